Context: an optimization exercise on an open-source flow, tuned for small area. The choices shown serve that exercise and are no tape-out recipe. At most, simulation tests tie the RTL to the original design; equivalence was not proved. The runs stand in the order in which they began. Some may have run side by side, so a run need not build on the results above it, and the first need not be the original design. Not every run is shown, and edits may drop behaviour that the tests do not exercise. Only the layout flow was run in runs 2 to 4, 7 and 8; the RTL was not checked for function there. The clock port is modelled as an ideal driver; clocking choices that lean on that would not hold on a real chip. Power figures rest on the tool's default switching activity, not on a simulated workload.

File: design/flow/design.v
module DoutReader (
    input clk_i,   
    input reset_i,   
    input drdy,   
    input dclk,   
    input din,   
    output [23:0] ch1_o,   
    output [23:0] ch2_o,   
    output tick_o   
);
    typedef enum logic [4:0] {
        WAIT_DRDY,
        WAIT_DLCK,
        WRITE_DATA,
        FINALISE_DATA
    } state_e;
    typedef struct packed {
        state_e state;
        logic [5:0] i;   
        logic drdy_1;   
        logic drdy_2;   
        logic dclk_1;   
        logic dclk_2;   
        logic [63:0] in_data;   
        logic [63:0] final_data;
        logic tick;   
    } state_t;
    state_t state_d;
    state_t state_q;
    always_ff @(posedge clk_i) begin
        if (reset_i) begin
            state_q.state <= WAIT_DRDY;
            state_q.i <= 63;
            state_q.in_data <= 0;
            state_q.final_data <= 0;
            state_q.drdy_1 <= 0;
            state_q.drdy_2 <= 0;
            state_q.dclk_1 <= 0;
            state_q.dclk_2 <= 0;
            state_q.tick <= 0;
        end
        else begin
            state_q <= state_d;   
            state_q.drdy_2 <= state_d.drdy_1;
            state_q.drdy_1 <= drdy;
            state_q.dclk_2 <= state_d.dclk_1;
            state_q.dclk_1 <= dclk;
        end
    end   
    always_comb begin
        state_d = state_q;   
        case (state_q.state)
            WAIT_DRDY: begin
                state_d.i = 63;
                state_d.in_data = 0;
                state_d.tick = 0;
                if (state_q.drdy_2 && !state_q.drdy_1) begin
                    state_d.state = WAIT_DLCK;
                end
            end
            WAIT_DLCK: begin
                if (state_q.dclk_2 && !state_q.dclk_1) begin
                    state_d.state = WRITE_DATA;
                end
            end
            WRITE_DATA: begin
                state_d.in_data[state_q.i] = din;
                state_d.i = state_q.i - 1;
                if (state_q.i == 0) begin
                    state_d.state = FINALISE_DATA;
                end   
                else begin
                    state_d.state = WAIT_DLCK;
                end
            end
            FINALISE_DATA: begin
                state_d.final_data = state_q.in_data;
                state_d.state = WAIT_DRDY;
                state_d.tick = 1;
            end
            default: begin
                state_d.state = WAIT_DRDY;
            end
        endcase
    end   
    assign ch1_o = state_q.final_data[55:32];
    assign ch2_o = state_q.final_data[23:0];
    assign tick_o = state_q.tick;
endmodule
File: design/flow/run.sh
#!/bin/bash
# synth_recipe.tcl (not shown) runs the flow's synth.tcl, then flattens the netlist and writes it again
# the make line also repeats each setting of config.mk as NAME=value (left out here)
make -C /OpenROAD-flow-scripts/flow DESIGN_CONFIG=/design/flow/config.mk WORK_HOME=/design/flow/orfs CLKGATE_MAP_FILE= SYNTH_SCRIPT=/design/flow/synth_recipe.tcl finish
File: design/flow/config.mk
export PLATFORM = sky130hd
export DESIGN_NAME = DoutReader
export DESIGN_NICKNAME = DoutReader
export VERILOG_FILES = /design/flow/design.v
export SDC_FILE = /design/flow/constraint.sdc
export NUM_CORES = 4
export LEC_CHECK = 0
export CAP_MARGIN = 20
export CORE_MARGIN = 2
export CORE_UTILIZATION = 40
export SLEW_MARGIN = 20
File: design/flow/constraint.sdc
create_clock -name core_clock -period 5.0 [get_ports {clk_i}]
set_input_delay 1.0000 -clock core_clock [delete_from_list [all_inputs] [get_ports {clk_i}]]
set_output_delay 1.0000 -clock core_clock [all_outputs]
set_load 0.01 [all_outputs]
==> flow_metrics.tcl, run 1 <==
set metrics [dict create \
    setup-tns-final_ps 0 \
    critPathMaxFanout 16 \
    syn-cell-area_sq_um 5270 \
    grt_pass1_vias 3751 \
    die_area_sq_um 14100 \
    layout_common_cells "dfxtp_1 (109), nor2_1 (74), mux2i_1 (52), clkdlybuf4s50_1 (52), nand2_1 (46)" \
    reg_top3 "state_q: 109 flops" \
    post_cts_resized 0 \
    area_growth_pct 9.17 \
    ir_drop_uv 194 \
    max_slew_margin_pct 28.7 \
    diodes 0 \
    synth.area.top_cells "dfxtp_1 (41%), mux2i_1 (9.9%), buf_4 (7.0%), nor2_1 (5.3%), a32o_1 (4.4%)" \
    drive_gt1_share_pct 8.04 \
    hpwlAfterDp_mm 8.81 \
    tightest_slew_ps 1070 \
    drc 0 \
    clock.fmax_ghz 0.319 \
    place_congestion 0.967 \
    ys.warnings.count 1 \
    rsz0062_at_grt "no" \
    fin_nets 571 \
    port_buffers 53 \
    htree_levels 3 \
    dp_cells 718 \
    start_kind "flop" \
    place_area_sq_um 5480 \
    dr.pass1.iters 4 \
    core-area_sq_um 12700 \
    timing.rr.end "state_q[101]$_SDFFE_PP0P_" \
    finalInstanceArea_sq_um 5750 \
    numCtsBuffers 9 \
    fin_skew_ps 7.08 \
    hold_path_startpoint "state_q[132]$_SDFF_PP0_" \
    grt_pass1_wl_mm 20.3 \
    top_usage_layer "met2" \
    top_register "state_q" \
    cap_violations 0 \
    grt_use_met1_pct 25.1 \
    hold_viol 0 \
    die_w_microns 119 \
    synth.distinct_cells 63 \
    synth_edf_count 0 \
    min_path_type "flop to flop" \
    cts_root_buf "clkbuf_16" \
    clk_pin_slew_ps 70 \
    post_cts.repair.setup_buffers 0 \
    clock_path_buffers 2 \
    fin_util_pct 45.2 \
    maxSlewViolCount 0 \
    antenna_found_initial 0 \
    postRouteWirelength_mm 12.5 \
    io_pins 54 \
    min_to "state_q[131]$_SDFF_PP0_" \
    drtAntennaViolNets 0 \
    hold_buffers 0 \
    critPathKind "flop to flop" \
    met2_usage_pct 27.2 \
    clock_latency_ps 350 \
    rr_worst_depth 7 \
    wl_per_cell_microns 17.0 \
    use_met3_pct 4.49 \
    cts_num_sinks 109 \
    synth-seq-cells 109 \
    synth_top_area_cell "dfxtp_1" \
    worstReg2RegStart "state_q[133]$_SDFFE_PP1P_" \
    ys_seq_area_share_pct 41.4 \
    synth_cells 576 \
    hold_path_depth 1 \
    synthFlopType "dfxtp_1" \
    period_share_pct 62.6 \
    die_h_microns 119 \
    cp.required_ps 5210 \
    cts_tree "done" \
    synth_area_per_cell_sq_um 9.14 \
    drtIter0Drc 302 \
    grt.overflow.total 0 \
    track_usage_pct 18.0 \
    vias_per_cell 5.45 \
    num_vias 3987 \
    p_per_area_nw_per_um2 307 \
    largest_reg_flops 109 \
    synth_top_area_share_pct 41.4 \
    fin_cells 732 \
    rows 41 \
    leakage_nw 1.93 \
    final_common_cell "dfxtp_1" \
    outcome "timing/DRC/antenna clean" \
    async_reset_ff_share_pct 0 \
    fin_crit_ps 3130 \
    rrSetupSlack_ps 1870 \
    end_kind "flop" \
    finalSetupViolCount 0 \
    arrival_ps 3340 \
    start_util_pct 41.4 \
    grt_max_degree 48 \
    syn-num-nets 590 \
]
-- kinds of logic after synthesis --
group                    Yosys count  share of synthesized area (%)
buffers and inverters             96                           11.2
adder cells (fa/ha/maj)            9                           2.14
flip-flops                       109                           41.4
AO/OA/AOI/OAI                     99                           15.2
multiplexers                      52                           9.89
AND/OR/NAND/NOR                  207                           19.5
XOR/XNOR                           4                          0.666
-- power breakdown --
| group | internal (mW) | switching (mW) | total [mW] |
|---|---|---|---|
| sequential | 0.876 | 0.0115 | 0.888 |
| clock | 0.348 | 0.318 | 0.666 |
| combinational | 0.0593 | 0.149 | 0.209 |
-- metal layers --
metal | share of wire [%] | vias to the layer above
met4 | 1.5 | 0
met1 | 50 | 1907
met3 | 4.9 | 20
met5 | 0 | -
met2 | 44 | 90
li1 | - | 1970
-- final cells by class --
cell class,count,area [sq um]
fillers,1276,6970
multi-input cells,371,2500
flip-flops and latches,109,2180
repair buffers,57,556
clock buffers,11,243
well taps,172,215
inverters,9,33.8
clock inverters,3,21.3
-- worst max-delay path by stage --
stage,slack (ps),startpoint,cells past startpoint,end
finish,1870,state_q[133]$_SDFFE_PP1P_,7,state_q[101]$_SDFFE_PP0P_
global route,1690,state_q[133]$_SDFFE_PP1P_,7,state_q[68]$_SDFFE_PP0P_
CTS,1920,state_q[133]$_SDFFE_PP1P_,7,state_q[101]$_SDFFE_PP0P_
detailed placement,1910,reset_i,6,state_q[99]$_SDFFE_PP0P_
global placement,1950,reset_i,6,state_q[99]$_SDFFE_PP0P_
floorplan,2400,state_q[133]$_SDFFE_PP1P_,9,state_q[67]$_SDFFE_PP0P_
-- per-stage QoR --
step | power, mW | setup WS, ps | hold WS [ps]
detailed placement | 1.11 | 1910 | 450
CTS | 1.77 | 1920 | 460
global route | 1.83 | 1690 | 485
global placement | 1.11 | 1950 | 439
floorplan | 1.06 | 2400 | 429
finish | 1.76 | 1870 | 459
-- critical path: stages (launching register included) --
cell	delay [ps]
dfxtp_1	640
inv_1	220
ha_1	340
xor2_1	320
nor3_1	810
o21ai_0	300
a22oi_1	250
o22ai_1	110
-- cell usage after synthesis (8+ instances only) --
master,count
a21oi_1,16
a32o_1,23
buf_1,12
buf_4,49
clkbuf_1,15
dfxtp_1,109
ha_1,9
inv_1,9
mux2i_1,52
nand2_1,46
nand2b_1,8
nand3_1,19
nor2_1,74
o21ai_0,12
==> run 2: changes to the inputs <==
==> design/flow/design.v (replaced) <==
module DoutReader (
    input clk_i,   
    input reset_i,   
    input drdy,   
    input dclk,   
    input din,   
    output [23:0] ch1_o,   
    output [23:0] ch2_o,   
    output tick_o   
);
    localparam logic [1:0] WAIT_DRDY = 2'd0, WAIT_DCLK = 2'd1, WRITE_DATA = 2'd2, FINALISE_DATA = 2'd3;
    logic [1:0] state_q;
    logic [5:0] i_q;   
    logic drdy_1, drdy_2, dclk_1, dclk_2;
    logic tick_q;
    logic [23:0] sr1_q, sr2_q;   
    logic [23:0] ch1_q, ch2_q;   
    wire drdy_fall = drdy_2 & ~drdy_1;
    wire dclk_fall = dclk_2 & ~dclk_1;
    wire in_write = (state_q == WRITE_DATA);
    wire fin = (state_q == FINALISE_DATA);
    wire not_crc = ~(i_q[4] & i_q[3]);
    wire sh1 = in_write & i_q[5] & not_crc;
    wire sh2 = in_write & ~i_q[5] & not_crc;
    wire hold1 = ~sh1;
    wire hold2 = ~sh2;
    wire ld = fin & ~reset_i;
    wire keep = ~fin & ~reset_i;
    logic [1:0] state_d;
    always_comb begin
        state_d = state_q;
        case (state_q)
            WAIT_DRDY: if (drdy_fall) state_d = WAIT_DCLK;
            WAIT_DCLK: if (dclk_fall) state_d = WRITE_DATA;
            WRITE_DATA: state_d = (i_q == 6'd0) ? FINALISE_DATA : WAIT_DCLK;
            default: state_d = WAIT_DRDY;
        endcase
    end
    always_ff @(posedge clk_i) begin
        if (reset_i) begin
            state_q <= WAIT_DRDY;
            i_q <= 6'd63;
            drdy_1 <= 1'b0;
            drdy_2 <= 1'b0;
            dclk_1 <= 1'b0;
            dclk_2 <= 1'b0;
            tick_q <= 1'b0;
        end else begin
            state_q <= state_d;
            if (state_q == WAIT_DRDY) i_q <= 6'd63;
            else if (in_write) i_q <= i_q - 6'd1;
            drdy_1 <= drdy;
            drdy_2 <= drdy_1;
            dclk_1 <= dclk;
            dclk_2 <= dclk_1;
            tick_q <= fin;
        end
    end
    always_ff @(posedge clk_i) begin
        sr1_q <= ({24{sh1}} & {sr1_q[22:0], din}) | ({24{hold1}} & sr1_q);
        sr2_q <= ({24{sh2}} & {sr2_q[22:0], din}) | ({24{hold2}} & sr2_q);
        ch1_q <= ({24{ld}} & sr1_q) | ({24{keep}} & ch1_q);
        ch2_q <= ({24{ld}} & sr2_q) | ({24{keep}} & ch2_q);
    end
    assign ch1_o = ch1_q;
    assign ch2_o = ch2_q;
    assign tick_o = tick_q;
endmodule
==> run 2 against run 1 <==
Effect of this change: clock power down about 30%; fmax up 21%; die area down 33%; setup slack better by 550 ps; power down 19%; via count down 53%; critical path type is now input port to flop; critical endpoint is now ch1_q[5]$_DFF_P_; largest cell class is now registers; highest routed layer unchanged.
==> flow_metrics.tcl, run 2 <==
set metrics [dict create \
    outcome "timing/DRC/antenna clean" \
    max_stage_delay_ps 650 \
    diodes 0 \
    synth.area.top_cells "edfxtp_1 (41%), dfxtp_1 (35%), a22o_1 (12%), buf_2 (1.0%), a211oi_1 (0.86%)" \
    syn-cell-area_sq_um 3480 \
    synth_cells 218 \
    post_cts.repair.setup_buffers 0 \
    ir_drop_uv 116 \
    port_buffers 53 \
    worst_hold_slack_ps 434 \
    clock_latency_ps 360 \
    num_vias 1879 \
    hpwlAfterDp_mm 3.38 \
    finalInstanceArea_sq_um 4320 \
    maxSlewViolCount 0 \
    critPathKind "input port to flop" \
    post_cts_resized 0 \
    critPathMaxFanout 25 \
    wl_per_cell_microns 14.1 \
    clock.fmax_ghz 0.387 \
    path_cells "clkdlybuf4s50_1 -> a21oi_4 -> buf_4 -> a22o_1" \
    fin_skew_ps 9.23 \
    rrSetupSlack_ps 2910 \
    syn-num-nets 225 \
    synth-seq-cells 109 \
    start_util_pct 40.5 \
    postRouteWirelength_mm 5.44 \
    finalSetupViolCount 0 \
    fin_crit_ps 2580 \
    numCtsBuffers 9 \
    setup-tns-final_ps 0 \
    start_kind "input port" \
    period_share_pct 51.7 \
    dr.pass1.iters 4 \
    place_congestion 0.689 \
    rows 34 \
    grt_pass1_vias 1763 \
    grt_pass1_wl_mm 8.96 \
    io_pins 54 \
    synth_area_per_cell_sq_um 16.0 \
    hold_viol 0 \
    clk_pin_slew_ps 90 \
    core-area_sq_um 8590 \
    final_common_cell "dfxtp_1" \
    cts_num_sinks 109 \
    synth.distinct_cells 31 \
    clock_path_buffers 2 \
    crit_slowest_cell "clkdlybuf4s50_1" \
    nFillCells 762 \
    area_growth_pct 24.2 \
    cts_tree "done" \
    grt.overflow.total 0 \
    synthFlopType "dfxtp_1" \
    arrival_ps 2890 \
    ys.warnings.count 1 \
    fin_util_pct 50.3 \
    drc 0 \
    htree_levels 3 \
    p_total_mw 1.43 \
    place_area_sq_um 4120 \
    dp_slack_ps 2010 \
    drtIter0Drc 85 \
    leakage_nw 1.56 \
    path_buf_inv 2 \
    cap_violations 0 \
    crit_family "buffers and inverters" \
    min_path_type "flop to flop" \
    track_usage_pct 12.0 \
    synth_top_area_cell "edfxtp_1" \
    vias_per_cell 4.87 \
    synth_edf_count 48 \
    max_slew_margin_pct 54.4 \
    dp_cells 369 \
    cp.required_ps 5300 \
    die_h_microns 97.3 \
    die_w_microns 97.3 \
    ys_seq_area_share_pct 76.5 \
    synth_top_area_share_pct 41.4 \
    fin_nets 280 \
    hold_buffers 0 \
    drtAntennaViolNets 0 \
    layout_common_cells "dfxtp_1 (61), clkdlybuf4s50_1 (53), a22o_1 (48), edfxtp_1 (48), clkbuf_8 (9)" \
    async_reset_ff_share_pct 0 \
    cts_root_buf "clkbuf_8" \
    yosysMostFrequentCell "dfxtp_1" \
    grt_max_degree 50 \
    synth_commonest_cells "dfxtp_1 (61), a22o_1 (48), edfxtp_1 (48)" \
    antenna_found_initial 0 \
    end_kind "flop" \
    drive_gt1_share_pct 10.1 \
    die_area_sq_um 9460 \
    tightest_slew_ps 682 \
    fin_cells 386 \
    rsz0062_at_grt "no" \
    p_per_area_nw_per_um2 331 \
    worst_slack_ps 2420 \
]
## run 2: kinds of logic (layout without fill, tap and decap cells)
group | after synthesis | count (layout) | share of synthesized area [%]
and+or+nand+nor | 26 | 26 | 4.78
buffers and inverters | 19 | 79 | 2.84
adders and majority gates | 2 | 2 | 0.719
DFF | 109 | 109 | 76.5
xor gates and xnor gates | 1 | 1 | 0.252
AOI/OAI and AO/OA | 61 | 61 | 14.9
## run 2: area by class of cell
type                    count  area, sq um  share of cell area, %
clock inverters             7         48.8                   1.13
clock buffers               9          124                   2.87
well taps                 108          135                   3.13
repair buffers             57          588                   13.6
inverters                   6         22.5                  0.521
flip-flops and latches    109         2660                   61.6
multi-input cells          90          738                   17.1
## run 2: worst paths after layout
path,from,end,cells past startpoint
max,reset_i,ch1_q[5]$_DFF_P_,4
max reg2reg,state_q[1]$_SDFFE_PP0P_,flop,4
min,drdy_1$_SDFF_PP0_,drdy_2$_SDFF_PP0_,2
min reg2reg,drdy_1$_SDFF_PP0_,drdy_2$_SDFF_PP0_,2
## run 2: layer usage
metal	vias up	track usage, %	part of all wire (%)
met1	890	18.1	53
met4	0	6.09	1.8
li1	938	-	-
met3	9	3.38	4.6
met2	42	15.5	40
met5	-	0	0
## run 2: worst min-delay path: stages (launching register included)
cell and delay [ps]:
dfxtp_1 310, inv_1 60, nor2_1 40
## run 2: power by group
part / internal [mW] / switching, mW
combinational: 0.0150 / 0.0162
sequential: 0.927 / 0.00706
clock: 0.183 / 0.283
total: 1.12 / 0.306
==> run 3: changes to the inputs <==
--- a/design/flow/design.v
+++ b/design/flow/design.v
@@ -24,4 +24,6 @@
     wire sh2 = in_write & ~i_q[5] & not_crc;
-    wire hold1 = ~sh1;
-    wire hold2 = ~sh2;
+    wire shr1 = sh1 & ~reset_i;
+    wire shr2 = sh2 & ~reset_i;
+    wire hold1 = ~sh1 & ~reset_i;
+    wire hold2 = ~sh2 & ~reset_i;
     wire ld = fin & ~reset_i;
@@ -41,3 +43,2 @@
             state_q <= WAIT_DRDY;
-            i_q <= 6'd63;
             drdy_1 <= 1'b0;
@@ -49,4 +50,2 @@
             state_q <= state_d;
-            if (state_q == WAIT_DRDY) i_q <= 6'd63;
-            else if (in_write) i_q <= i_q - 6'd1;
             drdy_1 <= drdy;
@@ -59,4 +58,8 @@
     always_ff @(posedge clk_i) begin
-        sr1_q <= ({24{sh1}} & {sr1_q[22:0], din}) | ({24{hold1}} & sr1_q);
-        sr2_q <= ({24{sh2}} & {sr2_q[22:0], din}) | ({24{hold2}} & sr2_q);
+        if (state_q == WAIT_DRDY) i_q <= 6'd63;
+        else if (in_write) i_q <= i_q - 6'd1;
+    end
+    always_ff @(posedge clk_i) begin
+        sr1_q <= ({24{shr1}} & {sr1_q[22:0], din}) | ({24{hold1}} & sr1_q);
+        sr2_q <= ({24{shr2}} & {sr2_q[22:0], din}) | ({24{hold2}} & sr2_q);
         ch1_q <= ({24{ld}} & sr1_q) | ({24{keep}} & ch1_q);
==> design/flow/flow/run.sh (new file) <==
#!/bin/bash
# Own layout flow: the standard flow (standard.sh, standard synthesis
# unchanged) with smaller port buffers and a clock tree without dummy loads.
set -euo pipefail
bash standard.sh \
  "BUFFER_PORTS_ARGS=-buffer_cell sky130_fd_sc_hd__buf_1" \
  "CTS_ARGS=-sink_clustering_enable -repair_clock_nets -dont_use_dummy_load" \
  finish > flow_make.log 2>&1
==> design/flow/standard.sh (new file) <==
#!/bin/bash
# synth_recipe.tcl (not shown) runs the flow's synth.tcl, then flattens the netlist and writes it again
# the make line also repeats each setting of config.mk as NAME=value (left out here)
make -C /OpenROAD-flow-scripts/flow DESIGN_CONFIG=/design/flow/config.mk WORK_HOME=/design/flow/orfs CLKGATE_MAP_FILE= SYNTH_SCRIPT=/design/flow/synth_recipe.tcl "${@:-finish}"
--- a/design/flow/config.mk
+++ b/design/flow/config.mk
@@ -9,3 +9,3 @@
 export CORE_MARGIN = 2
-export CORE_UTILIZATION = 40
+export CORE_UTILIZATION = 60
 export SLEW_MARGIN = 20
removed: design/flow/run.sh
==> run 3 against run 2 <==
Effect of this change: flip-flop and latch count stayed put; routed wire length is 12% higher; combinational power is 34% lower; hold slack better by 29 ps; sequential power is 6.7% lower; first-iteration DRC count is 71% higher; synthesized area is 2.2% higher; highest routed layer unchanged.
==> flow_metrics.tcl, run 3 <==
set metrics [dict create \
    numCtsBuffers 9 \
    tightest_slew_ps 864 \
    fin_crit_ps 2260 \
    synth_area_per_cell_sq_um 12.9 \
    cap_violations 0 \
    synth_cells 276 \
    regArea_sq_um 2180 \
    synth-seq-cells 109 \
    vias_per_cell 5.76 \
    worstReg2RegStart "state_q[1]$_SDFFE_PP0P_" \
    layout_common_cells "dfxtp_1 (109), a22o_1 (96), buf_1 (53)" \
    critPathMaxFanout 24 \
    end_kind "flop" \
    port_buffers 53 \
    maxSlewViolCount 0 \
    grt.overflow.total 0 \
    synth.area.top_cells "dfxtp_1 (61%), a22o_1 (24%), buf_6 (1.9%), nor2b_1 (1.2%), a31oi_4 (1.2%)" \
    drtAntennaViolNets 0 \
    setup-tns-final_ps 0 \
    area_growth_pct 7.64 \
    grt_pass1_vias 2034 \
    dr.pass1.iters 4 \
    syn-cell-area_sq_um 3550 \
    internal_power_mw 1.04 \
    synth_commonest_cells "dfxtp_1 (109), a22o_1 (96), nor2b_1 (7)" \
    hold_viol 0 \
    fin_nets 326 \
    fin_util_pct 65.8 \
    leakage_nw 1.45 \
    power_frac_comb_pct 1.6 \
    synth.distinct_cells 33 \
    rr_worst_depth 3 \
    drtIter0Drc 145 \
    min_to "drdy_2$_SDFF_PP0_" \
    synthFlopType "dfxtp_1" \
    swShare_pct 20.4 \
    multi_input_area_sq_um 1180 \
    outcome "timing/DRC/antenna clean" \
    async_reset_ff_share_pct 0 \
    start_util_pct 61.1 \
    synth_top_family_by_area "compound AO/OA/AOI/OAI gates" \
    clock_latency_ps 350 \
    synth_top_area_share_pct 61.4 \
    worst_hold_slack_ps 463 \
    drive_gt1_share_pct 5.36 \
    post_cts_resized 0 \
    hpwlAfterDp_mm 3.65 \
    met2_usage_pct 29.0 \
    start_kind "input port" \
    worst_slack_ps 2740 \
    final_common_cell "dfxtp_1" \
    seqPwrFrac_pct 66.9 \
    ys.warnings.count 1 \
    grt_pass1_wl_mm 9.78 \
    place_congestion 0.796 \
    rsz0062_at_grt "no" \
    post_cts.repair.setup_buffers 0 \
    arrival_ps 2480 \
    die_h_microns 81.0 \
    htree_levels 3 \
    num_vias 2257 \
    core-area_sq_um 5820 \
    dp_slack_ps 2330 \
    hold_path_startpoint "drdy_1$_SDFF_PP0_" \
    synth_compound_area_share_pct 27.1 \
    clock_path_buffers 2 \
    ir_drop_uv 189 \
    hold_buffers 0 \
    wl_per_cell_microns 15.5 \
    critPathKind "input port to flop" \
    max_slew_margin_pct 42.4 \
    cts_tree "done" \
    use_met3_pct 4.89 \
    p_total_mw 1.30 \
    antenna_found_initial 0 \
    p_per_area_nw_per_um2 340 \
    syn-num-nets 283 \
    clk_pin_slew_ps 70 \
    period_share_pct 45.3 \
    finalSetupViolCount 0 \
    hold_path_depth 1 \
    rows 28 \
    synth-xor-area-share_pct 0 \
    cts_root_buf "clkbuf_8" \
    drc 0 \
    timing.rr.end "sr1_q[1]$_DFF_P_" \
    top_usage_layer "met2" \
    die_area_sq_um 6560 \
    nFillCells 486 \
    min_path_type "flop to flop" \
    grt_use_met1_pct 26.0 \
    grt_max_degree 50 \
    cts_num_sinks 109 \
    diodes 0 \
    ys_seq_area_share_pct 61.4 \
    synth_mux_area_share_pct 0.282 \
    fin_skew_ps 30.2 \
    die_w_microns 81.0 \
    track_usage_pct 19.3 \
    synth_edf_count 0 \
    yosysMostFrequentCell "dfxtp_1" \
    synth_top_area_cell "dfxtp_1" \
    yosys.area_share.simple_pct 4.82 \
    cp.required_ps 5220 \
    io_pins 54 \
    p_clk_share_pct 31.5 \
    rrSetupSlack_ps 3010 \
    synth_fa_ha_area_share_pct 0.704 \
    p_sw_mw 0.265 \
    postRouteWirelength_mm 6.07 \
    clock.fmax_ghz 0.442 \
]
==> run 3: cell count changes in the layout (fill, tap and decap cells not counted), moves of 3 or more <==
cell             before  now
buf_1                 0   53
clkdlybuf4s50_1      53    0
a22o_1               48   96
dfxtp_1              61  109
edfxtp_1             48    0
a211oi_1              4    0
nor2b_1               3    7
a311oi_1              0    3
==> run 3: per-layer routing <==
layer | routed length (microns) | vias up
li1 | - | 1128
met1 | 3100 | 1078
met4 | 87 | 0
met2 | 2640 | 44
met5 | 0 | -
met3 | 253 | 7
==> run 3: power by group through the flow <==
stage | Sequential (mW) | Combinational (mW) | Clock, mW
floorplan | 0.890 | 0.0202 | 0
global placement | 0.891 | 0.0203 | 0
detailed placement | 0.892 | 0.0207 | 0
CTS | 0.871 | 0.0206 | 0.417
global route | 0.872 | 0.0227 | 0.450
finish | 0.871 | 0.0205 | 0.410
==> run 3: kinds of logic (layout without fill, tap and decap cells) <==
group | after synthesis | after routing
multiplexers | 1 | 1
flip-flops | 109 | 109
adder cells (fa/ha/maj) | 2 | 2
AO/OA/AOI/OAI | 109 | 109
AND/OR/NAND/NOR | 28 | 28
buffers and inverters | 27 | 68
==> run 3: worst max-delay path: stages <==
cell	delay (ps)
buf_1	610
and4b_1	560
a22o_1	300
==> run 3: how the worst max path moves through the flow <==
stage | start | end | slack (ps)
global placement | reset_i | ch1_q[10]$_DFF_P_ | 2370
detailed placement | reset_i | ch1_q[11]$_DFF_P_ | 2330
floorplan | reset_i | ch2_q[10]$_DFF_P_ | 3110
CTS | reset_i | ch1_q[3]$_DFF_P_ | 2680
global route | reset_i | sr1_q[7]$_DFF_P_ | 2630
finish | reset_i | sr1_q[1]$_DFF_P_ | 2740
==> run 3: final cells by class <==
cell class	instances	area share [%]
Inverter	4	0.392
Clock buffer	9	3.24
Tap cell	75	2.45
Sequential cell	109	57.0
Timing Repair Buffer	55	5.92
Multi-Input combinational cell	140	31.0
==> run 3: per-stage QoR <==
| stage | std cells | instance area (sq um) |
|---|---|---|
| final | 392 | 3830 |
| after global routing | 392 | 3830 |
| after CTS | 391 | 3810 |
| after detailed placement | 382 | 3680 |
| after global placement | 382 | 3680 |
| after floorplan | 276 | 3550 |
==> run 4: changes to the inputs <==
--- a/design/flow/design.v
+++ b/design/flow/design.v
@@ -10,3 +10,3 @@
 );
-    localparam logic [1:0] WAIT_DRDY = 2'd0, WAIT_DCLK = 2'd1, WRITE_DATA = 2'd2, FINALISE_DATA = 2'd3;
+    localparam logic [1:0] WAIT_DRDY = 2'b00, WAIT_DCLK = 2'b01, WRITE_DATA = 2'b11, FINALISE_DATA = 2'b10;
     logic [1:0] state_q;
@@ -45,4 +45,2 @@
             drdy_2 <= 1'b0;
-            dclk_1 <= 1'b0;
-            dclk_2 <= 1'b0;
             tick_q <= 1'b0;
@@ -52,6 +50,8 @@
             drdy_2 <= drdy_1;
-            dclk_1 <= dclk;
-            dclk_2 <= dclk_1;
             tick_q <= fin;
         end
+    end
+    always_ff @(posedge clk_i) begin
+        dclk_1 <= dclk;
+        dclk_2 <= dclk_1;
     end
==> design/flow/flow/run.sh (replaced) <==
#!/bin/bash
# Own layout flow: the standard flow (standard.sh, standard synthesis
# unchanged) with smaller port buffers and a smaller clock tree.
set -euo pipefail
bash standard.sh \
  "BUFFER_PORTS_ARGS=-buffer_cell sky130_fd_sc_hd__buf_1" \
  "CTS_ARGS=-sink_clustering_enable -repair_clock_nets -dont_use_dummy_load -buf_list sky130_fd_sc_hd__clkbuf_8 -root_buf sky130_fd_sc_hd__clkbuf_8 -sink_clustering_size 25 -sink_clustering_max_diameter 100" \
  finish > flow_make.log 2>&1
==> run 4 against run 3 <==
Effect of this change: still clean; count of clock-buffer cells in the layout is the same; synthesized cell count grew 1.4%; clock skew shrank 2.2 ps; sequential power is essentially flat; critical path depth grew 1; sequential share of layout area shrank 0.52 points.
==> flow_metrics.tcl, run 4 <==
set metrics [dict create \
    io_pins 54 \
    cp.required_ps 5290 \
    grt_max_degree 50 \
    synth_edf_count 0 \
    drtAntennaViolNets 0 \
    grt.overflow.total 0 \
    tightest_slew_ps 1070 \
    outcome "timing/DRC/antenna clean" \
    end_kind "flop" \
    top_layer "met4" \
    power_frac_comb_pct 1.7 \
    dp_slack_ps 2460 \
    internal_power_mw 1.04 \
    wl_met1_mm 2.99 \
    fin_nets 332 \
    wl_per_cell_microns 15.8 \
    num_vias 2366 \
    p_sw_mw 0.264 \
    yosysMostFrequentCell "dfxtp_1" \
    place_area_sq_um 3730 \
    ys_seq_area_share_pct 62.1 \
    critPathKind "flop to flop" \
    leakage_nw 1.43 \
    fin_skew_ps 28.0 \
    final_common_cell "dfxtp_1" \
    die_h_microns 80.5 \
    finalSetupViolCount 0 \
    cap_violations 0 \
    synth.area.top_cells "dfxtp_1 (62%), a22o_1 (24%), buf_2 (1.6%), a2111oi_4 (0.78%), a21oi_1 (0.71%)" \
    synth_top_area_share_pct 62.1 \
    finalInstanceArea_sq_um 3860 \
    worstReg2RegStart "state_q[0]$_SDFFE_PP0P_" \
    drc 0 \
    routed-wl-met3_microns 262 \
    ir_drop_uv 227 \
    hold_buffers 0 \
    drtIter0Drc 104 \
    synthFlopType "dfxtp_1" \
    p_total_mw 1.30 \
    async_reset_ff_share_pct 0 \
    worst_slack_ps 2740 \
    max_slew_margin_pct 28.6 \
    arrival_ps 2550 \
    clock.fmax_ghz 0.442 \
    p_clk_share_pct 31.2 \
    htree_levels 3 \
    synth_area_per_cell_sq_um 12.6 \
    clk_pin_slew_ps 80 \
    diodes 0 \
    drive_gt1_share_pct 6.50 \
    synth.distinct_cells 36 \
    clock_path_buffers 2 \
    setup-tns-final_ps 0 \
    hold_viol 0 \
    syn-cell-area_sq_um 3510 \
    dr.pass1.iters 4 \
    hpwlAfterDp_mm 3.92 \
    synth-seq-cells 109 \
    rows 27 \
    postRouteWirelength_mm 6.26 \
    period_share_pct 45.3 \
    antenna_found_initial 0 \
    p_per_area_nw_per_um2 337 \
    post_cts.repair.setup_buffers 0 \
    grt_pass1_vias 2160 \
    synth_commonest_cells "dfxtp_1 (109), a22o_1 (96), buf_2 (11)" \
    die_area_sq_um 6490 \
    start_util_pct 63.1 \
    rsz0062_at_grt "no" \
    vias_per_cell 5.99 \
    met2WireLength_mm 2.92 \
    cts_root_buf "clkbuf_8" \
    cts_num_sinks 109 \
    swShare_pct 20.3 \
    critPathMaxFanout 25 \
    fin_crit_ps 2260 \
    track_usage_pct 21.3 \
    cts_tree "done" \
    clock_latency_ps 350 \
    seqPwrFrac_pct 67.1 \
    numCtsBuffers 9 \
    synth_top_area_cell "dfxtp_1" \
    syn-num-nets 287 \
    crit_path_start "state_q[0]$_SDFFE_PP0P_" \
    grt_pass1_wl_mm 10.5 \
    maxSlewViolCount 0 \
    hold_path_startpoint "dclk_1$_DFF_P_" \
    port_buffers 53 \
    start_kind "flop" \
    synth_cells 280 \
    area_growth_pct 9.86 \
    layout_common_cells "dfxtp_1 (109), a22o_1 (96), buf_1 (53)" \
    place_congestion 0.772 \
    min_path_type "flop to flop" \
    core-area_sq_um 5570 \
    ys.warnings.count 1 \
    post_cts_resized 0 \
    die_w_microns 80.5 \
]
==> run 4: cell count changes after synthesis, moves of 2 or more <==
| cell | before | now |
|---|---|---|
| a21oi_1 | 3 | 5 |
| a311oi_1 | 3 | 1 |
| a31oi_1 | 0 | 2 |
| a31oi_4 | 2 | 0 |
| buf_12 | 2 | 0 |
| buf_2 | 5 | 11 |
| buf_4 | 5 | 3 |
| buf_6 | 6 | 2 |
| clkbuf_1 | 3 | 6 |
| nand3b_1 | 2 | 0 |
| nor2_1 | 4 | 6 |
| nor2b_1 | 7 | 2 |
==> run 4: metal layers <==
metal	track usage, %	vias to the layer above
met3	6.63	8
met5	0	-
li1	-	1150
met4	8.47	0
met2	31.9	45
met1	28.6	1163
==> run 4: logic make-up after synthesis <==
family / synth area share, %
AO/OA/AOI/OAI: 28.8
flip-flops: 62.1
buffers and inverters: 4.13
AND/OR/NAND/NOR: 4.06
adder cells (fa/ha/maj): 0.712
XOR/XNOR: 0.249
==> run 4: power by group through the flow <==
stage	clock network [mW]	logic, mW	registers (mW)
global placement	0	0.0222	0.893
CTS	0.417	0.0224	0.872
floorplan	0	0.0189	0.890
detailed placement	0	0.0223	0.893
global route	0.456	0.0252	0.873
finish	0.406	0.0225	0.872
==> run 4: worst paths after layout <==
check	end	slack, ps	cells after the start
max	ch2_q[16]$_DFF_P_	2740	4
min	dclk_2$_DFF_P_	350	0
max reg2reg	ch2_q[16]$_DFF_P_	2740	4
min reg2reg	dclk_2$_DFF_P_	350	0
==> run 4: area by class of cell <==
cell class	count	area, sq um
timing repair buffer	57	229
multi-input combinational	143	1220
inverter	5	18.8
clock buffer	9	124
sequential	109	2180
fill	470	1710
tap	72	90.1
==> run 4: through the flow <==
stage	instances	utilization (%)	hold WS [ps]
6_report	395	69.3	354
5_1_grt	395	69.3	361
3_5_place_dp	386	66.9	343
3_3_place_gp	386	66.9	338
2_1_floorplan	280	-	332
4_1_cts	395	69.1	357
==> run 4: critical path, cell delays in order (launching register included) <==
cell	delay, ps
dfxtp_1	790
inv_1	200
a21oi_4	620
buf_4	410
a22o_1	190
==> run 5: changes to the inputs <==
==> design/flow/design.v (replaced) <==
module DoutReader (
    input clk_i,   
    input reset_i,   
    input drdy,   
    input dclk,   
    input din,   
    output [23:0] ch1_o,   
    output [23:0] ch2_o,   
    output tick_o   
);
    logic x_q, y_q;
    logic [5:0] cnt_q;   
    logic drdy_1, drdy_2, dclk_1, dclk_2;
    logic tick_q;
    logic [23:0] sr1_q, sr2_q;   
    logic [23:0] ch1_q, ch2_q;   
    wire drdy_fall = drdy_2 & ~drdy_1;
    wire dclk_fall = dclk_2 & ~dclk_1;
    wire wait_drdy = ~x_q & ~y_q;
    wire wait_dclk = x_q & ~y_q;
    wire write = ~x_q & y_q;
    wire fin = x_q & y_q;
    wire last = &cnt_q;   
    wire first_half = ~cnt_q[5];   
    wire x_d = wait_drdy & drdy_fall | wait_dclk & ~dclk_fall | write;
    wire y_d = wait_dclk & dclk_fall | write & last;
    always_ff @(posedge clk_i) begin
        if (reset_i) begin
            x_q <= 1'b0;
            y_q <= 1'b0;
            cnt_q <= 6'd0;
            drdy_1 <= 1'b0;
            drdy_2 <= 1'b0;
            tick_q <= 1'b0;
        end else begin
            x_q <= x_d;
            y_q <= y_d;
            if (write) cnt_q <= cnt_q + 6'd1;
            drdy_1 <= drdy;
            drdy_2 <= drdy_1;
            tick_q <= fin;
        end
    end
    always_ff @(posedge clk_i) begin
        dclk_1 <= dclk;
        dclk_2 <= dclk_1;
    end
    wire sh1 = y_q & first_half;
    wire hold1 = x_q | ~first_half;
    wire sh2 = y_q;
    wire hold2 = x_q;
    wire ld = fin & ~reset_i;
    wire keep = ~fin & ~reset_i;
    always_ff @(posedge clk_i) begin
        sr1_q <= ({24{sh1}} & {sr1_q[22:0], din}) | ({24{hold1}} & sr1_q);
        sr2_q <= ({24{sh2}} & {sr2_q[22:0], din}) | ({24{hold2}} & sr2_q);
        ch1_q <= ({24{ld}} & sr1_q) | ({24{keep}} & ch1_q);
        ch2_q <= ({24{ld}} & sr2_q) | ({24{keep}} & ch2_q);
    end
    assign ch1_o = ch1_q;
    assign ch2_o = ch2_q;
    assign tick_o = tick_q;
endmodule
==> design/flow/flow/run.sh (replaced) <==
#!/bin/bash
# Own layout flow: the standard flow (standard.sh, standard synthesis
# unchanged) with the smallest buffer on each port, a clock tree without dummy
# loads, and clock buffers sized to their loads (flow/post_cts.tcl).
set -euo pipefail
here=$(pwd)
bash standard.sh \
  "BUFFER_PORTS_ARGS=-buffer_cell sky130_fd_sc_hd__buf_1" \
  "CTS_ARGS=-sink_clustering_enable -repair_clock_nets -dont_use_dummy_load" \
  "POST_CTS_TCL=$here/flow/post_cts.tcl" \
  finish > flow_make.log 2>&1
==> design/flow/flow/post_cts.tcl (new file) <==
# After clock tree synthesis: give each clock buffer the smallest clkbuf size
# that keeps every flip-flop clock pin's slew under a target (with margin for
# the routed parasitics), instead of one size for the whole tree.
set clk_slew_target 0.115
set clk_sizes {sky130_fd_sc_hd__clkbuf_2 sky130_fd_sc_hd__clkbuf_4 sky130_fd_sc_hd__clkbuf_8 sky130_fd_sc_hd__clkbuf_16}

proc worst_clk_pin_slew {} {
  set worst 0
  foreach p [get_pins -hierarchical */CLK] {
    set s [get_property $p slew_max]
    if { $s > $worst } { set worst $s }
  }
  return $worst
}

proc worst_buf_in_slew {} {
  set worst 0
  foreach inst [get_cells clkbuf_*] {
    set s [get_property [get_pins [get_full_name $inst]/A] slew_max]
    if { $s > $worst } { set worst $s }
  }
  return $worst
}

estimate_parasitics -placement
puts "clock slew before resizing: [worst_clk_pin_slew]"
# leaves first (those driving flip-flops), then the buffers above them
set bufs {}
foreach c [get_cells clkbuf_*] { lappend bufs [get_full_name $c] }
set bufs [lsort -decreasing $bufs]
foreach name $bufs {
  set inst [get_cells $name]
  set orig [get_property $inst ref_name]
  set done 0
  foreach c $clk_sizes {
    replace_cell $inst $c
    estimate_parasitics -placement
    puts "  try $c: [worst_clk_pin_slew] [worst_buf_in_slew]"
    if { [worst_clk_pin_slew] <= $clk_slew_target && [worst_buf_in_slew] <= 0.25 } {
      set done 1
      break
    }
  }
  if { !$done } { replace_cell $inst $orig }
  estimate_parasitics -placement
  puts "clock buffer $name: $orig -> [get_property $inst ref_name]"
}
puts "clock slew after resizing: [worst_clk_pin_slew]"
==> run 5 against run 4 <==
Effect of this change: still clean on timing, DRC and antenna; non-clock buffer count fell by 2; final area decreased by 3.0%; sequential power about the same; sequential share of layout area up 1.8 points; register-to-register slack better by 360 ps; combinational power shrank 23%; largest cell class unchanged; highest routed layer unchanged.
==> flow_metrics.tcl, run 5 <==
set metrics [dict create \
    synth_mux_area_share_pct 1.39 \
    hold_viol 0 \
    syn-num-nets 273 \
    critPathKind "input port to flop" \
    io_pins 54 \
    wl_per_cell_microns 15.6 \
    synth_compound_area_share_pct 25.4 \
    yosys.area_share.simple_pct 4.62 \
    path_buf_inv 2 \
    synth_cells 267 \
    synth-seq-cells 109 \
    track_usage_pct 20.1 \
    hold_path_startpoint "dclk_1$_DFF_P_" \
    diodes 0 \
    timing.rr.end "sr1_q[11]$_DFF_P_" \
    start_util_pct 62.0 \
    drtIter0Drc 95 \
    synth_edf_count 0 \
    power_frac_comb_pct 1.4 \
    async_reset_ff_share_pct 0 \
    ir_drop_uv 197 \
    clk_pin_slew_ps 100 \
    fin_skew_ps 26.7 \
    antenna_found_initial 0 \
    setup-tns-final_ps 0 \
    ys.warnings.count 1 \
    postRouteWirelength_mm 5.90 \
    cts_tree "done" \
    worst_slack_ps 2810 \
    fin_util_pct 68.0 \
    cts_num_sinks 109 \
    grt_pass1_wl_mm 9.79 \
    clock.fmax_ghz 0.456 \
    synth_top_area_cell "dfxtp_1" \
    drtAntennaViolNets 0 \
    rrSetupSlack_ps 3100 \
    rr_worst_depth 2 \
    vias_per_cell 5.80 \
    finalSetupViolCount 0 \
    synth_commonest_cells "dfxtp_1 (109), a22o_1 (96), buf_2 (15)" \
    synth_top_family_by_area "compound AO/OA/AOI/OAI gates" \
    crit_family "compound AO/OA/AOI/OAI gates" \
    hold_path_depth 0 \
    die_h_microns 79.4 \
    cp.required_ps 5350 \
    period_share_pct 43.9 \
    crit_slowest_cell "a21oi_4" \
    swShare_pct 20.1 \
    die_area_sq_um 6310 \
    cap_violations 0 \
    rows 27 \
    p_total_mw 1.27 \
    synthFlopType "dfxtp_1" \
    core-area_sq_um 5510 \
    arrival_ps 2540 \
    grt_max_degree 50 \
    synth.area.top_cells "dfxtp_1 (64%), a22o_1 (25%), buf_2 (2.2%), nor2b_1 (1.5%), buf_4 (1.1%)" \
    max_stage_delay_ps 620 \
    p_clk_share_pct 29.9 \
    synth_fa_ha_area_share_pct 0.367 \
    p_per_area_nw_per_um2 340 \
    synth.distinct_cells 24 \
    layout_common_cells "dfxtp_1 (107), a22o_1 (96), buf_1 (53)" \
    synth_area_per_cell_sq_um 12.8 \
    max_slew_margin_pct 37.1 \
    min_to "dclk_2$_DFF_P_" \
    fin_crit_ps 2190 \
    yosysMostFrequentCell "dfxtp_1" \
    drive_gt1_share_pct 5.86 \
    end_kind "flop" \
    port_buffers 53 \
    p_sw_mw 0.256 \
    hpwlAfterDp_mm 3.54 \
    fin_nets 315 \
    leakage_nw 1.42 \
    area_growth_pct 9.72 \
    seqPwrFrac_pct 68.7 \
    dp_slack_ps 2370 \
    synth-xor-area-share_pct 0.513 \
    outcome "timing/DRC/antenna clean" \
    internal_power_mw 1.02 \
    path_cells "buf_1 -> a21oi_4 -> buf_4 -> a22o_1" \
    worstReg2RegStart "y_q$_SDFF_PP0_" \
    dr.pass1.iters 4 \
    maxSlewViolCount 0 \
    rsz0062_at_grt "no" \
    num_vias 2199 \
    grt_pass1_vias 2048 \
    place_congestion 0.737 \
    grt.overflow.total 0 \
    die_w_microns 79.4 \
    critPathMaxFanout 26 \
    clock_latency_ps 430 \
    ys_seq_area_share_pct 64.0 \
    drc 0 \
    synth_top_area_share_pct 64.0 \
    tightest_slew_ps 939 \
    syn-cell-area_sq_um 3410 \
    final_common_cell "dfxtp_1" \
    min_path_type "flop to flop" \
    start_kind "input port" \
]
-- run 5: changes by cell type after synthesis, moves of 2 or more --
cell,delta
and3_1,+2
buf_2,+4
a31oi_1,-2
buf_4,+2
mux2_1,+2
clkbuf_1,-2
nand3b_1,+2
buf_6,-2
nor2_1,+2
nor3_1,-4
nor2b_1,+6
inv_1,-5
a21oi_1,-3
o21ai_0,-2
-- run 5: area by class of cell --
| class | count | area [sq um] |
|---|---|---|
| multi-input cells | 134 | 1120 |
| clock buffers | 9 | 111 |
| flip-flops and latches | 109 | 2180 |
| fillers | 436 | 1760 |
| well taps | 72 | 90.1 |
| repair buffers | 55 | 234 |
-- run 5: metal layers --
metal / global-route usage (%) / part of all wire, % / vias to the layer above
met5: 0 / 0 / -
met3: 5.43 / 4.9 / 7
li1: - / - / 1085
met1: 26.4 / 49 / 1060
met4: 10.3 / 1.6 / 0
met2: 30.3 / 45 / 47
-- run 5: power by group through the flow --
stage | Clock [mW] | Combinational [mW] | Sequential (mW)
after floorplan | 0 | 0.0171 | 0.891
after global placement | 0 | 0.0171 | 0.895
after detailed placement | 0 | 0.0174 | 0.895
after global routing | 0.426 | 0.0196 | 0.876
final | 0.381 | 0.0174 | 0.875
-- run 5: how the worst max path moves through the flow --
stage	cells after the start	from	endpoint
2_1_floorplan	4	reset_i	ch2_q[10]$_DFF_P_
3_3_place_gp	3	reset_i	ch1_q[10]$_DFF_P_
3_5_place_dp	3	reset_i	ch2_q[8]$_DFF_P_
5_1_grt	4	reset_i	ch2_q[3]$_DFF_P_
6_report	4	reset_i	ch2_q[12]$_DFF_P_
-- run 5: logic make-up after synthesis --
kind of cell,after synthesis
xor+xnor,2
flops,109
buf+inv,24
simple gates,27
compound gates,100
mux,4
fa+ha+maj,1
-- run 5: metrics by stage --
| stage | cell area, sq um | hold slack [ps] | std cells |
|---|---|---|---|
| final | 3740 | 379 | 379 |
| after global routing | 3740 | 387 | 379 |
| after detailed placement | 3600 | 365 | 369 |
| after global placement | 3600 | 358 | 369 |
| after floorplan | 3410 | 344 | 267 |
==> run 6: changes to the inputs <==
--- a/design/flow/config.mk
+++ b/design/flow/config.mk
@@ -7,5 +7,5 @@
 export LEC_CHECK = 0
-export CAP_MARGIN = 20
+export CAP_MARGIN = 0
 export CORE_MARGIN = 2
 export CORE_UTILIZATION = 60
-export SLEW_MARGIN = 20
+export SLEW_MARGIN = 0
==> run 6 against run 5 <==
Effect of this change: via count increased by 0.14%; final area decreased by 0.80%; non-clock buffer count decreased by 1; cell count decreased by 0.26%; critical path depth decreased by 1; sequential power about the same; synthesized cell count unchanged; first-iteration DRC count increased by 15%; sequential share of layout area increased by 0.40 points; global-route usage unchanged; critical path type is now flop to flop; largest power group unchanged; highest routed layer unchanged.
==> flow_metrics.tcl, run 6 <==
set metrics [dict create \
    critPathKind "flop to flop" \
    grt_pass1_vias 2048 \
    drc 0 \
    num_vias 2202 \
    ys_seq_area_share_pct 64.0 \
    hpwlAfterDp_mm 3.54 \
    worstReg2RegStart "x_q$_SDFF_PP0_" \
    fin_skew_ps 27.1 \
    fin_crit_ps 2530 \
    clk_pin_slew_ps 100 \
    leakage_nw 1.41 \
    drtAntennaViolNets 0 \
    drtIter0Drc 109 \
    synth_area_per_cell_sq_um 12.8 \
    internal_power_mw 1.02 \
    cts_tree "done" \
    critPathMaxFanout 49 \
    maxSlewViolCount 0 \
    hold_path_startpoint "dclk_1$_DFF_P_" \
    yosysMostFrequentCell "dfxtp_1" \
    place_congestion 0.737 \
    track_usage_pct 20.1 \
    wl_per_cell_microns 15.6 \
    max_slew_margin_pct 25.3 \
    finalInstanceArea_sq_um 3710 \
    antenna_found_initial 0 \
    drive_gt1_share_pct 4.90 \
    diodes 0 \
    die_w_microns 79.4 \
    grt.overflow.total 0 \
    cts_num_sinks 109 \
    cp.required_ps 5350 \
    final_common_cell "dfxtp_1" \
    die_area_sq_um 6310 \
    min_path_type "flop to flop" \
    area_growth_pct 8.84 \
    dr.pass1.iters 4 \
    synth.distinct_cells 24 \
    ys.warnings.count 1 \
    swShare_pct 20.2 \
    synthFlopType "dfxtp_1" \
    die_h_microns 79.4 \
    p_clk_share_pct 30.1 \
    p_total_mw 1.28 \
    fin_nets 314 \
    grt_pass1_wl_mm 9.79 \
    clock_latency_ps 430 \
    p_per_area_nw_per_um2 343 \
    grt_max_degree 50 \
    power_frac_comb_pct 1.4 \
    postRouteWirelength_mm 5.91 \
    crit_path_start "x_q$_SDFF_PP0_" \
    start_kind "flop" \
    period_share_pct 50.5 \
    synth-seq-cells 109 \
    io_pins 54 \
    synth_top_area_cell "dfxtp_1" \
    rsz0062_at_grt "no" \
    synth_cells 267 \
    place_area_sq_um 3600 \
    syn-cell-area_sq_um 3410 \
    arrival_ps 2870 \
    hold_viol 0 \
    end_kind "flop" \
    ir_drop_uv 196 \
    p_sw_mw 0.258 \
    rows 27 \
    finalSetupViolCount 0 \
    synth_commonest_cells "dfxtp_1 (109), a22o_1 (96), buf_2 (15)" \
    port_buffers 53 \
    rrSetupSlack_ps 2470 \
    seqPwrFrac_pct 68.6 \
    cap_violations 0 \
    clock.fmax_ghz 0.396 \
    setup-tns-final_ps 0 \
    vias_per_cell 5.83 \
    layout_common_cells "dfxtp_1 (109), a22o_1 (96), buf_1 (53)" \
    core-area_sq_um 5510 \
    start_util_pct 62.0 \
    outcome "timing/DRC/antenna clean" \
    synth_top_area_share_pct 64.0 \
    syn-num-nets 273 \
    synth_edf_count 0 \
    async_reset_ff_share_pct 0 \
    tightest_slew_ps 1120 \
    synth.area.top_cells "dfxtp_1 (64%), a22o_1 (25%), buf_2 (2.2%), nor2b_1 (1.5%), buf_4 (1.1%)" \
]
## run 6: cell count changes in the layout (fill, tap and decap cells not counted), sizes merged
cell	delta
buf	-1
## run 6: cell type report
| class | instances | area [sq um] |
|---|---|---|
| sequential | 109 | 2180 |
| clock buffer | 9 | 111 |
| fill | 437 | 1790 |
| tap | 72 | 90.1 |
| multi-input combinational | 134 | 1120 |
| timing repair buffer | 54 | 206 |
## run 6: worst paths after layout
check	cells past startpoint	end
hold reg to reg	0	dclk_2$_DFF_P_
hold / removal	0	dclk_2$_DFF_P_
setup / recovery	3	ch2_q[8]$_DFF_P_
setup reg to reg	3	ch2_q[8]$_DFF_P_
## run 6: per-layer routing
metal | vias up | share of wire (%) | track usage (%)
li1 | 1082 | - | -
met1 | 1068 | 49 | 26.4
met2 | 45 | 45 | 30.3
met3 | 7 | 4.6 | 5.43
met4 | 0 | 1.6 | 10.3
met5 | - | 0 | 0
## run 6: cell families after synthesis
kind of cell	share of synthesized area, %
flip-flops	64.0
AO/OA/AOI/OAI	25.4
AND/OR/NAND/NOR	4.62
buffers and inverters	3.74
multiplexers	1.39
XOR/XNOR	0.513
adder cells (fa/ha/maj)	0.367
## run 6: stage by stage
| stage | cells | worst slack (ps) | hold WS [ps] | util, % |
|---|---|---|---|---|
| final | 378 | 2470 | 375 | 67.4 |
| after global routing | 378 | 2160 | 387 | 67.4 |
| after detailed placement | 369 | 2370 | 365 | 65.4 |
| after global placement | 369 | 2410 | 358 | 65.4 |
| after floorplan | 267 | 3290 | 344 | - |
## run 6: power by group through the flow
stage | clock network [mW] | logic, mW | registers, mW
after global routing | 0.426 | 0.0196 | 0.876
after detailed placement | 0 | 0.0174 | 0.895
final | 0.383 | 0.0175 | 0.874
after floorplan | 0 | 0.0171 | 0.891
after global placement | 0 | 0.0171 | 0.895
## run 6: critical path, stage by stage, from the launching register on
cell	delay, ps
dfxtp_1	1050
nand2_1	210
nor2_4	900
a22o_1	250
==> run 7: changes to the inputs <==
--- a/design/flow/design.v
+++ b/design/flow/design.v
@@ -30,3 +30,2 @@
             y_q <= 1'b0;
-            cnt_q <= 6'd0;
             drdy_1 <= 1'b0;
@@ -37,3 +36,2 @@
             y_q <= y_d;
-            if (write) cnt_q <= cnt_q + 6'd1;
             drdy_1 <= drdy;
@@ -42,2 +40,6 @@
         end
+    end
+    always_ff @(posedge clk_i) begin
+        for (int k = 0; k < 6; k++)
+            cnt_q[k] <= ~wait_drdy & (cnt_q[k] ^ (y_q & (&(cnt_q | ~((6'd1 << k) - 6'd1)))));
     end
==> run 7 against run 6 <==
Effect of this change: still clean on timing, DRC and antenna; routed wire length down 3.5%; sequential share of layout area about the same; sequential power down 0.5%; synthesized cell count down 0.37%; cell count up 1.1%; first-iteration DRC count up 18%; final area about the same.
==> flow_metrics.tcl, run 7 <==
set metrics [dict create \
    clock.fmax_ghz 0.487 \
    cts_tree "done" \
    period_share_pct 41.0 \
    finalSetupViolCount 0 \
    place_congestion 0.714 \
    synth_cells 266 \
    p_total_mw 1.27 \
    die_h_microns 79.6 \
    setup-tns-final_ps 0 \
    p_per_area_nw_per_um2 343 \
    worst_slack_ps 2950 \
    postRouteWirelength_mm 5.70 \
    grt_max_degree 50 \
    final_common_cell "dfxtp_1" \
    worst_hold_slack_ps 350 \
    layout_common_cells "dfxtp_1 (109), a22o_1 (96), buf_1 (53)" \
    critPathKind "input port to flop" \
    maxSlewViolCount 0 \
    num_vias 2217 \
    start_util_pct 62.2 \
    clk_pin_slew_ps 80 \
    yosysMostFrequentCell "dfxtp_1" \
    synthFlopType "dfxtp_1" \
    core-area_sq_um 5510 \
    async_reset_ff_share_pct 0 \
    path_cells "buf_1 -> nor2_4 -> a22o_1" \
    cp.required_ps 5350 \
    multi_input_area_sq_um 1090 \
    synth_area_per_cell_sq_um 12.9 \
    ys.warnings.count 1 \
    rsz0062_at_grt "no" \
    vias_per_cell 5.80 \
    critPathMaxFanout 49 \
    synth_top_area_share_pct 63.7 \
    start_kind "input port" \
    max_slew_margin_pct 24.7 \
    syn-cell-area_sq_um 3430 \
    synth_commonest_cells "dfxtp_1 (109), a22o_1 (96), buf_2 (13)" \
    clock_latency_ps 420 \
    drtIter0Drc 129 \
    end_kind "flop" \
    area_growth_pct 8.29 \
    syn-num-nets 272 \
    track_usage_pct 18.7 \
    nFillCells 445 \
    drtAntennaViolNets 0 \
    synth.distinct_cells 26 \
    rows 27 \
    ys_seq_area_share_pct 63.7 \
    wl_per_cell_microns 14.9 \
    grt_pass1_wl_mm 9.42 \
    cap_violations 0 \
    grt_pass1_vias 1995 \
    max_stage_delay_ps 920 \
    die_w_microns 79.6 \
    arrival_ps 2400 \
    synth-seq-cells 109 \
    port_buffers 53 \
    antenna_found_initial 0 \
    dr.pass1.iters 4 \
    leakage_nw 1.39 \
    min_path_type "flop to flop" \
    drive_gt1_share_pct 5.81 \
    regArea_sq_um 2180 \
    dp_slack_ps 2520 \
    synth.area.top_cells "dfxtp_1 (64%), a22o_1 (25%), buf_6 (2.3%), buf_2 (1.9%), nand2_1 (0.77%)" \
    fin_skew_ps 24.2 \
    hold_viol 0 \
    grt.overflow.total 0 \
    crit_slowest_cell "nor2_4" \
    ir_drop_uv 246 \
    synth_edf_count 0 \
    fin_crit_ps 2050 \
    fin_nets 318 \
    outcome "timing/DRC/antenna clean" \
    io_pins 54 \
    synth_top_area_cell "dfxtp_1" \
    drc 0 \
    diodes 0 \
    tightest_slew_ps 1130 \
    cts_num_sinks 109 \
    die_area_sq_um 6330 \
    hpwlAfterDp_mm 3.45 \
]
-- run 7: routing by layer --
layer	up-vias	share of wire, %	track usage (%)
met5	-	0	0
met4	0	1.6	7.93
met3	9	4.8	4.19
met2	46	43	27.7
met1	1078	51	26.4
li1	1084	-	-
-- run 7: layout make-up --
type,instances,share of cell area (%)
Sequential cell,109,58.8
Multi-Input combinational cell,133,29.4
Timing Repair Buffer,57,6.17
Clock buffer,9,3.00
Tap cell,72,2.43
Inverter,2,0.202
-- run 7: worst paths after layout --
kind | slack, ps | start | end | depth (start not counted)
worst min register to register | 350 | dclk_1$_DFF_P_ | dclk_2$_DFF_P_ | 0
worst max register to register | 3240 | y_q$_SDFF_PP0_ | ch1_q[15]$_DFF_P_ | 4
worst max-delay path | 2950 | reset_i | ch2_q[11]$_DFF_P_ | 3
worst min-delay path | 350 | dclk_1$_DFF_P_ | dclk_2$_DFF_P_ | 0
-- run 7: cells by family after synthesis --
group	Yosys count	synth area share [%]
flops	109	63.7
compound gates	105	26.3
buf+inv	24	4.86
simple gates	23	3.76
xor+xnor	4	1.02
fa+ha+maj	1	0.365
-- run 7: critical path, delay by kind of cell --
family	cells	cell delay, ps
AND/OR/NAND/NOR	1	920
AO/OA/AOI/OAI	1	260
buffers and inverters	1	200
-- run 7: stage by stage --
stage                     cell area [sq um]  cells  utilization (%)
final                                  3710    382             67.4
after floorplan                        3430    266                -
after detailed placement               3600    373             65.4
after global placement                 3600    373             65.4
after global routing                   3710    382             67.4
-- run 7: where the power goes --
group          internal [mW]  switching (mW)
Combinational        0.00474          0.0174
Clock                  0.144           0.238
Sequential             0.869        0.000718
==> run 8: changes to the inputs <==
--- a/design/flow/config.mk
+++ b/design/flow/config.mk
@@ -9,3 +9,4 @@
 export CORE_MARGIN = 2
-export CORE_UTILIZATION = 60
+export CORE_UTILIZATION = 80
+export PLACE_DENSITY = 0.85
 export SLEW_MARGIN = 0
==> run 8 against run 7 <==
Effect of this change: setup slack lost 610 ps; sequential share of layout area is 0.89 points higher; fmax shrank 23%; cell count is 6.3% lower; largest cell class unchanged; critical path type is now flop to flop; die area down 24%; power fell by 0.69%; critical path depth stayed put; synthesized cell count is the same; routed wire length increased by 27%; via count up 6.1%.
==> flow_metrics.tcl, run 8 <==
set metrics [dict create \
    outcome "timing/DRC/antenna clean" \
    power_frac_comb_pct 1.4 \
    synth-seq-cells 109 \
    synth_top_area_share_pct 63.7 \
    place_congestion 0.724 \
    rows 23 \
    die_h_microns 69.5 \
    end_kind "flop" \
    clk_pin_slew_ps 110 \
    crit_slowest_cell "dfxtp_1" \
    p_per_area_nw_per_um2 346 \
    clock.fmax_ghz 0.375 \
    cap_violations 0 \
    cp.required_ps 5350 \
    drtAntennaViolNets 0 \
    synth.area.top_cells "dfxtp_1 (64%), a22o_1 (25%), buf_6 (2.3%), buf_2 (1.9%), nand2_1 (0.77%)" \
    synth_top_area_cell "dfxtp_1" \
    ys_seq_area_share_pct 63.7 \
    crit_family "flip-flops" \
    num_vias 2353 \
    max_slew_margin_pct 18.0 \
    fin_cells 358 \
    fin_util_pct 90.1 \
    core-area_sq_um 4060 \
    tightest_slew_ps 1230 \
    place_area_sq_um 3560 \
    synth_area_per_cell_sq_um 12.9 \
    cts_num_sinks 109 \
    fin_crit_ps 2670 \
    dp_slack_ps 2470 \
    path_buf_inv 0 \
    drtIter0Drc 248 \
    p_sw_mw 0.264 \
    critPathMaxFanout 49 \
    maxSlewViolCount 0 \
    track_usage_pct 31.8 \
    swShare_pct 20.9 \
    synth_cells 266 \
    min_path_type "flop to flop" \
    diodes 0 \
    grt_pass1_wl_mm 12.0 \
    drc 0 \
    rsz0062_at_grt "no" \
    clock_latency_ps 430 \
    ir_drop_uv 245 \
    grt.overflow.total 0 \
    finalSetupViolCount 0 \
    die_area_sq_um 4820 \
    finalInstanceArea_sq_um 3660 \
    critPathKind "flop to flop" \
    syn-cell-area_sq_um 3430 \
    internal_power_mw 1.00 \
    seqPwrFrac_pct 69.1 \
    layout_common_cells "dfxtp_1 (109), a22o_1 (96), buf_1 (53)" \
    period_share_pct 53.3 \
    start_util_pct 84.5 \
    hold_viol 0 \
    synth_commonest_cells "dfxtp_1 (109), a22o_1 (96), buf_2 (13)" \
    cts_tree "done" \
    postRouteWirelength_mm 7.26 \
    max_stage_delay_ps 1150 \
    worst_slack_ps 2330 \
    p_clk_share_pct 29.5 \
    area_growth_pct 6.68 \
    dp_cells 349 \
    io_pins 54 \
    async_reset_ff_share_pct 0 \
    nFillCells 171 \
    synthFlopType "dfxtp_1" \
    regArea_sq_um 2180 \
    arrival_ps 3020 \
    leakage_nw 1.37 \
    final_common_cell "dfxtp_1" \
    setup-tns-final_ps 0 \
    multi_input_area_sq_um 1090 \
    syn-num-nets 272 \
    path_cells "nand2_1 -> nor2_4 -> a22o_1" \
    vias_per_cell 6.57 \
    start_kind "flop" \
    fin_skew_ps 33.3 \
    port_buffers 53 \
    die_w_microns 69.5 \
    dr.pass1.iters 4 \
    antenna_found_initial 0 \
    drive_gt1_share_pct 5.19 \
    synth.distinct_cells 26 \
    hpwlAfterDp_mm 4.06 \
    synth_edf_count 0 \
    ys.warnings.count 1 \
    fin_nets 316 \
    grt_pass1_vias 2306 \
    grt_max_degree 50 \
    wl_per_cell_microns 20.3 \
    yosysMostFrequentCell "dfxtp_1" \
]
[run 8: cell counts after synthesis]
No cell type changed its count.
[run 8: path summary, 6_finish.rpt]
kind                            slack, ps          endpoint  cells past startpoint            from
worst max register to register       2330  ch1_q[1]$_DFF_P_                      3  y_q$_SDFF_PP0_
worst min register to register        350    dclk_2$_DFF_P_                      0  dclk_1$_DFF_P_
worst min-delay path                  350    dclk_2$_DFF_P_                      0  dclk_1$_DFF_P_
worst max-delay path                 2330  ch1_q[1]$_DFF_P_                      3  y_q$_SDFF_PP0_
[run 8: power by group through the flow]
| stage | clock [mW] | combinational (mW) | sequential, mW |
|---|---|---|---|
| floorplan | 0 | 0.0200 | 0.891 |
| global placement | 0 | 0.0167 | 0.894 |
| global route | 0.398 | 0.0194 | 0.875 |
| detailed placement | 0 | 0.0171 | 0.895 |
| finish | 0.373 | 0.0177 | 0.875 |
[run 8: through the flow]
stage | total power [mW] | hold WS, ps
floorplan | 0.911 | 323
global placement | 0.911 | 332
detailed placement | 0.912 | 338
global route | 1.29 | 369
finish | 1.26 | 354
[run 8: cells by family (layout without fill, tap and decap cells)]
group,after synthesis,count (layout),synth area share (%)
and+or+nand+nor,23,23,3.76
adders and majority gates,1,1,0.365
buffers and inverters,24,66,4.86
xor gates and xnor gates,4,4,1.02
DFF,109,109,63.7
AOI/OAI and AO/OA,105,105,26.3
[run 8: cell type report]
class,count,area share (%)
Inverter,2,0.205
Sequential cell,109,59.7
Tap cell,50,1.71
Multi-Input combinational cell,133,29.8
Timing Repair Buffer,55,5.85
Clock buffer,9,2.70
[run 8: worst reg2reg max path: stages, from the launching register on]
cell and delay [ps]:
dfxtp_1 1150, nand2_1 240, nor2_4 900, a22o_1 290
[run 8: layer usage]
metal	up-vias	global-route usage (%)	share of wire (%)
li1	1077	-	-
met1	1145	40.0	41
met2	118	54.8	51
met5	-	0	0
met4	0	10.2	1.8
met3	13	6.98	6.1
==> run 9: changes to the inputs <==
--- a/design/flow/design.v
+++ b/design/flow/design.v
@@ -13,3 +13,2 @@
     logic drdy_1, drdy_2, dclk_1, dclk_2;
-    logic tick_q;
     logic [23:0] sr1_q, sr2_q;   
@@ -32,3 +31,2 @@
             drdy_2 <= 1'b0;
-            tick_q <= 1'b0;
         end else begin
@@ -38,3 +36,2 @@
             drdy_2 <= drdy_1;
-            tick_q <= fin;
         end
@@ -43,3 +40,3 @@
         for (int k = 0; k < 6; k++)
-            cnt_q[k] <= ~wait_drdy & (cnt_q[k] ^ (y_q & (&(cnt_q | ~((6'd1 << k) - 6'd1)))));
+            cnt_q[k] <= ~reset_i & ~wait_drdy & (cnt_q[k] ^ (y_q & (&(cnt_q | ~((6'd1 << k) - 6'd1)))));
     end
@@ -63,3 +60,3 @@
     assign ch2_o = ch2_q;
-    assign tick_o = tick_q;
+    assign tick_o = wait_drdy & cnt_q[0];
 endmodule
--- a/design/flow/config.mk
+++ b/design/flow/config.mk
@@ -9,4 +9,4 @@
 export CORE_MARGIN = 2
-export CORE_UTILIZATION = 80
-export PLACE_DENSITY = 0.85
+export CORE_UTILIZATION = 90
+export PLACE_DENSITY = 0.92
 export SLEW_MARGIN = 0
==> run 9 against run 8 <==
Effect of this change: the run now fails in global placement without I/O; synthesized cell count shrank 0.75%; synthesized area shrank 2.9%.
==> flow_metrics.tcl, run 9 <==
set metrics [dict create \
    outcome "aborted with a tool error" \
    stop_stage "global placement without I/O" \
    run.stop_error "[ERROR GPL-0301] Utilization 100.564 % exceeds 100%." \
    yosys.area_share.simple_pct 3.50 \
    synth_mux_area_share_pct 0 \
    synth-xor-area-share_pct 0.790 \
    synth_top_area_cell "dfxtp_1" \
    ys_seq_area_share_pct 65.0 \
    synth_commonest_cells "dfxtp_1 (108), a22o_1 (96), buf_2 (13)" \
    yosysMostFrequentCell "dfxtp_1" \
    synth_fa_ha_area_share_pct 0.376 \
    synth.area.top_cells "dfxtp_1 (65%), a22o_1 (25%), buf_2 (2.0%), nor2b_1 (0.94%), clkbuf_1 (0.79%)" \
    rows 22 \
    synth_top_area_share_pct 65.0 \
    synth_cells 264 \
    start_util_pct 92.3 \
    synth_edf_count 0 \
    syn-num-nets 270 \
    synth.distinct_cells 22 \
    synth-seq-cells 108 \
    die_h_microns 64.8 \
    die_w_microns 64.8 \
    ys.warnings.count 1 \
    synth_area_per_cell_sq_um 12.6 \
    synth_top_family_by_area "compound AO/OA/AOI/OAI gates" \
    synthFlopType "dfxtp_1" \
    async_reset_ff_share_pct 0 \
    syn-cell-area_sq_um 3330 \
    synth_compound_area_share_pct 26.9 \
]
[run 9: changes by cell type after synthesis, moves of 3 or more]
cell / previous run / this run
o21ai_1: 3 / 0
buf_6: 7 / 0
a21oi_1: 1 / 5
o21ai_0: 0 / 3
clkbuf_1: 0 / 7
inv_1: 0 / 4
nand2_1: 7 / 2
nor2_1: 2 / 5
[run 9: cell families after synthesis]
kind of cell | Yosys count
flops | 108
fa+ha+maj | 1
buf+inv | 26
simple gates | 20
xor+xnor | 3
compound gates | 106
==> run 10: changes to the inputs <==
--- a/design/flow/config.mk
+++ b/design/flow/config.mk
@@ -9,4 +9,4 @@
 export CORE_MARGIN = 2
-export CORE_UTILIZATION = 90
-export PLACE_DENSITY = 0.92
+export CORE_UTILIZATION = 80
+export PLACE_DENSITY = 0.85
 export SLEW_MARGIN = 0
==> run 10 against run 9 <==
Effect of this change: the run now finishes clean; synthesized cell count unchanged; synthesized area did not move.
==> flow_metrics.tcl, run 10 <==
set metrics [dict create \
    outcome "timing/DRC/antenna clean" \
    start_util_pct 83.2 \
    power_frac_comb_pct 1.4 \
    hold_viol 0 \
    period_share_pct 56.7 \
    synth_area_per_cell_sq_um 12.6 \
    drtIter0Drc 190 \
    finalSetupViolCount 0 \
    fin_util_pct 90.7 \
    max_slew_margin_pct 25.9 \
    die_w_microns 68.5 \
    track_usage_pct 31.5 \
    final_common_cell "dfxtp_1" \
    drc 0 \
    synth_top_area_cell "dfxtp_1" \
    antenna_found_initial 0 \
    top_usage_layer "met2" \
    internal_power_mw 0.992 \
    setup-tns-final_ps 0 \
    ir_drop_uv 286 \
    max_stage_delay_ps 1070 \
    die_h_microns 68.5 \
    crit_path_start "x_q$_SDFF_PP0_" \
    diodes 0 \
    place_congestion 0.746 \
    p_per_area_nw_per_um2 342 \
    wl_per_cell_microns 19.0 \
    async_reset_ff_share_pct 0 \
    hold_path_startpoint "dclk_1$_DFF_P_" \
    synth_edf_count 0 \
    worstReg2RegStart "x_q$_SDFF_PP0_" \
    io_pins 54 \
    yosysMostFrequentCell "dfxtp_1" \
    finalInstanceArea_sq_um 3630 \
    ys.warnings.count 1 \
    tightest_slew_ps 1110 \
    critPathMaxFanout 32 \
    syn-num-nets 270 \
    vias_per_cell 6.42 \
    clk_pin_slew_ps 110 \
    port_buffers 53 \
    core-area_sq_um 4000 \
    use_met3_pct 11.5 \
    synth.area.top_cells "dfxtp_1 (65%), a22o_1 (25%), buf_2 (2.0%), nor2b_1 (0.94%), clkbuf_1 (0.79%)" \
    drive_gt1_share_pct 5.21 \
    worst_hold_slack_ps 371 \
    crit_slowest_cell "dfxtp_1" \
    drtAntennaViolNets 0 \
    layout_common_cells "dfxtp_1 (108), a22o_1 (96), buf_1 (53)" \
    synth_cells 264 \
    maxSlewViolCount 0 \
    worst_slack_ps 2170 \
    fin_crit_ps 2830 \
    rows 23 \
    grt_pass1_vias 2021 \
    leakage_nw 1.37 \
    grt.overflow.total 0 \
    rsz0062_at_grt "no" \
    postRouteWirelength_mm 6.78 \
    hpwlAfterDp_mm 4.30 \
    cts_num_sinks 108 \
    synth.distinct_cells 22 \
    met2_usage_pct 49.2 \
    synth-seq-cells 108 \
    synth_commonest_cells "dfxtp_1 (108), a22o_1 (96), buf_2 (13)" \
    synthFlopType "dfxtp_1" \
    area_growth_pct 9.10 \
    p_clk_share_pct 28.9 \
    end_kind "output pin" \
    num_vias 2292 \
    p_total_mw 1.24 \
    cts_tree "done" \
    clock_latency_ps 430 \
    ys_seq_area_share_pct 65.0 \
    die_area_sq_um 4690 \
    syn-cell-area_sq_um 3330 \
    dp_slack_ps 2560 \
    grt_use_met1_pct 39.8 \
    cp.required_ps 4000 \
    p_sw_mw 0.250 \
    synth_top_area_share_pct 65.0 \
    fin_skew_ps 32.3 \
    start_kind "flop" \
    min_path_type "flop to flop" \
    dp_cells 348 \
    dr.pass1.iters 4 \
    grt_max_degree 49 \
    fin_nets 315 \
    swShare_pct 20.2 \
    arrival_ps 1830 \
    grt_pass1_wl_mm 10.3 \
    cap_violations 0 \
    clock.fmax_ghz 0.353 \
    critPathKind "flop to output pin" \
    fin_cells 357 \
    path_cells "nor3b_1 -> buf_1" \
    seqPwrFrac_pct 69.7 \
    place_area_sq_um 3530 \
]
[run 10: cells by family (layout without fill, tap and decap cells)]
kind of cell / count (synthesis) / after routing / synth area share, %
xor gates and xnor gates: 3 / 3 / 0.790
adders and majority gates: 1 / 1 / 0.376
DFF: 108 / 108 / 65.0
AOI/OAI and AO/OA: 106 / 106 / 26.9
and+or+nand+nor: 20 / 20 / 3.50
buffers and inverters: 26 / 69 / 3.42
[run 10: layer usage]
layer  vias up  wire length [microns]  part of all wire [%]
met5         -                      0                     0
met3        14                    421                   6.2
met4         0                    160                   2.4
met1      1111                   2760                    41
met2        94                   3440                    51
li1       1073                      -                     -
[run 10: cell type report]
class                   count  area (sq um)
fillers                   170           370
clock buffers               9          98.8
multi-input cells         130          1070
well taps                  50          62.6
inverters                   4          15.0
flip-flops and latches    108          2160
repair buffers             56           221
[run 10: path summary, 6_finish.rpt]
path / to / slack, ps / depth (start not counted)
worst min register to register: dclk_2$_DFF_P_ / 370 / 0
worst max-delay path: tick_o / 2170 / 2
worst max register to register: ch1_q[1]$_DFF_P_ / 2440 / 3
worst min-delay path: dclk_2$_DFF_P_ / 370 / 0
[run 10: critical path, delay by kind of cell (launching register included)]
family                 cells  cell delay (ps)
DFF                        1             1070
and+or+nand+nor            1              140
buffers and inverters      1              180
[run 10: power by group through the flow]
| stage | Combinational [mW] | Clock, mW | Sequential [mW] |
|---|---|---|---|
| 3_3_place_gp | 0.0165 | 0 | 0.886 |
| 3_5_place_dp | 0.0172 | 0 | 0.886 |
| 2_1_floorplan | 0.0150 | 0 | 0.883 |
| 5_1_grt | 0.0191 | 0.400 | 0.867 |
| 6_report | 0.0176 | 0.359 | 0.866 |
==> run 11: changes to the inputs <==
--- a/design/flow/config.mk
+++ b/design/flow/config.mk
@@ -9,4 +9,4 @@
 export CORE_MARGIN = 2
-export CORE_UTILIZATION = 80
-export PLACE_DENSITY = 0.85
+export CORE_UTILIZATION = 85
+export PLACE_DENSITY = 0.9
 export SLEW_MARGIN = 0
==> run 11 against run 10 <==
Effect of this change: the flow now stops in global placement; synthesized area is the same; synthesized cell count is the same.
==> flow_metrics.tcl, run 11 <==
set metrics [dict create \
    outcome "aborted with a tool error" \
    stop_stage "global placement" \
    run.stop_error "[ERROR GPL-0301] Utilization 100.221 % exceeds 100%." \
    die_w_microns 66.6 \
    start_util_pct 89.5 \
    port_buffers 53 \
    ys.warnings.count 1 \
    synth_cells 264 \
    io_pins 54 \
    synth.area.top_cells "dfxtp_1 (65%), a22o_1 (25%), buf_2 (2.0%), nor2b_1 (0.94%), clkbuf_1 (0.79%)" \
    rows 22 \
    syn-cell-area_sq_um 3330 \
    synth-seq-cells 108 \
    synth_top_area_cell "dfxtp_1" \
    synthFlopType "dfxtp_1" \
    synth_edf_count 0 \
    async_reset_ff_share_pct 0 \
    yosysMostFrequentCell "dfxtp_1" \
    synth_area_per_cell_sq_um 12.6 \
    synth_top_area_share_pct 65.0 \
    synth_commonest_cells "dfxtp_1 (108), a22o_1 (96), buf_2 (13)" \
    die_h_microns 66.6 \
    syn-num-nets 270 \
    ys_seq_area_share_pct 65.0 \
    synth.distinct_cells 22 \
]
run 11: cell counts after synthesis:
No cell type changed its count.
run 11: kinds of logic after synthesis:
kind of cell | after synthesis | share of synthesized area [%]
flip-flops | 108 | 65.0
AO/OA/AOI/OAI | 106 | 26.9
buffers and inverters | 26 | 3.42
AND/OR/NAND/NOR | 20 | 3.50
XOR/XNOR | 3 | 0.790
adder cells (fa/ha/maj) | 1 | 0.376
==> run 12: changes to the inputs <==
--- a/design/flow/design.v
+++ b/design/flow/design.v
@@ -11,3 +11,4 @@
     logic x_q, y_q;
-    logic [5:0] cnt_q;   
+    logic [4:0] lc_q;   
+    logic h_q;   
     logic drdy_1, drdy_2, dclk_1, dclk_2;
@@ -21,4 +22,6 @@
     wire fin = x_q & y_q;
-    wire last = &cnt_q;   
-    wire first_half = ~cnt_q[5];   
+    wire lc_z = ~|lc_q[3:0];
+    wire lc_end = lc_q[4] & lc_z;   
+    wire last = h_q & lc_end;   
+    wire first_half = ~h_q;   
     wire x_d = wait_drdy & drdy_fall | wait_dclk & ~dclk_fall | write;
@@ -38,5 +41,8 @@
     end
+    wire cnt_step = y_q;
+    wire cnt_hold = x_q;
     always_ff @(posedge clk_i) begin
-        for (int k = 0; k < 6; k++)
-            cnt_q[k] <= ~reset_i & ~wait_drdy & (cnt_q[k] ^ (y_q & (&(cnt_q | ~((6'd1 << k) - 6'd1)))));
+        lc_q[4:1] <= ({4{cnt_step}} & lc_q[3:0]) | ({4{cnt_hold}} & lc_q[4:1]);
+        lc_q[0] <= ~reset_i & ((cnt_step & (lc_q[4] ^ lc_q[2] ^ lc_z)) | (cnt_hold & lc_q[0]));
+        h_q <= (cnt_step & (h_q ^ lc_end)) | (cnt_hold & h_q);
     end
@@ -60,3 +66,3 @@
     assign ch2_o = ch2_q;
-    assign tick_o = wait_drdy & cnt_q[0];
+    assign tick_o = wait_drdy & lc_q[0];
 endmodule
--- a/design/flow/config.mk
+++ b/design/flow/config.mk
@@ -9,4 +9,4 @@
 export CORE_MARGIN = 2
-export CORE_UTILIZATION = 85
-export PLACE_DENSITY = 0.9
+export CORE_UTILIZATION = 80
+export PLACE_DENSITY = 0.85
 export SLEW_MARGIN = 0
==> run 12 against run 11 <==
Effect of this change: the run now finishes clean; synthesized area rose by 1.2%; synthesized cell count fell by 2.7%.
==> flow_metrics.tcl, run 12 <==
set metrics [dict create \
    die_area_sq_um 4740 \
    synth.distinct_cells 27 \
    layout_common_cells "dfxtp_1 (108), a22o_1 (101), buf_1 (53)" \
    fin_nets 306 \
    antenna_found_initial 0 \
    drc 0 \
    synthFlopType "dfxtp_1" \
    ys_seq_area_share_pct 64.2 \
    worstReg2RegStart "y_q$_SDFF_PP0_" \
    p_clk_share_pct 29.6 \
    place_congestion 0.754 \
    synth_top_area_share_pct 64.2 \
    start_kind "flop" \
    rr_worst_depth 3 \
    synth-seq-cells 108 \
    p_per_area_nw_per_um2 348 \
    die_w_microns 68.9 \
    clock_latency_ps 440 \
    fin_skew_ps 33.4 \
    grt_max_degree 49 \
    dp_slack_ps 2400 \
    die_h_microns 68.9 \
    crit_path_start "y_q$_SDFF_PP0_" \
    worst_slack_ps 2200 \
    io_pins 54 \
    clock.fmax_ghz 0.357 \
    num_vias 2258 \
    track_usage_pct 26.7 \
    hpwlAfterDp_mm 3.60 \
    postRouteWirelength_mm 6.24 \
    maxSlewViolCount 0 \
    p_sw_mw 0.254 \
    drive_gt1_share_pct 5.03 \
    critPathMaxFanout 20 \
    synth_area_per_cell_sq_um 13.1 \
    grt_pass1_wl_mm 9.20 \
    period_share_pct 56.0 \
    core-area_sq_um 4030 \
    port_buffers 53 \
    hold_viol 0 \
    synth.area.top_cells "dfxtp_1 (64%), a22o_1 (26%), buf_6 (2.3%), buf_2 (0.89%), clkbuf_1 (0.78%)" \
    swShare_pct 20.2 \
    final_common_cell "dfxtp_1" \
    internal_power_mw 1.00 \
    timing.rr.end "ch2_q[14]$_DFF_P_" \
    synth_top_area_cell "dfxtp_1" \
    critPathKind "flop to output pin" \
    worst_hold_slack_ps 375 \
    ir_drop_uv 296 \
    tightest_slew_ps 1240 \
    vias_per_cell 6.49 \
    yosysMostFrequentCell "dfxtp_1" \
    drtAntennaViolNets 0 \
    wl_per_cell_microns 17.9 \
    synth_cells 257 \
    dr.pass1.iters 4 \
    rsz0062_at_grt "no" \
    p_total_mw 1.25 \
    area_growth_pct 7.14 \
    cap_violations 0 \
    finalSetupViolCount 0 \
    rows 23 \
    nFillCells 189 \
    arrival_ps 1800 \
    cts_tree "done" \
    rrSetupSlack_ps 2790 \
    diodes 0 \
    grt_pass1_vias 1904 \
    synth_commonest_cells "dfxtp_1 (108), a22o_1 (101), buf_6 (7), clkbuf_1 (7), buf_2 (6)" \
    setup-tns-final_ps 0 \
    min_path_type "flop to flop" \
    seqPwrFrac_pct 68.8 \
    power_frac_comb_pct 1.6 \
    cp.required_ps 4000 \
    leakage_nw 1.38 \
    syn-num-nets 263 \
    crit_end "tick_o" \
    fin_crit_ps 2800 \
    drtIter0Drc 108 \
    synth_edf_count 0 \
    fin_util_pct 89.5 \
    clk_pin_slew_ps 110 \
    grt.overflow.total 0 \
    async_reset_ff_share_pct 0 \
    end_kind "output pin" \
    ys.warnings.count 1 \
    outcome "timing/DRC/antenna clean" \
    max_slew_margin_pct 17.3 \
    syn-cell-area_sq_um 3370 \
    cts_num_sinks 108 \
    start_util_pct 83.5 \
]
[run 12: cell count changes after synthesis, sizes merged, moves of 2 or more]
cell,delta
a21oi,-3
a22o,+5
buf,+2
inv,-2
nor2,-3
nor3,+2
o21ai,-2
o21bai,-2
or3,-2
xnor2,-2
[run 12: cells by family (layout without fill, tap and decap cells)]
kind of cell / after synthesis / after routing / synth area share, %
buffers and inverters: 26 / 67 / 5.02
and+or+nand+nor: 14 / 14 / 2.60
DFF: 108 / 108 / 64.2
adders and majority gates: 1 / 1 / 0.372
AOI/OAI and AO/OA: 108 / 108 / 27.8
[run 12: cell type report]
type	instances	area (sq um)	area share, %
repair buffers	56	221	6.14
well taps	50	62.6	1.73
inverters	2	7.51	0.208
flip-flops and latches	108	2160	60.0
clock buffers	9	105	2.91
multi-input cells	123	1050	29.0
[run 12: metrics by stage]
stage          instance area (sq um)  std cells
3_3_place_gp                    3500        339
6_report                        3610        348
5_1_grt                         3610        348
3_5_place_dp                    3500        339
2_1_floorplan                   3370        257
[run 12: metal layers]
metal | wire (microns) | share of wire, % | global-route usage, %
met2 | 3130 | 50 | 41.5
met4 | 67 | 1.1 | 8.82
met5 | 0 | 0 | 0
met1 | 2760 | 44 | 35.9
met3 | 277 | 4.4 | 7.95
[run 12: power by group through the flow]
stage | logic [mW] | registers [mW] | clock network, mW
2_1_floorplan | 0.0189 | 0.882 | 0
3_3_place_gp | 0.0190 | 0.883 | 0
3_5_place_dp | 0.0195 | 0.884 | 0
5_1_grt | 0.0214 | 0.864 | 0.400
6_report | 0.0197 | 0.863 | 0.371
[run 12: how the worst min path moves through the flow]
| stage | start | to | slack [ps] | cells past startpoint |
|---|---|---|---|---|
| finish | dclk_1$_DFF_P_ | dclk_2$_DFF_P_ | 370 | 0 |
| global route | dclk_1$_DFF_P_ | dclk_2$_DFF_P_ | 390 | 0 |
| detailed placement | dclk_1$_DFF_P_ | dclk_2$_DFF_P_ | 360 | 0 |
| global placement | dclk_1$_DFF_P_ | dclk_2$_DFF_P_ | 360 | 0 |
| floorplan | dclk_1$_DFF_P_ | dclk_2$_DFF_P_ | 350 | 0 |
[run 12: worst max-delay path, stage by stage (launching register included)]
cell and delay [ps]:
dfxtp_1 770, buf_4 360, nor3b_1 90, buf_1 140
==> run 13: changes to the inputs <==
--- a/design/flow/config.mk
+++ b/design/flow/config.mk
@@ -10,2 +10,4 @@
 export CORE_UTILIZATION = 80
+export GPL_ROUTABILITY_DRIVEN = 0
+export GPL_TIMING_DRIVEN = 0
 export PLACE_DENSITY = 0.85
==> run 13 against run 12 <==
Effect of this change: still clean on timing, DRC and antenna; die area unchanged; cell count up 6.0%; setup slack better by 220 ps; via count up 10%; count of clock-buffer cells in the layout unchanged; synthesized cell count unchanged; register-to-register slack better by 820 ps; first-iteration DRC count up 46%; utilization up 3.4 points; routed wire length up 28%; global-route usage up 9.7 points; critical endpoint unchanged.
==> flow_metrics.tcl, run 13 <==
set metrics [dict create \
    ir_drop_uv 325 \
    antenna_found_initial 0 \
    synth-seq-cells 108 \
    p_per_area_nw_per_um2 343 \
    routed-wl-met3_microns 522 \
    postRouteWirelength_mm 7.98 \
    cts_num_sinks 108 \
    cp.required_ps 4000 \
    multi_input_area_sq_um 1030 \
    tightest_slew_ps 538 \
    rsz0062_at_grt "no" \
    dp_cells 360 \
    p_clk_share_pct 30.7 \
    worst_slack_ps 2420 \
    yosysMostFrequentCell "dfxtp_1" \
    synth_commonest_cells "dfxtp_1 (108), a22o_1 (101), buf_6 (7), clkbuf_1 (7), buf_2 (6)" \
    power_frac_comb_pct 2.2 \
    seqPwrFrac_pct 67.1 \
    ys_seq_area_share_pct 64.2 \
    arrival_ps 1580 \
    period_share_pct 51.5 \
    clock.fmax_ghz 0.388 \
    area_growth_pct 11.3 \
    fin_nets 327 \
    maxSlewViolCount 0 \
    diodes 0 \
    die_area_sq_um 4740 \
    num_vias 2494 \
    track_usage_pct 36.4 \
    final_common_cell "dfxtp_1" \
    start_util_pct 83.5 \
    die_h_microns 68.9 \
    die_w_microns 68.9 \
    clock_latency_ps 450 \
    min_path_type "flop to flop" \
    p_total_mw 1.29 \
    fin_cells 369 \
    fin_crit_ps 2580 \
    setup-tns-final_ps 0 \
    internal_power_mw 1.02 \
    synth_top_area_share_pct 64.2 \
    critPathKind "flop to output pin" \
    synth_edf_count 0 \
    cap_violations 0 \
    outcome "timing/DRC/antenna clean" \
    synth_cells 257 \
    cts_tree "done" \
    core-area_sq_um 4030 \
    io_pins 54 \
    swShare_pct 20.6 \
    nFillCells 131 \
    wl_per_cell_microns 21.6 \
    syn-num-nets 263 \
    ys.warnings.count 1 \
    synth.area.top_cells "dfxtp_1 (64%), a22o_1 (26%), buf_6 (2.3%), buf_2 (0.89%), clkbuf_1 (0.78%)" \
    rows 23 \
    p_sw_mw 0.265 \
    met2WireLength_mm 4.07 \
    grt_pass1_vias 2404 \
    async_reset_ff_share_pct 0 \
    hpwlAfterDp_mm 4.88 \
    synth.distinct_cells 27 \
    vias_per_cell 6.76 \
    port_buffers 53 \
    end_kind "output pin" \
    hold_viol 0 \
    drive_gt1_share_pct 8.78 \
    max_slew_margin_pct 64.1 \
    grt.overflow.total 0 \
    syn-cell-area_sq_um 3370 \
    regArea_sq_um 2160 \
    dr.pass1.iters 5 \
    synth_top_area_cell "dfxtp_1" \
    drtAntennaViolNets 0 \
    top_layer "met4" \
    start_kind "flop" \
    grt_pass1_wl_mm 12.1 \
    clk_pin_slew_ps 80 \
    dp_slack_ps 2820 \
    leakage_nw 1.47 \
    drtIter0Drc 158 \
    wl_met1_mm 3.10 \
    finalSetupViolCount 0 \
    synth_area_per_cell_sq_um 13.1 \
    layout_common_cells "dfxtp_1 (108), a22o_1 (101), buf_1 (54)" \
    drc 0 \
    fin_skew_ps 18.5 \
    grt_max_degree 17 \
    synthFlopType "dfxtp_1" \
    critPathMaxFanout 10 \
]
-- run 13: path summary, 6_finish.rpt --
path                  start           endpoint  slack, ps  depth (start not counted)
max reg2reg  y_q$_SDFF_PP0_  ch2_q[20]$_DFF_P_       3610                          6
min          dclk_1$_DFF_P_     dclk_2$_DFF_P_        390                          0
max          y_q$_SDFF_PP0_             tick_o       2420                          4
min reg2reg  dclk_1$_DFF_P_     dclk_2$_DFF_P_        390                          0
-- run 13: logic make-up (layout without fill, tap and decap cells) --
logic type	Yosys count	in the layout	share of synthesized area, %
AOI/OAI and AO/OA	108	108	27.8
DFF	108	108	64.2
buffers and inverters	26	88	5.02
and+or+nand+nor	14	14	2.60
adders and majority gates	1	1	0.372
-- run 13: worst max-delay path, cell delays in order (launching register included) --
cell      delay (ps)
dfxtp_1          330
buf_4            180
clkbuf_1         380
nor3b_1          100
buf_1            140
-- run 13: layout make-up --
class,instances,share of cell area [%]
plain buffers,24,4.31
clock buffers,9,3.14
inverters,2,0.200
multi-input cells,123,27.6
flip-flops and latches,108,57.7
well taps,50,1.67
repair buffers,53,5.31
-- run 13: through the flow --
step | utilization, % | hold WS [ps] | instance area (sq um)
2_1_floorplan | - | 351 | 3370
3_3_place_gp | 90.0 | 361 | 3630
3_5_place_dp | 90.0 | 379 | 3630
5_1_grt | 93.0 | 391 | 3740
6_report | 93.0 | 388 | 3740
-- run 13: routing by layer --
| metal | up-vias | track usage (%) |
|---|---|---|
| li1 | 1102 | - |
| met2 | 147 | 62.7 |
| met5 | - | 0 |
| met1 | 1213 | 40.2 |
| met4 | 0 | 18.4 |
| met3 | 32 | 11.7 |
-- run 13: power groups by stage --
stage               Combinational [mW]  Clock, mW  Sequential, mW
finish                          0.0286      0.395           0.863
global route                    0.0302      0.424           0.863
detailed placement              0.0267          0           0.883
floorplan                       0.0189          0           0.882
global placement                0.0251          0           0.883
==> run 14: changes to the inputs <==
--- a/design/flow/flow/post_cts.tcl
+++ b/design/flow/flow/post_cts.tcl
@@ -3,3 +3,3 @@
 # the routed parasitics), instead of one size for the whole tree.
-set clk_slew_target 0.115
+set clk_slew_target 0.122
 set clk_sizes {sky130_fd_sc_hd__clkbuf_2 sky130_fd_sc_hd__clkbuf_4 sky130_fd_sc_hd__clkbuf_8 sky130_fd_sc_hd__clkbuf_16}
--- a/design/flow/config.mk
+++ b/design/flow/config.mk
@@ -9,6 +9,4 @@
 export CORE_MARGIN = 2
-export CORE_UTILIZATION = 80
-export GPL_ROUTABILITY_DRIVEN = 0
-export GPL_TIMING_DRIVEN = 0
-export PLACE_DENSITY = 0.85
+export CORE_UTILIZATION = 83
+export PLACE_DENSITY = 0.88
 export SLEW_MARGIN = 0
==> run 14 against run 13 <==
Effect of this change: die area fell by 3.4%; routed wire length shrank 19%; non-clock buffer count fell by 21; power decreased by 3.2%; clock skew rose by 13 ps; count of clock-buffer cells in the layout did not move; critical path type unchanged; highest routed layer unchanged.
==> flow_metrics.tcl, run 14 <==
set metrics [dict create \
    vias_per_cell 6.49 \
    drive_gt1_share_pct 5.03 \
    io_pins 54 \
    synth_top_area_share_pct 64.2 \
    clock_latency_ps 440 \
    synth-seq-cells 108 \
    cp.required_ps 4000 \
    p_per_area_nw_per_um2 346 \
    swShare_pct 20.3 \
    grt.overflow.total 0 \
    max_stage_delay_ps 620 \
    grt_pass1_vias 2021 \
    met2_usage_pct 43.6 \
    critPathMaxFanout 22 \
    postRouteWirelength_mm 6.46 \
    finalSetupViolCount 0 \
    synth_commonest_cells "dfxtp_1 (108), a22o_1 (101), buf_6 (7), clkbuf_1 (7), buf_2 (6)" \
    synth_top_area_cell "dfxtp_1" \
    max_slew_margin_pct 18.0 \
    cap_violations 0 \
    syn-num-nets 263 \
    outcome "timing/DRC/antenna clean" \
    core-area_sq_um 3940 \
    synthFlopType "dfxtp_1" \
    drtIter0Drc 154 \
    wl_per_cell_microns 18.6 \
    critPathKind "flop to output pin" \
    drc 0 \
    area_growth_pct 6.95 \
    rsz0062_at_grt "no" \
    die_w_microns 67.7 \
    fin_skew_ps 31.5 \
    leakage_nw 1.38 \
    die_area_sq_um 4580 \
    yosysMostFrequentCell "dfxtp_1" \
    tightest_slew_ps 1230 \
    p_total_mw 1.24 \
    cts_num_sinks 108 \
    p_clk_share_pct 29.0 \
    antenna_found_initial 0 \
    grt_pass1_wl_mm 9.83 \
    syn-cell-area_sq_um 3370 \
    place_area_sq_um 3500 \
    grt_use_met1_pct 39.6 \
    crit_slowest_cell "dfxtp_1" \
    cts_tree "done" \
    power_frac_comb_pct 1.6 \
    period_share_pct 53.1 \
    synth_cells 257 \
    synth.distinct_cells 27 \
    rows 23 \
    setup-tns-final_ps 0 \
    clock.fmax_ghz 0.377 \
    fin_nets 306 \
    track_usage_pct 29.6 \
    final_common_cell "dfxtp_1" \
    dr.pass1.iters 5 \
    end_kind "output pin" \
    diodes 0 \
    hold_viol 0 \
    path_cells "buf_4 -> nor3b_1 -> buf_1" \
    seqPwrFrac_pct 69.5 \
    start_kind "flop" \
    hpwlAfterDp_mm 3.90 \
    ir_drop_uv 228 \
    drtAntennaViolNets 0 \
    internal_power_mw 0.992 \
    place_congestion 0.750 \
    start_util_pct 85.4 \
    ys.warnings.count 1 \
    async_reset_ff_share_pct 0 \
    ys_seq_area_share_pct 64.2 \
    grt_max_degree 49 \
    layout_common_cells "dfxtp_1 (108), a22o_1 (101), buf_1 (53)" \
    die_h_microns 67.7 \
    port_buffers 53 \
    clk_pin_slew_ps 100 \
    use_met3_pct 9.67 \
    p_sw_mw 0.253 \
    num_vias 2258 \
    synth_edf_count 0 \
    arrival_ps 1650 \
    top_usage_layer "met2" \
    synth_area_per_cell_sq_um 13.1 \
    fin_crit_ps 2650 \
    finalInstanceArea_sq_um 3600 \
    maxSlewViolCount 0 \
    min_path_type "flop to flop" \
    synth.area.top_cells "dfxtp_1 (64%), a22o_1 (26%), buf_6 (2.3%), buf_2 (0.89%), clkbuf_1 (0.78%)" \
]
[run 14: changes by cell type in the layout (fill, tap and decap cells not counted), moves of 3 or more]
cell	previous run	this run
buf_6	7	0
clkbuf_1	7	0
buf_2	6	0
clkbuf_4	1	4
clkbuf_8	8	5
[run 14: critical path, delay by kind of cell (launching register included)]
kind / cells / cell delay (ps)
buffers and inverters: 2 / 520
and+or+nand+nor: 1 / 80
DFF: 1 / 620
[run 14: power by group through the flow]
stage	combinational, mW	clock, mW	sequential, mW
3_5_place_dp	0.0190	0	0.884
3_3_place_gp	0.0182	0	0.884
2_1_floorplan	0.0189	0	0.882
6_report	0.0194	0.361	0.865
5_1_grt	0.0210	0.392	0.865
[run 14: per-layer routing]
metal | wire length (microns) | vias up
met4 | 122 | 0
met3 | 405 | 14
met2 | 3010 | 99
met5 | 0 | -
met1 | 2930 | 1082
li1 | - | 1063
[run 14: cells by family after synthesis]
kind of cell | count (synthesis) | synth area share [%]
flops | 108 | 64.2
buf+inv | 26 | 5.02
compound gates | 108 | 27.8
simple gates | 14 | 2.60
fa+ha+maj | 1 | 0.372
[run 14: through the flow]
step / hold slack, ps / utilization [%] / cells / setup WS [ps]
global route: 424 / 91.3 / 348 / 2220
global placement: 363 / 88.8 / 339 / 2500
floorplan: 351 / - / 257 / 3030
detailed placement: 373 / 88.8 / 339 / 2440
finish: 419 / 91.3 / 348 / 2350
[run 14: area by class of cell]
class                   count  area (sq um)
inverters                   2          7.51
clock buffers               9          98.8
well taps                  50          62.6
fillers                   146           343
flip-flops and latches    108          2160
repair buffers             56           221
multi-input cells         123          1050
[run 14: final timing paths]
kind,start,endpoint,cells past startpoint,slack (ps)
worst min-delay path,dclk_1$_DFF_P_,dclk_2$_DFF_P_,0,420
worst max register to register,y_q$_SDFF_PP0_,ch2_q[14]$_DFF_P_,4,2520
worst max-delay path,x_q$_SDFF_PP0_,tick_o,3,2350
worst min register to register,dclk_1$_DFF_P_,dclk_2$_DFF_P_,0,420
==> run 15: changes to the inputs <==
--- a/design/flow/flow/post_cts.tcl
+++ b/design/flow/flow/post_cts.tcl
@@ -3,3 +3,3 @@
 # the routed parasitics), instead of one size for the whole tree.
-set clk_slew_target 0.122
+set clk_slew_target 0.115
 set clk_sizes {sky130_fd_sc_hd__clkbuf_2 sky130_fd_sc_hd__clkbuf_4 sky130_fd_sc_hd__clkbuf_8 sky130_fd_sc_hd__clkbuf_16}
==> run 15 against run 14 <==
Effect of this change: still clean on timing, DRC and antenna; synthesized cell count stayed put; utilization stayed put; combinational power hardly changed; register-to-register slack hardly changed; synthesized area stayed put; via count stayed put; flip-flop and latch count stayed put; cell count stayed put; largest cell class unchanged; largest power group unchanged.
==> flow_metrics.tcl, run 15 <==
set metrics [dict create \
    outcome "timing/DRC/antenna clean" \
    fin_skew_ps 31.5 \
    p_per_area_nw_per_um2 346 \
    dr.pass1.iters 5 \
    max_slew_margin_pct 18.0 \
    clock_latency_ps 440 \
    yosysMostFrequentCell "dfxtp_1" \
    cp.required_ps 4000 \
    port_buffers 53 \
    arrival_ps 1650 \
    synth_top_area_cell "dfxtp_1" \
    synth_commonest_cells "dfxtp_1 (108), a22o_1 (101), buf_6 (7), clkbuf_1 (7), buf_2 (6)" \
    area_growth_pct 6.95 \
    cts_tree "done" \
    final_common_cell "dfxtp_1" \
    async_reset_ff_share_pct 0 \
    critPathKind "flop to output pin" \
    dp_slack_ps 2440 \
    synth.distinct_cells 27 \
    antenna_found_initial 0 \
    cap_violations 0 \
    finalSetupViolCount 0 \
    maxSlewViolCount 0 \
    end_kind "output pin" \
    num_vias 2258 \
    rsz0062_at_grt "no" \
    die_h_microns 67.7 \
    die_area_sq_um 4580 \
    fin_crit_ps 2650 \
    die_w_microns 67.7 \
    swShare_pct 20.3 \
    worst_slack_ps 2350 \
    p_sw_mw 0.253 \
    ys_seq_area_share_pct 64.2 \
    ir_drop_uv 228 \
    synth-seq-cells 108 \
    setup-tns-final_ps 0 \
    p_total_mw 1.24 \
    path_buf_inv 2 \
    synth.area.top_cells "dfxtp_1 (64%), a22o_1 (26%), buf_6 (2.3%), buf_2 (0.89%), clkbuf_1 (0.78%)" \
    synth_cells 257 \
    min_path_type "flop to flop" \
    wl_per_cell_microns 18.6 \
    hold_viol 0 \
    place_congestion 0.750 \
    synth_area_per_cell_sq_um 13.1 \
    max_stage_delay_ps 620 \
    diodes 0 \
    grt.overflow.total 0 \
    track_usage_pct 29.6 \
    seqPwrFrac_pct 69.5 \
    start_kind "flop" \
    internal_power_mw 0.992 \
    p_clk_share_pct 29.0 \
    fin_util_pct 91.3 \
    drtAntennaViolNets 0 \
    clk_pin_slew_ps 100 \
    tightest_slew_ps 1230 \
    layout_common_cells "dfxtp_1 (108), a22o_1 (101), buf_1 (53)" \
    postRouteWirelength_mm 6.46 \
    syn-cell-area_sq_um 3370 \
    fin_nets 306 \
    start_util_pct 85.4 \
    drc 0 \
    crit_slowest_cell "dfxtp_1" \
    grt_pass1_vias 2021 \
    power_frac_comb_pct 1.6 \
    synthFlopType "dfxtp_1" \
    cts_num_sinks 108 \
    syn-num-nets 263 \
    ys.warnings.count 1 \
    critPathMaxFanout 22 \
    path_cells "buf_4 -> nor3b_1 -> buf_1" \
    synth_edf_count 0 \
    clock.fmax_ghz 0.377 \
    vias_per_cell 6.49 \
    core-area_sq_um 3940 \
    hpwlAfterDp_mm 3.90 \
    rows 23 \
    synth_top_area_share_pct 64.2 \
    grt_pass1_wl_mm 9.83 \
    io_pins 54 \
    drive_gt1_share_pct 5.03 \
    period_share_pct 53.1 \
    grt_max_degree 49 \
    drtIter0Drc 154 \
    leakage_nw 1.38 \
    crit_family "flip-flops" \
]
==> run 15: cell counts in the layout (fill, tap and decap cells not counted) <==
Identical to the previous run, type by type.
==> run 15: layout make-up <==
cell class              count  area, sq um
flip-flops and latches    108         2160
multi-input cells         123         1050
fillers                   146          343
repair buffers             56          221
clock buffers               9         98.8
well taps                  50         62.6
inverters                   2         7.51
==> run 15: stage by stage <==
stage | area (sq um) | cells | hold slack, ps
floorplan | 3370 | 257 | 351
global placement | 3500 | 339 | 363
detailed placement | 3500 | 339 | 373
global route | 3600 | 348 | 424
finish | 3600 | 348 | 419
==> run 15: cells by family (layout without fill, tap and decap cells) <==
kind of cell	Yosys count	count (layout)	share of synthesized area, %
AOI/OAI and AO/OA	108	108	27.8
DFF	108	108	64.2
buffers and inverters	26	67	5.02
and+or+nand+nor	14	14	2.60
adders and majority gates	1	1	0.372
==> run 15: power by group through the flow <==
stage,logic [mW],registers (mW),clock network (mW)
floorplan,0.0189,0.882,0
global placement,0.0182,0.884,0
detailed placement,0.0190,0.884,0
global route,0.0210,0.865,0.392
finish,0.0194,0.865,0.361
==> run 15: path summary, 6_finish.rpt <==
path,start,endpoint,slack (ps),cells past startpoint
max,x_q$_SDFF_PP0_,tick_o,2350,3
min,dclk_1$_DFF_P_,dclk_2$_DFF_P_,420,0
max reg2reg,y_q$_SDFF_PP0_,ch2_q[14]$_DFF_P_,2520,4
min reg2reg,dclk_1$_DFF_P_,dclk_2$_DFF_P_,420,0
==> run 15: layer usage <==
layer	up-vias	global-route usage [%]	share of wire, %
met5	-	0	0
met4	0	13.3	1.9
met3	14	9.67	6.3
met2	99	43.6	47
met1	1082	39.6	45
li1	1063	-	-

[static timing again, ports no longer ideal]
How much do the figures lean on ideal ports? The routed layouts below were timed once more, with nothing changed but the port constraints.
Step 1 (the two cells are an assumption about what drives the block):
set clk [get_ports {clk_i}]
set_driving_cell -lib_cell sky130_fd_sc_hd__clkbuf_16 $clk
set_driving_cell -lib_cell sky130_fd_sc_hd__buf_2 [delete_from_list [all_inputs] $clk]
Step 2 moves the port delays by t, midway between the first and last clock arrival at a register: inputs arrive t later, outputs are due t later. That takes back most of the time a late clock gives input paths.
Three values: no drivers, after step 1, after step 2; two values: the first two.
| run | t (ns) | setup slack, ns | worst setup path after step 2 | slew at the worst register clock pin (ns) |
|---|---|---|---|---|
| run 1 | 0.384 | 1.868 / 1.868 / 1.868 | register to register | 0.07 / 0.07 |
| run 2 | 0.383 | 2.417 / 2.427 / 2.044 | input to register | 0.10 / 0.10 |
| run 3 | 0.368 | 2.737 / 2.740 / 2.372 | input to register | 0.11 / 0.11 |
| run 4 | 0.369 | 2.735 / 2.735 / 2.451 | input to register | 0.10 / 0.10 |
| run 5 | 0.441 | 2.806 / 2.815 / 2.374 | input to register | 0.10 / 0.10 |
| run 6 | 0.442 | 2.474 / 2.474 / 2.357 | input to register | 0.11 / 0.11 |
| run 7 | 0.432 | 2.948 / 2.952 / 2.519 | input to register | 0.10 / 0.10 |
| run 8 | 0.445 | 2.334 / 2.334 / 2.334 | register to register | 0.11 / 0.11 |
| run 10 | 0.443 | 2.167 / 2.139 / 2.440 | register to register | 0.11 / 0.11 |
| run 12 | 0.442 | 2.199 / 2.176 / 2.363 | input to register | 0.11 / 0.11 |
| run 13 | 0.471 | 2.423 / 2.393 / 2.758 | input to register | 0.10 / 0.10 |
| run 14 | 0.452 | 2.347 / 2.320 / 2.327 | input to register | 0.11 / 0.11 |
| run 15 | 0.452 | 2.347 / 2.320 / 2.327 | input to register | 0.11 / 0.11 |
After both steps setup and hold are still met in every run listed. The setup slack of run 5, which loses most, moves by +0.009 ns with the drivers and by -0.432 ns with both steps.
